This design comes from an exercise in tuning for small area, a short achievable clock period and few clock cycles on the open sky130 flow, not from production work.
In this exercise RTL edits were held to simulation tests only and were not proved equivalent to the original.
Order is by start time. A run may have started before the one above it ended, and the first run may already hold edits.
Some runs may be left out. An edit can pass the tests and still lose a function that they never use.

<file path="flow/design.v">
module MulDiv(input clk, input reset,
    output io_req_ready,
    input  io_req_valid,
    input [3:0] io_req_bits_fn,
    input  io_req_bits_dw,
    input [63:0] io_req_bits_in1,
    input [63:0] io_req_bits_in2,
    input [4:0] io_req_bits_tag,
    input  io_kill,
    input  io_resp_ready,
    output io_resp_valid,
    output[63:0] io_resp_bits_data,
    output[4:0] io_resp_bits_tag
);
  reg [4:0] req_tag;
  wire[4:0] T0;
  wire T1;
  wire[63:0] T2;
  wire[63:0] T3;
  reg [129:0] remainder;
  wire[129:0] T4;
  wire[129:0] T5;
  wire[129:0] T6;
  wire[129:0] T7;
  wire[129:0] T8;
  wire[129:0] T9;
  wire[129:0] T10;
  wire[129:0] T188;
  wire[63:0] negated_remainder;
  wire[63:0] T126;
  wire T11;
  wire T12;
  reg  isMul;
  wire T13;
  wire cmdMul;
  wire T14;
  wire T15;
  wire[3:0] T16;
  wire T17;
  wire[3:0] T18;
  wire T19;
  wire T20;
  reg [2:0] state;
  wire[2:0] T189;
  wire[2:0] T21;
  wire[2:0] T22;
  wire[2:0] T23;
  wire[2:0] T24;
  wire[2:0] T25;
  wire[2:0] T26;
  wire[2:0] T27;
  wire[2:0] T28;
  reg  neg_out;
  wire T29;
  wire T30;
  wire T31;
  wire T32;
  wire T33;
  reg  isHi;
  wire T34;
  wire cmdHi;
  wire T35;
  wire T36;
  wire T37;
  wire[3:0] T38;
  wire T39;
  wire[3:0] T40;
  wire T41;
  wire T42;
  wire less;
  wire[64:0] subtractor;
  reg [64:0] divisor;
  wire[64:0] T43;
  wire[64:0] T44;
  wire T45;
  wire T46;
  wire T47;
  wire[64:0] T48;
  wire[63:0] rhs_in;
  wire[31:0] T49;
  wire[31:0] T50;
  wire[31:0] T51;
  wire[31:0] T190;
  wire[31:0] T52;
  wire T53;
  wire T54;
  wire rhs_sign;
  wire T55;
  wire T56;
  wire T57;
  wire T58;
  wire T59;
  wire rhsSigned;
  wire T60;
  wire T61;
  wire[3:0] T62;
  wire[64:0] T63;
  wire T64;
  reg [6:0] count;
  wire[6:0] T65;
  wire[6:0] T66;
  wire[6:0] T67;
  wire[6:0] T68;
  wire[6:0] T69;
  wire[6:0] T70;
  wire[6:0] T191;
  wire[5:0] T71;
  wire[5:0] T72;
  wire[5:0] T73;
  wire[5:0] T192;
  wire[5:0] T193;
  wire[5:0] T194;
  wire[5:0] T195;
  wire[5:0] T196;
  wire[5:0] T197;
  wire[5:0] T198;
  wire[5:0] T199;
  wire[5:0] T200;
  wire[5:0] T201;
  wire[5:0] T202;
  wire[5:0] T203;
  wire[5:0] T204;
  wire[5:0] T205;
  wire[5:0] T206;
  wire[5:0] T207;
  wire[5:0] T208;
  wire[5:0] T209;
  wire[5:0] T210;
  wire[5:0] T211;
  wire[5:0] T212;
  wire[5:0] T213;
  wire[5:0] T214;
  wire[5:0] T215;
  wire[5:0] T216;
  wire[5:0] T217;
  wire[5:0] T218;
  wire[5:0] T219;
  wire[5:0] T220;
  wire[5:0] T221;
  wire[5:0] T222;
  wire[5:0] T223;
  wire[4:0] T224;
  wire[4:0] T225;
  wire[4:0] T226;
  wire[4:0] T227;
  wire[4:0] T228;
  wire[4:0] T229;
  wire[4:0] T230;
  wire[4:0] T231;
  wire[4:0] T232;
  wire[4:0] T233;
  wire[4:0] T234;
  wire[4:0] T235;
  wire[4:0] T236;
  wire[4:0] T237;
  wire[4:0] T238;
  wire[4:0] T239;
  wire[3:0] T240;
  wire[3:0] T241;
  wire[3:0] T242;
  wire[3:0] T243;
  wire[3:0] T244;
  wire[3:0] T245;
  wire[3:0] T246;
  wire[3:0] T247;
  wire[2:0] T248;
  wire[2:0] T249;
  wire[2:0] T250;
  wire[2:0] T251;
  wire[1:0] T252;
  wire[1:0] T253;
  wire T254;
  wire[63:0] T75;
  wire[63:0] T76;
  wire T255;
  wire T256;
  wire T257;
  wire T258;
  wire T259;
  wire T260;
  wire T261;
  wire T262;
  wire T263;
  wire T264;
  wire T265;
  wire T266;
  wire T267;
  wire T268;
  wire T269;
  wire T270;
  wire T271;
  wire T272;
  wire T273;
  wire T274;
  wire T275;
  wire T276;
  wire T277;
  wire T278;
  wire T279;
  wire T280;
  wire T281;
  wire T282;
  wire T283;
  wire T284;
  wire T285;
  wire T286;
  wire T287;
  wire T288;
  wire T289;
  wire T290;
  wire T291;
  wire T292;
  wire T293;
  wire T294;
  wire T295;
  wire T296;
  wire T297;
  wire T298;
  wire T299;
  wire T300;
  wire T301;
  wire T302;
  wire T303;
  wire T304;
  wire T305;
  wire T306;
  wire T307;
  wire T308;
  wire T309;
  wire T310;
  wire T311;
  wire T312;
  wire T313;
  wire T314;
  wire T315;
  wire T316;
  wire[5:0] T77;
  wire[5:0] T317;
  wire[5:0] T318;
  wire[5:0] T319;
  wire[5:0] T320;
  wire[5:0] T321;
  wire[5:0] T322;
  wire[5:0] T323;
  wire[5:0] T324;
  wire[5:0] T325;
  wire[5:0] T326;
  wire[5:0] T327;
  wire[5:0] T328;
  wire[5:0] T329;
  wire[5:0] T330;
  wire[5:0] T331;
  wire[5:0] T332;
  wire[5:0] T333;
  wire[5:0] T334;
  wire[5:0] T335;
  wire[5:0] T336;
  wire[5:0] T337;
  wire[5:0] T338;
  wire[5:0] T339;
  wire[5:0] T340;
  wire[5:0] T341;
  wire[5:0] T342;
  wire[5:0] T343;
  wire[5:0] T344;
  wire[5:0] T345;
  wire[5:0] T346;
  wire[5:0] T347;
  wire[5:0] T348;
  wire[4:0] T349;
  wire[4:0] T350;
  wire[4:0] T351;
  wire[4:0] T352;
  wire[4:0] T353;
  wire[4:0] T354;
  wire[4:0] T355;
  wire[4:0] T356;
  wire[4:0] T357;
  wire[4:0] T358;
  wire[4:0] T359;
  wire[4:0] T360;
  wire[4:0] T361;
  wire[4:0] T362;
  wire[4:0] T363;
  wire[4:0] T364;
  wire[3:0] T365;
  wire[3:0] T366;
  wire[3:0] T367;
  wire[3:0] T368;
  wire[3:0] T369;
  wire[3:0] T370;
  wire[3:0] T371;
  wire[3:0] T372;
  wire[2:0] T373;
  wire[2:0] T374;
  wire[2:0] T375;
  wire[2:0] T376;
  wire[1:0] T377;
  wire[1:0] T378;
  wire T379;
  wire[63:0] T79;
  wire[63:0] T80;
  wire T380;
  wire T381;
  wire T382;
  wire T383;
  wire T384;
  wire T385;
  wire T386;
  wire T387;
  wire T388;
  wire T389;
  wire T390;
  wire T391;
  wire T392;
  wire T393;
  wire T394;
  wire T395;
  wire T396;
  wire T397;
  wire T398;
  wire T399;
  wire T400;
  wire T401;
  wire T402;
  wire T403;
  wire T404;
  wire T405;
  wire T406;
  wire T407;
  wire T408;
  wire T409;
  wire T410;
  wire T411;
  wire T412;
  wire T413;
  wire T414;
  wire T415;
  wire T416;
  wire T417;
  wire T418;
  wire T419;
  wire T420;
  wire T421;
  wire T422;
  wire T423;
  wire T424;
  wire T425;
  wire T426;
  wire T427;
  wire T428;
  wire T429;
  wire T430;
  wire T431;
  wire T432;
  wire T433;
  wire T434;
  wire T435;
  wire T436;
  wire T437;
  wire T438;
  wire T439;
  wire T440;
  wire T441;
  wire T81;
  wire T82;
  wire T83;
  wire T84;
  wire lhs_sign;
  wire T85;
  wire T86;
  wire T87;
  wire T88;
  wire T89;
  wire lhsSigned;
  wire T90;
  wire T91;
  wire[3:0] T92;
  wire T93;
  wire T94;
  wire[2:0] T95;
  wire T96;
  wire T97;
  wire T98;
  wire T99;
  wire T100;
  wire[63:0] T101;
  wire[63:0] T102;
  wire[63:0] T103;
  wire[64:0] T104;
  wire[5:0] T105;
  wire[10:0] T106;
  wire[63:0] T107;
  wire[128:0] T108;
  wire[63:0] T109;
  wire[64:0] T110;
  wire T111;
  wire T112;
  wire T113;
  wire T114;
  wire T115;
  wire[2:0] T116;
  wire[2:0] T117;
  wire T118;
  wire T119;
  wire T120;
  wire T121;
  wire[2:0] T122;
  wire T123;
  wire T124;
  wire T125;
  wire[129:0] T442;
  wire T127;
  wire[129:0] T443;
  wire[63:0] T128;
  wire T129;
  wire[129:0] T130;
  wire[64:0] T131;
  wire[63:0] T132;
  wire[128:0] T133;
  wire[63:0] T134;
  wire[128:0] T135;
  wire[128:0] T136;
  wire[128:0] T137;
  wire[55:0] T138;
  wire[72:0] T139;
  wire[72:0] T444;
  wire[64:0] T140;
  wire[64:0] T141;
  wire[7:0] T445;
  wire T446;
  wire[72:0] T142;
  wire[8:0] T143;
  wire[8:0] T144;
  wire[7:0] T145;
  wire[64:0] T146;
  wire[128:0] T147;
  wire[5:0] T148;
  wire[10:0] T149;
  wire[10:0] T150;
  wire[64:0] T151;
  wire[64:0] T152;
  wire T153;
  wire T154;
  wire[129:0] T447;
  wire[128:0] T155;
  wire[64:0] T156;
  wire T157;
  wire[63:0] T158;
  wire[63:0] T159;
  wire[63:0] T160;
  wire[63:0] T161;
  wire T162;
  wire T163;
  wire T164;
  wire[129:0] T448;
  wire[127:0] T165;
  wire[6:0] eout_shift;
  wire[63:0] T166;
  wire T167;
  wire T168;
  wire T169;
  wire T170;
  wire T171;
  wire T172;
  wire[129:0] T449;
  wire[63:0] lhs_in;
  wire[31:0] T173;
  wire[31:0] T174;
  wire[31:0] T175;
  wire[31:0] T450;
  wire[31:0] T176;
  wire T177;
  wire T178;
  wire[63:0] T179;
  wire[31:0] T180;
  wire[31:0] T181;
  wire[31:0] T451;
  wire T182;
  wire T183;
  wire T184;
  reg  req_dw;
  wire T185;
  wire T186;
  wire T187;
  assign eout_shift = T81 ? 7'h40 : ({1'h0, T72} + 7'h1);
  assign io_resp_bits_tag = req_tag;
  assign T0 = T1 ? io_req_bits_tag : req_tag;
  assign T1 = io_req_ready & io_req_valid;
  assign io_resp_bits_data = T2;
  assign T2 = T183 ? T179 : T3;
  assign T3 = remainder[6'h3f:1'h0];
  assign T4 = T1 ? T449 : T5;
  assign T5 = T167 ? T448 : T6;
  assign T6 = T162 ? T447 : T7;
  assign T7 = T153 ? T130 : T8;
  assign T8 = T129 ? T443 : T9;
  assign T9 = T127 ? T442 : T10;
  assign T10 = T11 ? T188 : remainder;
  assign T188 = {66'h0, negated_remainder};
  assign negated_remainder = 64'h0 - T126;
  assign T126 = remainder[6'h3f:1'h0];
  assign T11 = T20 & T12;
  assign T12 = T19 | isMul;
  assign T13 = T1 ? cmdMul : isMul;
  assign cmdMul = T14;
  assign T14 = T17 | T15;
  assign T15 = T16 == 4'h8;
  assign T16 = io_req_bits_fn & 4'h8;
  assign T17 = T18 == 4'h0;
  assign T18 = io_req_bits_fn & 4'h4;
  assign T19 = remainder[6'h3f:6'h3f];
  assign T20 = state == 3'h1;
  assign T189 = reset ? 3'h0 : T21;
  assign T21 = T1 ? T122 : T22;
  assign T22 = T120 ? 3'h0 : T23;
  assign T23 = T118 ? T116 : T24;
  assign T24 = T96 ? T95 : T25;
  assign T25 = T129 ? T28 : T26;
  assign T26 = T127 ? 3'h5 : T27;
  assign T27 = T20 ? 3'h2 : state;
  assign T28 = neg_out ? 3'h4 : 3'h5;
  assign T29 = T1 ? T82 : T30;
  assign T30 = T31 ? 1'h0 : neg_out;
  assign T31 = T162 & T32;
  assign T32 = T41 & T33;
  assign T33 = isHi ^ 1'h1;
  assign T34 = T1 ? cmdHi : isHi;
  assign cmdHi = T35;
  assign T35 = T36 | T15;
  assign T36 = T39 | T37;
  assign T37 = T38 == 4'h2;
  assign T38 = io_req_bits_fn & 4'h2;
  assign T39 = T40 == 4'h1;
  assign T40 = io_req_bits_fn & 4'h5;
  assign T41 = T64 & T42;
  assign T42 = less ^ 1'h1;
  assign less = subtractor[7'h40:7'h40];
  assign subtractor = T63 - divisor;
  assign T43 = T1 ? T48 : T44;
  assign T44 = T45 ? subtractor : divisor;
  assign T45 = T20 & T46;
  assign T46 = T47 | isMul;
  assign T47 = divisor[6'h3f:6'h3f];
  assign T48 = {rhs_sign, rhs_in};
  assign rhs_in = {T50, T49};
  assign T49 = io_req_bits_in2[5'h1f:1'h0];
  assign T50 = T53 ? T52 : T51;
  assign T51 = 32'h0 - T190;
  assign T190 = {31'h0, rhs_sign};
  assign T52 = io_req_bits_in2[6'h3f:6'h20];
  assign T53 = 1'h1 == T54;
  assign T54 = io_req_bits_dw & 1'h1;
  assign rhs_sign = rhsSigned & T55;
  assign T55 = T58 ? T57 : T56;
  assign T56 = io_req_bits_in2[5'h1f:5'h1f];
  assign T57 = io_req_bits_in2[6'h3f:6'h3f];
  assign T58 = 1'h1 == T59;
  assign T59 = io_req_bits_dw & 1'h1;
  assign rhsSigned = T60;
  assign T60 = T61 | T17;
  assign T61 = T62 == 4'h0;
  assign T62 = io_req_bits_fn & 4'h9;
  assign T63 = remainder[8'h80:7'h40];
  assign T64 = count == 7'h0;
  assign T65 = T1 ? 7'h0 : T66;
  assign T66 = T167 ? T191 : T67;
  assign T67 = T162 ? T70 : T68;
  assign T68 = T153 ? T69 : count;
  assign T69 = count + 7'h1;
  assign T70 = count + 7'h1;
  assign T191 = eout_shift;
  assign T71 = T81 ? 6'h3f : T72;
  assign T72 = T73[3'h5:1'h0];
  assign T73 = T77 - T192;
  assign T192 = T316 ? 6'h3f : T193;
  assign T193 = T315 ? 6'h3e : T194;
  assign T194 = T314 ? 6'h3d : T195;
  assign T195 = T313 ? 6'h3c : T196;
  assign T196 = T312 ? 6'h3b : T197;
  assign T197 = T311 ? 6'h3a : T198;
  assign T198 = T310 ? 6'h39 : T199;
  assign T199 = T309 ? 6'h38 : T200;
  assign T200 = T308 ? 6'h37 : T201;
  assign T201 = T307 ? 6'h36 : T202;
  assign T202 = T306 ? 6'h35 : T203;
  assign T203 = T305 ? 6'h34 : T204;
  assign T204 = T304 ? 6'h33 : T205;
  assign T205 = T303 ? 6'h32 : T206;
  assign T206 = T302 ? 6'h31 : T207;
  assign T207 = T301 ? 6'h30 : T208;
  assign T208 = T300 ? 6'h2f : T209;
  assign T209 = T299 ? 6'h2e : T210;
  assign T210 = T298 ? 6'h2d : T211;
  assign T211 = T297 ? 6'h2c : T212;
  assign T212 = T296 ? 6'h2b : T213;
  assign T213 = T295 ? 6'h2a : T214;
  assign T214 = T294 ? 6'h29 : T215;
  assign T215 = T293 ? 6'h28 : T216;
  assign T216 = T292 ? 6'h27 : T217;
  assign T217 = T291 ? 6'h26 : T218;
  assign T218 = T290 ? 6'h25 : T219;
  assign T219 = T289 ? 6'h24 : T220;
  assign T220 = T288 ? 6'h23 : T221;
  assign T221 = T287 ? 6'h22 : T222;
  assign T222 = T286 ? 6'h21 : T223;
  assign T223 = T285 ? 6'h20 : T224;
  assign T224 = T284 ? 5'h1f : T225;
  assign T225 = T283 ? 5'h1e : T226;
  assign T226 = T282 ? 5'h1d : T227;
  assign T227 = T281 ? 5'h1c : T228;
  assign T228 = T280 ? 5'h1b : T229;
  assign T229 = T279 ? 5'h1a : T230;
  assign T230 = T278 ? 5'h19 : T231;
  assign T231 = T277 ? 5'h18 : T232;
  assign T232 = T276 ? 5'h17 : T233;
  assign T233 = T275 ? 5'h16 : T234;
  assign T234 = T274 ? 5'h15 : T235;
  assign T235 = T273 ? 5'h14 : T236;
  assign T236 = T272 ? 5'h13 : T237;
  assign T237 = T271 ? 5'h12 : T238;
  assign T238 = T270 ? 5'h11 : T239;
  assign T239 = T269 ? 5'h10 : T240;
  assign T240 = T268 ? 4'hf : T241;
  assign T241 = T267 ? 4'he : T242;
  assign T242 = T266 ? 4'hd : T243;
  assign T243 = T265 ? 4'hc : T244;
  assign T244 = T264 ? 4'hb : T245;
  assign T245 = T263 ? 4'ha : T246;
  assign T246 = T262 ? 4'h9 : T247;
  assign T247 = T261 ? 4'h8 : T248;
  assign T248 = T260 ? 3'h7 : T249;
  assign T249 = T259 ? 3'h6 : T250;
  assign T250 = T258 ? 3'h5 : T251;
  assign T251 = T257 ? 3'h4 : T252;
  assign T252 = T256 ? 2'h3 : T253;
  assign T253 = T255 ? 2'h2 : T254;
  assign T254 = T75[1'h1:1'h1];
  assign T75 = T76[6'h3f:1'h0];
  assign T76 = remainder[6'h3f:1'h0];
  assign T255 = T75[2'h2:2'h2];
  assign T256 = T75[2'h3:2'h3];
  assign T257 = T75[3'h4:3'h4];
  assign T258 = T75[3'h5:3'h5];
  assign T259 = T75[3'h6:3'h6];
  assign T260 = T75[3'h7:3'h7];
  assign T261 = T75[4'h8:4'h8];
  assign T262 = T75[4'h9:4'h9];
  assign T263 = T75[4'ha:4'ha];
  assign T264 = T75[4'hb:4'hb];
  assign T265 = T75[4'hc:4'hc];
  assign T266 = T75[4'hd:4'hd];
  assign T267 = T75[4'he:4'he];
  assign T268 = T75[4'hf:4'hf];
  assign T269 = T75[5'h10:5'h10];
  assign T270 = T75[5'h11:5'h11];
  assign T271 = T75[5'h12:5'h12];
  assign T272 = T75[5'h13:5'h13];
  assign T273 = T75[5'h14:5'h14];
  assign T274 = T75[5'h15:5'h15];
  assign T275 = T75[5'h16:5'h16];
  assign T276 = T75[5'h17:5'h17];
  assign T277 = T75[5'h18:5'h18];
  assign T278 = T75[5'h19:5'h19];
  assign T279 = T75[5'h1a:5'h1a];
  assign T280 = T75[5'h1b:5'h1b];
  assign T281 = T75[5'h1c:5'h1c];
  assign T282 = T75[5'h1d:5'h1d];
  assign T283 = T75[5'h1e:5'h1e];
  assign T284 = T75[5'h1f:5'h1f];
  assign T285 = T75[6'h20:6'h20];
  assign T286 = T75[6'h21:6'h21];
  assign T287 = T75[6'h22:6'h22];
  assign T288 = T75[6'h23:6'h23];
  assign T289 = T75[6'h24:6'h24];
  assign T290 = T75[6'h25:6'h25];
  assign T291 = T75[6'h26:6'h26];
  assign T292 = T75[6'h27:6'h27];
  assign T293 = T75[6'h28:6'h28];
  assign T294 = T75[6'h29:6'h29];
  assign T295 = T75[6'h2a:6'h2a];
  assign T296 = T75[6'h2b:6'h2b];
  assign T297 = T75[6'h2c:6'h2c];
  assign T298 = T75[6'h2d:6'h2d];
  assign T299 = T75[6'h2e:6'h2e];
  assign T300 = T75[6'h2f:6'h2f];
  assign T301 = T75[6'h30:6'h30];
  assign T302 = T75[6'h31:6'h31];
  assign T303 = T75[6'h32:6'h32];
  assign T304 = T75[6'h33:6'h33];
  assign T305 = T75[6'h34:6'h34];
  assign T306 = T75[6'h35:6'h35];
  assign T307 = T75[6'h36:6'h36];
  assign T308 = T75[6'h37:6'h37];
  assign T309 = T75[6'h38:6'h38];
  assign T310 = T75[6'h39:6'h39];
  assign T311 = T75[6'h3a:6'h3a];
  assign T312 = T75[6'h3b:6'h3b];
  assign T313 = T75[6'h3c:6'h3c];
  assign T314 = T75[6'h3d:6'h3d];
  assign T315 = T75[6'h3e:6'h3e];
  assign T316 = T75[6'h3f:6'h3f];
  assign T77 = 6'h3f + T317;
  assign T317 = T441 ? 6'h3f : T318;
  assign T318 = T440 ? 6'h3e : T319;
  assign T319 = T439 ? 6'h3d : T320;
  assign T320 = T438 ? 6'h3c : T321;
  assign T321 = T437 ? 6'h3b : T322;
  assign T322 = T436 ? 6'h3a : T323;
  assign T323 = T435 ? 6'h39 : T324;
  assign T324 = T434 ? 6'h38 : T325;
  assign T325 = T433 ? 6'h37 : T326;
  assign T326 = T432 ? 6'h36 : T327;
  assign T327 = T431 ? 6'h35 : T328;
  assign T328 = T430 ? 6'h34 : T329;
  assign T329 = T429 ? 6'h33 : T330;
  assign T330 = T428 ? 6'h32 : T331;
  assign T331 = T427 ? 6'h31 : T332;
  assign T332 = T426 ? 6'h30 : T333;
  assign T333 = T425 ? 6'h2f : T334;
  assign T334 = T424 ? 6'h2e : T335;
  assign T335 = T423 ? 6'h2d : T336;
  assign T336 = T422 ? 6'h2c : T337;
  assign T337 = T421 ? 6'h2b : T338;
  assign T338 = T420 ? 6'h2a : T339;
  assign T339 = T419 ? 6'h29 : T340;
  assign T340 = T418 ? 6'h28 : T341;
  assign T341 = T417 ? 6'h27 : T342;
  assign T342 = T416 ? 6'h26 : T343;
  assign T343 = T415 ? 6'h25 : T344;
  assign T344 = T414 ? 6'h24 : T345;
  assign T345 = T413 ? 6'h23 : T346;
  assign T346 = T412 ? 6'h22 : T347;
  assign T347 = T411 ? 6'h21 : T348;
  assign T348 = T410 ? 6'h20 : T349;
  assign T349 = T409 ? 5'h1f : T350;
  assign T350 = T408 ? 5'h1e : T351;
  assign T351 = T407 ? 5'h1d : T352;
  assign T352 = T406 ? 5'h1c : T353;
  assign T353 = T405 ? 5'h1b : T354;
  assign T354 = T404 ? 5'h1a : T355;
  assign T355 = T403 ? 5'h19 : T356;
  assign T356 = T402 ? 5'h18 : T357;
  assign T357 = T401 ? 5'h17 : T358;
  assign T358 = T400 ? 5'h16 : T359;
  assign T359 = T399 ? 5'h15 : T360;
  assign T360 = T398 ? 5'h14 : T361;
  assign T361 = T397 ? 5'h13 : T362;
  assign T362 = T396 ? 5'h12 : T363;
  assign T363 = T395 ? 5'h11 : T364;
  assign T364 = T394 ? 5'h10 : T365;
  assign T365 = T393 ? 4'hf : T366;
  assign T366 = T392 ? 4'he : T367;
  assign T367 = T391 ? 4'hd : T368;
  assign T368 = T390 ? 4'hc : T369;
  assign T369 = T389 ? 4'hb : T370;
  assign T370 = T388 ? 4'ha : T371;
  assign T371 = T387 ? 4'h9 : T372;
  assign T372 = T386 ? 4'h8 : T373;
  assign T373 = T385 ? 3'h7 : T374;
  assign T374 = T384 ? 3'h6 : T375;
  assign T375 = T383 ? 3'h5 : T376;
  assign T376 = T382 ? 3'h4 : T377;
  assign T377 = T381 ? 2'h3 : T378;
  assign T378 = T380 ? 2'h2 : T379;
  assign T379 = T79[1'h1:1'h1];
  assign T79 = T80[6'h3f:1'h0];
  assign T80 = divisor[6'h3f:1'h0];
  assign T380 = T79[2'h2:2'h2];
  assign T381 = T79[2'h3:2'h3];
  assign T382 = T79[3'h4:3'h4];
  assign T383 = T79[3'h5:3'h5];
  assign T384 = T79[3'h6:3'h6];
  assign T385 = T79[3'h7:3'h7];
  assign T386 = T79[4'h8:4'h8];
  assign T387 = T79[4'h9:4'h9];
  assign T388 = T79[4'ha:4'ha];
  assign T389 = T79[4'hb:4'hb];
  assign T390 = T79[4'hc:4'hc];
  assign T391 = T79[4'hd:4'hd];
  assign T392 = T79[4'he:4'he];
  assign T393 = T79[4'hf:4'hf];
  assign T394 = T79[5'h10:5'h10];
  assign T395 = T79[5'h11:5'h11];
  assign T396 = T79[5'h12:5'h12];
  assign T397 = T79[5'h13:5'h13];
  assign T398 = T79[5'h14:5'h14];
  assign T399 = T79[5'h15:5'h15];
  assign T400 = T79[5'h16:5'h16];
  assign T401 = T79[5'h17:5'h17];
  assign T402 = T79[5'h18:5'h18];
  assign T403 = T79[5'h19:5'h19];
  assign T404 = T79[5'h1a:5'h1a];
  assign T405 = T79[5'h1b:5'h1b];
  assign T406 = T79[5'h1c:5'h1c];
  assign T407 = T79[5'h1d:5'h1d];
  assign T408 = T79[5'h1e:5'h1e];
  assign T409 = T79[5'h1f:5'h1f];
  assign T410 = T79[6'h20:6'h20];
  assign T411 = T79[6'h21:6'h21];
  assign T412 = T79[6'h22:6'h22];
  assign T413 = T79[6'h23:6'h23];
  assign T414 = T79[6'h24:6'h24];
  assign T415 = T79[6'h25:6'h25];
  assign T416 = T79[6'h26:6'h26];
  assign T417 = T79[6'h27:6'h27];
  assign T418 = T79[6'h28:6'h28];
  assign T419 = T79[6'h29:6'h29];
  assign T420 = T79[6'h2a:6'h2a];
  assign T421 = T79[6'h2b:6'h2b];
  assign T422 = T79[6'h2c:6'h2c];
  assign T423 = T79[6'h2d:6'h2d];
  assign T424 = T79[6'h2e:6'h2e];
  assign T425 = T79[6'h2f:6'h2f];
  assign T426 = T79[6'h30:6'h30];
  assign T427 = T79[6'h31:6'h31];
  assign T428 = T79[6'h32:6'h32];
  assign T429 = T79[6'h33:6'h33];
  assign T430 = T79[6'h34:6'h34];
  assign T431 = T79[6'h35:6'h35];
  assign T432 = T79[6'h36:6'h36];
  assign T433 = T79[6'h37:6'h37];
  assign T434 = T79[6'h38:6'h38];
  assign T435 = T79[6'h39:6'h39];
  assign T436 = T79[6'h3a:6'h3a];
  assign T437 = T79[6'h3b:6'h3b];
  assign T438 = T79[6'h3c:6'h3c];
  assign T439 = T79[6'h3d:6'h3d];
  assign T440 = T79[6'h3e:6'h3e];
  assign T441 = T79[6'h3f:6'h3f];
  assign T81 = T192 < T317;
  assign T82 = T94 & T83;
  assign T83 = cmdHi ? lhs_sign : T84;
  assign T84 = lhs_sign != rhs_sign;
  assign lhs_sign = lhsSigned & T85;
  assign T85 = T88 ? T87 : T86;
  assign T86 = io_req_bits_in1[5'h1f:5'h1f];
  assign T87 = io_req_bits_in1[6'h3f:6'h3f];
  assign T88 = 1'h1 == T89;
  assign T89 = io_req_bits_dw & 1'h1;
  assign lhsSigned = T90;
  assign T90 = T93 | T91;
  assign T91 = T92 == 4'h0;
  assign T92 = io_req_bits_fn & 4'h3;
  assign T93 = T61 | T17;
  assign T94 = cmdMul ^ 1'h1;
  assign T95 = isHi ? 3'h3 : 3'h5;
  assign T96 = T153 & T97;
  assign T97 = T99 | T98;
  assign T98 = count == 7'h7;
  assign T99 = T111 & T100;
  assign T100 = T101 == 64'h0;
  assign T101 = T107 & T102;
  assign T102 = ~ T103;
  assign T103 = T104[6'h3f:1'h0];
  assign T104 = $signed(65'h10000000000000000) >>> T105;
  assign T105 = T106[3'h5:1'h0];
  assign T106 = count * 4'h8;
  assign T107 = T108[6'h3f:1'h0];
  assign T108 = {T110, T109};
  assign T109 = remainder[6'h3f:1'h0];
  assign T110 = remainder[8'h81:7'h41];
  assign T111 = T113 & T112;
  assign T112 = isHi ^ 1'h1;
  assign T113 = T115 & T114;
  assign T114 = 1'h1;
  assign T115 = count != 7'h7;
  assign T116 = isHi ? 3'h3 : T117;
  assign T117 = neg_out ? 3'h4 : 3'h5;
  assign T118 = T162 & T119;
  assign T119 = count == 7'h40;
  assign T120 = T121 | io_kill;
  assign T121 = io_resp_ready & io_resp_valid;
  assign T122 = T123 ? 3'h1 : 3'h2;
  assign T123 = lhs_sign | T124;
  assign T124 = rhs_sign & T125;
  assign T125 = cmdMul ^ 1'h1;
  assign T442 = {66'h0, negated_remainder};
  assign T127 = state == 3'h4;
  assign T443 = {66'h0, T128};
  assign T128 = remainder[8'h80:7'h41];
  assign T129 = state == 3'h3;
  assign T130 = {T152, T131};
  assign T131 = {1'h0, T132};
  assign T132 = T133[6'h3f:1'h0];
  assign T133 = {T151, T134};
  assign T134 = T135[6'h3f:1'h0];
  assign T135 = T99 ? T147 : T136;
  assign T136 = T137;
  assign T137 = {T139, T138};
  assign T138 = T107[6'h3f:4'h8];
  assign T139 = T142 + T444;
  assign T444 = {T445, T140};
  assign T140 = T141;
  assign T141 = T108[8'h80:7'h40];
  assign T445 = T446 ? 8'hff : 8'h0;
  assign T446 = T140[7'h40:7'h40];
  assign T142 = $signed(T146) * $signed(T143);
  assign T143 = T144;
  assign T144 = {1'h0, T145};
  assign T145 = T107[3'h7:1'h0];
  assign T146 = divisor;
  assign T147 = T108 >> T148;
  assign T148 = T149[3'h5:1'h0];
  assign T149 = 11'h40 - T150;
  assign T150 = count * 4'h8;
  assign T151 = T136[8'h80:7'h40];
  assign T152 = T133 >> 7'h40;
  assign T153 = T154 & isMul;
  assign T154 = state == 3'h2;
  assign T447 = {1'h0, T155};
  assign T155 = {T159, T156};
  assign T156 = {T158, T157};
  assign T157 = less ^ 1'h1;
  assign T158 = remainder[6'h3f:1'h0];
  assign T159 = less ? T161 : T160;
  assign T160 = subtractor[6'h3f:1'h0];
  assign T161 = remainder[7'h7f:7'h40];
  assign T162 = T164 & T163;
  assign T163 = isMul ^ 1'h1;
  assign T164 = state == 3'h2;
  assign T448 = {2'h0, T165};
  assign T165 = {64'h0, T166} << eout_shift;
  assign T166 = remainder[6'h3f:1'h0];
  assign T167 = T162 & T168;
  assign T168 = T171 & T169;
  assign T169 = 1'h1;
  assign T170 = 6'h0 < T73;
  assign T171 = T172 & less;
  assign T172 = count == 7'h0;
  assign T449 = {66'h0, lhs_in};
  assign lhs_in = {T174, T173};
  assign T173 = io_req_bits_in1[5'h1f:1'h0];
  assign T174 = T177 ? T176 : T175;
  assign T175 = 32'h0 - T450;
  assign T450 = {31'h0, lhs_sign};
  assign T176 = io_req_bits_in1[6'h3f:6'h20];
  assign T177 = 1'h1 == T178;
  assign T178 = io_req_bits_dw & 1'h1;
  assign T179 = {T181, T180};
  assign T180 = remainder[5'h1f:1'h0];
  assign T181 = 32'h0 - T451;
  assign T451 = {31'h0, T182};
  assign T182 = remainder[5'h1f:5'h1f];
  assign T183 = 1'h0 == T184;
  assign T184 = req_dw & 1'h1;
  assign T185 = T1 ? io_req_bits_dw : req_dw;
  assign io_resp_valid = T186;
  assign T186 = state == 3'h5;
  assign io_req_ready = T187;
  assign T187 = state == 3'h0;
  always @(posedge clk) begin
    if(T1) begin
      req_tag <= io_req_bits_tag;
    end
    if(T1) begin
      remainder <= T449;
    end else if(T167) begin
      remainder <= T448;
    end else if(T162) begin
      remainder <= T447;
    end else if(T153) begin
      remainder <= T130;
    end else if(T129) begin
      remainder <= T443;
    end else if(T127) begin
      remainder <= T442;
    end else if(T11) begin
      remainder <= T188;
    end
    if(T1) begin
      isMul <= cmdMul;
    end
    if(reset) begin
      state <= 3'h0;
    end else if(T1) begin
      state <= T122;
    end else if(T120) begin
      state <= 3'h0;
    end else if(T118) begin
      state <= T116;
    end else if(T96) begin
      state <= T95;
    end else if(T129) begin
      state <= T28;
    end else if(T127) begin
      state <= 3'h5;
    end else if(T20) begin
      state <= 3'h2;
    end
    if(T1) begin
      neg_out <= T82;
    end else if(T31) begin
      neg_out <= 1'h0;
    end
    if(T1) begin
      isHi <= cmdHi;
    end
    if(T1) begin
      divisor <= T48;
    end else if(T45) begin
      divisor <= subtractor;
    end
    if(T1) begin
      count <= 7'h0;
    end else if(T167) begin
      count <= T191;
    end else if(T162) begin
      count <= T70;
    end else if(T153) begin
      count <= T69;
    end
    if(T1) begin
      req_dw <= io_req_bits_dw;
    end
  end
endmodule
</file>
<file path="flow/run.sh">
#!/bin/bash
# synth_recipe.tcl (not shown) runs the flow's synth.tcl, then flattens the netlist and writes it again
# the make line also repeats each setting of config.mk as NAME=value (left out here)
make -C /OpenROAD-flow-scripts/flow DESIGN_CONFIG=/design/flow/config.mk WORK_HOME=/design/flow/orfs CLKGATE_MAP_FILE= SYNTH_SCRIPT=/design/flow/synth_recipe.tcl finish
</file>
<file path="flow/config.mk">
export PLATFORM = sky130hd
export DESIGN_NAME = MulDiv
export DESIGN_NICKNAME = MulDiv
export VERILOG_FILES = /design/flow/design.v
export SDC_FILE = /design/flow/constraint.sdc
export NUM_CORES = 4
export LEC_CHECK = 0
export CAP_MARGIN = 20
export CORE_MARGIN = 2
export CORE_UTILIZATION = 40
export PLACE_DENSITY = 0.6
export SLEW_MARGIN = 20
</file>
<file path="flow/constraint.sdc">
create_clock -name core_clock -period 12.0 [get_ports {clk}]
set_input_delay 2.4000 -clock core_clock [delete_from_list [all_inputs] [get_ports {clk}]]
set_output_delay 2.4000 -clock core_clock [all_outputs]
set_load 0.01 [all_outputs]
</file>
==> results.txt, run 1 <==
- Most numerous cell in the Yosys netlist: nand2_1
- Slew HR: 14.0%
- Top post-synthesis cells by count: nand2_1, nor2_1, inv_1
- Startpoint Class: flip-flop
- Final Cycle Share: 83.5%
- M1 GR Usage: 55.1%
- Sequential area share after synthesis: 11.6%
- GR Overflow Total: 0
- DRC Markers: 0
- Routing usage on met3: 14.7%
- Clock Latency Late Sink: 650 ps
- Flop2flop setup slack: 1980 ps
- Starting Density: 40.2%
- Class of the worst hold path: reg2reg
- Post-synth EDFFs: 138
- Synth top area share: 19.0%
- I/O Buffers: 213
- Root Buffer: clkbuf_16
- GR peak layer: met2
- Post-synthesis cell area: 48900 um2
- Area Overhead vs Synth: 10.1%
- Clk sinks: 214
- Status: complete, no violations
- Die height: 354 um
- Hold Violations, Final: 0
- HPWL after detailed placement: 213 mm
- Antenna Violating Nets Remaining: 0
- Post-CTS sizing: 0
- Layout Skew: 73.7 ps
- Largest cells by area after synthesis: fa_1, edfxtp_1, nand2_1, ha_1, a21oi_1
- Critical path arrival: 10520 ps
- Async set-or-reset flop fraction in the synthesized netlist: 0%
- Reg clk slew, reported paths: 70 ps
- Largest net degree at the start of global routing: 84
- Mean Syn Cell Area: 7.63 um2
- Worst EP required: 12510 ps
- Cts hold-fix bufs: 0
- Slew @ Worst Pin: 1280 ps
- Share of cells above drive strength 1: 7.28%
- Drt initial violations: 8139
- H-Tree Level Count: 2
- Synthesis warning total: 1
- Drt via density: 6.73
- Register bit total from synthesis: 214
- Top_reg_cell synth: edfxtp_1
- First-pass GRT wire length: 392 mm
- Detailed-route wire length per cell: 35.0 um
- Worst-path maximum fanout: 15
- TritonCTS clock tree: yes
- RSZ-0062 raised after global routing: false
- Min Tclk post-route: 10020 ps
- Die X: 354 um
- Total Die Area: 125000 um2
- Global placer's final weighted congestion: 1.11
- Deepest clock path buffer count: 3
- Leading area contributor after synthesis: fa_1
- Overall routing resource usage: 43.6%
- Initial antenna violation count: 30
- Synth Instances: 6412
- Synth cell types: 105
- Row cnt: 128
- Core footprint: 122000 um2
- Final Max Tran Viols: 0
- Vias in the first global route: 51000
- Pre-antenna DRT Iters: 10
- Postcts setup bufs: 0
- Fmax: 99.8 MHz
- Critical Path End Type: flip-flop
- Num CTS Buffers: 35
- Final net count: 7187
- Final Routed Wirelength: 281 mm
- GRT met2 Usage: 61.1%
- I/O pins: 214
- Fin Setup TNS: 0 ps
- Setup violators final: 0
- Setup CP Type: reg2reg
- Max Cap Viol: 0
- Syn nets: 7254
- Via count: 53900
## metal layers
metal	routed length, um	vias to the layer above
met2	111000	4103
li1	-	22300
met1	105000	26300
met3	36900	1093
met4	27000	20
met5	146	-
## final timing paths
check / cells past startpoint / from / endpoint
min: 2 / count[4] / count[4]
min reg2reg: 2 / count[4] / count[4]
max reg2reg: 23 / divisor[2] / remainder[124]
max: 23 / divisor[2] / remainder[124]
## state kept, by name (all words and copies together), names as in the netlist
name and cells:
isMul 1, count 7, isHi 1, req_dw 1, neg_out 1, req_tag 5
remainder 130, state 3, divisor 65
## logic make-up (layout without fill, tap and decap cells)
| group | Yosys count | in the layout | synth area share [%] |
|---|---|---|---|
| adders and majority gates | 699 | 699 | 25.0 |
| AOI/OAI and AO/OA | 1827 | 1827 | 24.6 |
| other | 0 | 13 | 0 |
| xor gates and xnor gates | 181 | 181 | 3.30 |
| buffers and inverters | 1130 | 1089 | 9.20 |
| DFF | 214 | 214 | 11.6 |
| and+or+nand+nor | 2055 | 2055 | 18.8 |
| muxes | 306 | 306 | 7.48 |
## through the flow
step	instances	util [%]	area [um2]	hold slack [ps]	worst slack [ps]
6_report	8009	44.3	53800	508	1980
5_1_grt	7996	44.3	53800	560	1890
4_1_cts	7995	44.2	53800	515	2000
3_5_place_dp	7932	43.3	52600	506	2090
3_3_place_gp	7932	43.3	52600	496	2070
2_1_floorplan	6412	-	48900	474	1760
## cells in the final DEF (no fill, tap or decap), types with 36 or more instances in the layout
cell type,synthesis,final
a22oi_1,40,40
a31oi_1,76,75
inv_1,597,595
xnor2_1,109,109
a211oi_1,104,100
a21oi_1,494,494
nor2_1,603,589
a21o_1,95,95
dfxtp_1,76,74
and2_1,170,170
nand3_1,102,102
o211ai_1,102,102
o22ai_1,48,48
mux2_2,37,37
and3_1,37,37
o21a_1,45,44
xor2_1,70,70
a221oi_1,52,52
clkdlybuf4s50_1,0,212
fa_1,464,464
o21ai_0,376,374
edfxtp_1,138,138
nand4_1,44,44
ha_1,235,233
nor3_1,86,85
mux4_2,44,44
clkbuf_16,0,36
buf_4,41,206
mux2i_1,225,225
nand2_1,824,822
## critical path, stage by stage (launching register included)
cell	delay [ps]
edfxtp_1	490
nor2_1	110
o311ai_0	430
a311oi_1	240
o311ai_0	480
a311oi_1	200
o311ai_0	490
a311oi_1	200
o311ai_0	690
a21oi_1	260
nor4_2	1040
or4_1	300
fa_1	490
ha_1	730
clkinv_1	520
a221oi_2	620
o22ai_1	290
o21ai_0	730
mux2i_1	190
a211oi_2	690
nor2_1	160
a211oi_1	270
o21ai_0	130
o311ai_1	110
## area by class of cell
class	count	area [um2]
multi-input combinational	5068	39000
tap	1625	2030
clock buffer	45	955
clock inverter	18	170
timing repair buffer	422	3720
fill	12400	67700
antenna	13	32.5
inverter	604	2270
sequential	214	5670
Testbench counts, summed over its fixed seeds: cycles 28,774.
Power of run 1 is not shown: default switching activity piles up to over one toggle a cycle in this logic, so the estimate is an artifact.
==> inputs of run 2 (changes only) <==
==> flow/design.v (replaced) <==
module MulDiv(input clk, input reset,
    output io_req_ready,
    input  io_req_valid,
    input [3:0] io_req_bits_fn,
    input  io_req_bits_dw,
    input [63:0] io_req_bits_in1,
    input [63:0] io_req_bits_in2,
    input [4:0] io_req_bits_tag,
    input  io_kill,
    input  io_resp_ready,
    output io_resp_valid,
    output[63:0] io_resp_bits_data,
    output[4:0] io_resp_bits_tag
);
  wire [3:0] fn = io_req_bits_fn;
  wire       dw = io_req_bits_dw;
  wire cmdMul    = ((fn & 4'h4) == 4'h0) | ((fn & 4'h8) == 4'h8);
  wire cmdHi     = ((fn & 4'h5) == 4'h1) | ((fn & 4'h2) == 4'h2) | ((fn & 4'h8) == 4'h8);
  wire lhsSigned = ((fn & 4'h9) == 4'h0) | ((fn & 4'h4) == 4'h0) | ((fn & 4'h3) == 4'h0);
  wire rhsSigned = ((fn & 4'h9) == 4'h0) | ((fn & 4'h4) == 4'h0);
  wire lhs_sign  = lhsSigned & (dw ? io_req_bits_in1[63] : io_req_bits_in1[31]);
  wire rhs_sign  = rhsSigned & (dw ? io_req_bits_in2[63] : io_req_bits_in2[31]);
  wire [63:0] lhs_ext = dw ? io_req_bits_in1 : {{32{lhs_sign}}, io_req_bits_in1[31:0]};
  wire [63:0] rhs_ext = dw ? io_req_bits_in2 : {{32{rhs_sign}}, io_req_bits_in2[31:0]};
  wire [63:0] a_mag = lhs_sign ? (64'h0 - lhs_ext) : lhs_ext;
  wire [63:0] b_mag = rhs_sign ? (64'h0 - rhs_ext) : rhs_ext;
  wire [63:0] a_est = lhs_ext ^ {64{lhs_sign}};
  wire [63:0] b_est = rhs_ext ^ {64{rhs_sign}};
  wire  [7:0] a_nz, b_nz, a_th, b_th;
  genvar gi;
  generate for (gi = 0; gi < 8; gi = gi + 1) begin : g_est
    assign a_nz[gi] = |a_est[8*gi+7:8*gi];
    assign b_nz[gi] = |b_est[8*gi+7:8*gi];
    assign a_th[gi] = |a_nz[7:gi];
    assign b_th[gi] = |b_nz[7:gi];
  end endgenerate
  wire swap = cmdMul & (|(a_th & ~b_th));
  reg        busy;       
  reg        isMul, isHi, isW, sA, sB;
  reg        prep;       
  reg        tail;       
  reg  [5:0] cnt;        
  reg  [7:0] mm;         
  reg  [4:0] tag;
  reg [63:0] P;          
  reg [63:0] L;          
  reg [63:0] B;          
  reg        ov;         
  reg [63:0] od;
  reg        oneg, oinc, ow;
  reg  [4:0] otag;
  wire  [7:0] d = tail ? 8'h00 : L[7:0];
  wire [71:0] p0 = d[0] ? {8'b0, B} : 72'h0;
  wire [71:0] p1 = d[1] ? {7'b0, B, 1'b0} : 72'h0;
  wire [71:0] p2 = d[2] ? {6'b0, B, 2'b0} : 72'h0;
  wire [71:0] p3 = d[3] ? {5'b0, B, 3'b0} : 72'h0;
  wire [71:0] p4 = d[4] ? {4'b0, B, 4'b0} : 72'h0;
  wire [71:0] p5 = d[5] ? {3'b0, B, 5'b0} : 72'h0;
  wire [71:0] p6 = d[6] ? {2'b0, B, 6'b0} : 72'h0;
  wire [71:0] p7 = d[7] ? {1'b0, B, 7'b0} : 72'h0;
  wire [71:0] px = {8'b0, P};
  wire [71:0] s1 = px ^ p0 ^ p1, c1 = ((px & p0) | (px & p1) | (p0 & p1)) << 1;
  wire [71:0] s2 = p2 ^ p3 ^ p4, c2 = ((p2 & p3) | (p2 & p4) | (p3 & p4)) << 1;
  wire [71:0] s3 = p5 ^ p6 ^ p7, c3 = ((p5 & p6) | (p5 & p7) | (p6 & p7)) << 1;
  wire [71:0] s4 = s1 ^ c1 ^ s2, c4 = ((s1 & c1) | (s1 & s2) | (c1 & s2)) << 1;
  wire [71:0] s5 = c2 ^ s3 ^ c3, c5 = ((c2 & s3) | (c2 & c3) | (s3 & c3)) << 1;
  wire [71:0] s6 = s4 ^ c4 ^ s5, c6 = ((s4 & c4) | (s4 & s5) | (c4 & s5)) << 1;
  wire [71:0] s7 = s6 ^ c6 ^ c5, c7 = ((s6 & c6) | (s6 & c5) | (c6 & c5)) << 1;
  wire [71:0] s;
  wire        s_co;
  MulDiv_add #(72) u_madd(.a(s7), .b(c7), .cin(1'b0), .sum(s), .cout(s_co));
  wire  [7:0] nzb;
  generate for (gi = 0; gi < 8; gi = gi + 1) begin : g_nzb
    assign nzb[gi] = |L[8*gi+7:8*gi];
  end endgenerate
  wire more = |(nzb[7:1] & mm[7:1]);
  wire t32  = tail & (cnt[3:2] != 2'b00);            
  wire t16  = tail & ~t32 & cnt[1];                  
  reg  [63:0] mP;
  reg  [63:0] mL;
  reg   [5:0] mcnt;
  always @(*) begin
    if (t32) begin
      mP = {32'h0, P[63:32]};
      mL = {P[31:0], L[63:32]};
      mcnt = cnt - 6'd4;
    end else if (t16) begin
      mP = {16'h0, P[63:16]};
      mL = {P[15:0], L[63:16]};
      mcnt = cnt - 6'd2;
    end else begin
      mP = s[71:8];
      mL = {s[7:0], L[63:8]};
      mcnt = cnt - 6'd1;
    end
  end
  wire mul_last = (mcnt == 6'd0);
  wire mul_tail_next = tail | ~more;
  function [6:0] lzc64(input [63:0] x);
    reg [31:0] z1, c1;
    reg [15:0] z2; reg [31:0] c2;
    reg [7:0]  z3; reg [23:0] c3;
    reg [3:0]  z4; reg [15:0] c4;
    reg [1:0]  z5; reg [9:0]  c5;
    reg        z6; reg [5:0]  c6;
    integer i;
    begin
      for (i = 0; i < 32; i = i + 1) begin
        z1[i] = ~(x[2*i+1] | x[2*i]);
        c1[i] = ~x[2*i+1];
      end
      for (i = 0; i < 16; i = i + 1) begin
        z2[i] = z1[2*i+1] & z1[2*i];
        c2[2*i +: 2] = z1[2*i+1] ? {1'b1, c1[2*i]} : {1'b0, c1[2*i+1]};
      end
      for (i = 0; i < 8; i = i + 1) begin
        z3[i] = z2[2*i+1] & z2[2*i];
        c3[3*i +: 3] = z2[2*i+1] ? {1'b1, c2[2*(2*i) +: 2]} : {1'b0, c2[2*(2*i+1) +: 2]};
      end
      for (i = 0; i < 4; i = i + 1) begin
        z4[i] = z3[2*i+1] & z3[2*i];
        c4[4*i +: 4] = z3[2*i+1] ? {1'b1, c3[3*(2*i) +: 3]} : {1'b0, c3[3*(2*i+1) +: 3]};
      end
      for (i = 0; i < 2; i = i + 1) begin
        z5[i] = z4[2*i+1] & z4[2*i];
        c5[5*i +: 5] = z4[2*i+1] ? {1'b1, c4[4*(2*i) +: 4]} : {1'b0, c4[4*(2*i+1) +: 4]};
      end
      z6 = z5[1] & z5[0];
      c6 = z5[1] ? {1'b1, c5[4:0]} : {1'b0, c5[9:5]};
      lzc64 = z6 ? 7'd64 : {1'b0, c6};
    end
  endfunction
  wire [6:0] lzA = lzc64(L);
  wire [6:0] lzB = lzc64(B);
  wire       bzero = lzB[6];
  wire [6:0] dlt   = lzB - lzA;                     
  wire       dimm  = bzero | dlt[6];                
  wire [5:1] shh   = ~dlt[5:1];                     
  reg  [63:0] rot;
  always @(*) begin
    rot = L;
    if (shh[1]) rot = {rot[61:0], rot[63:62]};
    if (shh[2]) rot = {rot[59:0], rot[63:60]};
    if (shh[3]) rot = {rot[55:0], rot[63:56]};
    if (shh[4]) rot = {rot[47:0], rot[63:48]};
    if (shh[5]) rot = {rot[31:0], rot[63:32]};
  end
  wire [31:0] lm2 = ~({32{1'b1}} << shh);
  wire [63:0] lowmask;
  generate for (gi = 0; gi < 32; gi = gi + 1) begin : g_mask
    assign lowmask[2*gi+1:2*gi] = {2{lm2[gi]}};
  end endgenerate
  wire [63:0] pP = rot & lowmask;
  wire [63:0] pL = rot & ~lowmask;
  wire  [5:0] pcnt = {1'b0, dlt[5:1]} + 6'd1;
  wire [64:0] r2a  = {P, L[63]};
  wire [65:0] ta;
  wire        ta_co;
  MulDiv_add #(66) u_sa(.a({1'b0, r2a}), .b(~{2'b0, B}), .cin(1'b1), .sum(ta), .cout(ta_co));
  wire        qa   = ~ta[65];
  wire [64:0] ra   = qa ? ta[64:0] : r2a;
  wire [64:0] r2b  = {ra[63:0], L[62]};
  wire [65:0] tb;
  wire        tb_co;
  MulDiv_add #(66) u_sb(.a({1'b0, r2b}), .b(~{2'b0, B}), .cin(1'b1), .sum(tb), .cout(tb_co));
  wire        qb   = ~tb[65];
  wire [63:0] rb   = qb ? tb[63:0] : r2b[63:0];
  wire [63:0] dL   = {L[61:0], qa, qb};
  wire        div_last = prep ? dimm : (cnt == 6'd1);
  wire last     = isMul ? mul_last : div_last;
  wire oblock   = ov & ~io_resp_ready;
  wire ready    = ~busy | (last & ~oblock);
  wire fire     = io_req_valid & ready;
  wire complete = busy & last & ~oblock & ~io_kill;
  wire step     = busy & ~(last & oblock);
  assign io_req_ready = ready;
  assign io_resp_valid = ov;
  assign io_resp_bits_tag = otag;
  wire [63:0] ox = (od ^ {64{oneg}}) + {63'h0, oinc};
  assign io_resp_bits_data = ow ? {{32{ox[31]}}, ox[31:0]} : ox;
  reg [63:0] res;
  reg        rneg, rinc;
  always @(*) begin
    if (isMul) begin
      res  = isHi ? mP : (isW ? {32'h0, mL[63:32]} : mL);
      rneg = sA ^ sB;
      rinc = (sA ^ sB) & (~isHi | (mL == 64'h0));
    end else if (prep) begin
      res  = isHi ? L : (bzero ? {64{1'b1}} : 64'h0);
      rneg = isHi & sA;
      rinc = isHi & sA;
    end else begin
      res  = isHi ? rb : dL;
      rneg = isHi ? sA : (sA ^ sB);
      rinc = isHi ? sA : (sA ^ sB);
    end
  end
  always @(posedge clk) begin
    if (reset) begin
      busy <= 1'b0;
      ov   <= 1'b0;
    end else begin
      if (fire) busy <= 1'b1;
      else if (io_kill | complete) busy <= 1'b0;
      if (complete) ov <= 1'b1;
      else if (io_resp_ready) ov <= 1'b0;
    end
  end
  always @(posedge clk) begin
    if (complete) begin
      od   <= res;
      oneg <= rneg;
      oinc <= rinc;
      ow   <= isW;
      otag <= tag;
    end
  end
  always @(posedge clk) begin
    if (fire) begin
      isMul <= cmdMul;
      isHi  <= cmdHi;
      isW   <= ~dw;
      sA    <= lhs_sign;
      sB    <= rhs_sign;
      prep  <= ~cmdMul;
      tail  <= 1'b0;
      cnt   <= dw ? 6'd8 : 6'd4;
      mm    <= 8'hff;
      tag   <= io_req_bits_tag;
      P     <= 64'h0;
      L     <= swap ? b_mag : a_mag;
      B     <= swap ? a_mag : b_mag;
    end else if (step) begin
      if (isMul) begin
        P    <= mP;
        L    <= mL;
        cnt  <= mcnt;
        tail <= mul_tail_next;
        mm   <= {1'b0, mm[7:1]};
      end else if (prep) begin
        prep <= 1'b0;
        P    <= pP;
        L    <= pL;
        cnt  <= pcnt;
      end else begin
        P    <= rb;
        L    <= dL;
        cnt  <= cnt - 6'd1;
      end
    end
  end
endmodule
module MulDiv_add #(parameter W = 64) (input [W-1:0] a, input [W-1:0] b, input cin,
                                        output [W-1:0] sum, output cout);
  reg [W-1:0] G, P, c;
  integer l, i;
  always @(*) begin
    G = a & b;
    P = a ^ b;
    G[0] = G[0] | (P[0] & cin);
    for (l = 1; l < W; l = l * 2)
      for (i = 2*l - 1; i < W; i = i + 2*l) begin
        G[i] = G[i] | (P[i] & G[i-l]);
        P[i] = P[i] & P[i-l];
      end
    for (l = 64; l >= 1; l = l / 2)
      for (i = 3*l - 1; i < W; i = i + 2*l)
        if (l < W) begin
          G[i] = G[i] | (P[i] & G[i-l]);
          P[i] = P[i] & P[i-l];
        end
    c = {G[W-2:0], cin};
  end
  assign sum = a ^ b ^ c;
  assign cout = G[W-1];
endmodule
--- a/flow/config.mk
+++ b/flow/config.mk
@@ -11,2 +11,3 @@
 export PLACE_DENSITY = 0.6
+export SETUP_SLACK_MARGIN = 5
 export SLEW_MARGIN = 20
==> run 2 against run 1 <==
Compared with the run above:
- cell count increased by 13%
- maximum frequency is 29% higher
- die area rose by 11%
- global-route usage grew 5.0 points
- area after synthesis rose by 12%
- the layout now fails its checks (max-capacitance violations, max-slew violations)
- design area up 26%
- count of clock-buffer cells in the layout increased by 5
- synthesized cell count up 6.7%
- utilization up 5.8 points
- clock skew down 43 ps
- routed wire length grew 26%
==> results.txt, run 2 <==
- Non-filler cells, final: 9024 (was 8009)
- Top post-synthesis cells by count: inv_1, nand2_1, fa_1 (was nand2_1, nor2_1, inv_1)
- Critical Path End Type: output pin (was flip-flop)
- Syn nets: 7746 (was 7254)
- Via count: 60100 (was 53900)
- Flop2flop setup slack: 4260 ps (was 1980 ps)
- Die height: 373 um (was 354 um)
- Starting Density: 40.3% (was 40.2%)
- H-Tree Level Count: 2 (unchanged)
- Fmax: 129 MHz (was 99.8 MHz)
- Deepest clock path buffer count: 3 (unchanged)
- HPWL after detailed placement: 261 mm (was 213 mm)
- Startpoint Class: flip-flop (unchanged)
- First-pass GRT wire length: 473 mm (was 392 mm)
- Synthesis warning total: 3 (was 1)
- Share of cells above drive strength 1: 18.4% (was 7.28%)
- Leading area contributor after synthesis: fa_1 (unchanged)
- Critical path arrival: 5380 ps (was 10520 ps)
- Dpl cells: 8522 (was 7932)
- RSZ-0062 raised after global routing: true (was false)
- Worst r2r path cells: 35 (was 23)
- GR Overflow Total: 0 (unchanged)
- Fin Setup TNS: 0 ps (unchanged)
- Synth Instances: 6840 (was 6412)
- Final Cycle Share: 64.8% (was 83.5%)
- Top_reg_cell synth: edfxtp_1 (unchanged)
- Slew @ Worst Pin: 1790 ps (was 1280 ps)
- Final Routed Wirelength: 352 mm (was 281 mm)
- Num CTS Buffers: 43 (was 35)
- Drt initial violations: 8704 (was 8139)
- Async set-or-reset flop fraction in the synthesized netlist: 0% (unchanged)
- Reg2Reg Launch Point: B[6] (was divisor[2])
- TritonCTS clock tree: yes (unchanged)
- Post-synthesis cell area: 54500 um2 (was 48900 um2)
- Setup violators final: 0 (unchanged)
- Mean Syn Cell Area: 7.97 um2 (was 7.63 um2)
- Layout Skew: 30.6 ps (was 73.7 ps)
- Vias in the first global route: 56600 (was 51000)
- Reg-to-Reg End: od[62] (was remainder[124])
- DRC Markers: 0 (unchanged)
- Largest net degree at the start of global routing: 155 (was 84)
- Drt via density: 6.67 (was 6.73)
- Largest cells by area after synthesis: fa_1, edfxtp_1, mux2i_1, inv_1, ha_1 (was fa_1, edfxtp_1, nand2_1, ha_1, a21oi_1)
- Synth cell types: 105 (unchanged)
- Reg clk slew, reported paths: 60 ps (was 70 ps)
- Failing Checks: max-capacitance violations, max-slew violations
- Commonest non-fill, non-tap cells in the layout: inv_1, nand2_1, fa_1, a21oi_1, buf_4 (was nand2_1, inv_1, nor2_1, a21oi_1, fa_1)
- Status: failed layout checks (was complete, no violations)
- Hold Path End: otag[2] (was count[4])
- Max Cap Viol: 1 (was 0)
- Most numerous cell in the Yosys netlist: inv_1 (was nand2_1)
- I/O Buffers: 213 (unchanged)
- Row cnt: 135 (was 128)
- Clk sinks: 291 (was 214)
- Post-synth EDFFs: 217 (was 138)
- Setup CP Type: reg2out (was reg2reg)
- Root Buffer: clkbuf_16 (unchanged)
- Initial antenna violation count: 47 (was 30)
- Hold Violations, Final: 0 (unchanged)
- Pre-antenna DRT Iters: 9 (was 10)
- Global placer's final weighted congestion: 1.11 (about the same)
- Final net count: 8086 (was 7187)
- Worst-path maximum fanout: 4 (was 15)
- Commonest non-fill, non-tap cell in the layout: inv_1 (was nand2_1)
- Class of the worst hold path: reg2reg (unchanged)
- Clock Latency Late Sink: 690 ps (was 650 ps)
- Synth top area share: 19.7% (was 19.0%)
- Min Tclk post-route: 7780 ps (was 10020 ps)
- Hold path depth: 0 (was 2)
- Core footprint: 135000 um2 (was 122000 um2)
- Antenna Violating Nets Remaining: 0 (unchanged)
- Worst EP required: 9600 ps (was 12510 ps)
- Slew HR: -19.7% (was 14.0%)
- Overall routing resource usage: 48.7% (was 43.6%)
- Total Die Area: 139000 um2 (was 125000 um2)
- I/O pins: 214 (unchanged)
- Hold_sp: tag[2] (was count[4])
- Sequential area share after synthesis: 14.7% (was 11.6%)
- Die X: 373 um (was 354 um)
- Final Max Tran Viols: 2 (was 0)
- Detailed-route wire length per cell: 39.0 um (was 35.0 um)
- Area Overhead vs Synth: 24.6% (was 10.1%)
- Register bit total from synthesis: 291 (was 214)
==> run 2: cell type report <==
| type | count | area (um2) |
|---|---|---|
| Inverter | 813 | 3100 |
| Clock buffer | 50 | 1110 |
| Antenna cell | 29 | 72.6 |
| Tap cell | 1781 | 2230 |
| Fill cell | 13000 | 67500 |
| Timing Repair Buffer | 796 | 7950 |
| Sequential cell | 291 | 8020 |
| Multi-Input combinational cell | 5235 | 45100 |
| Clock inverter | 29 | 363 |
==> run 2: repair_timing <==
item                                    CTS  global route
pin swaps                               211           147
gates resized for setup                 649           218
cloned                                   18             9
hold buffers                              0             0
endpoints found under the setup margin  472           263
buffers inserted                        273            89
==> run 2: cell families after synthesis <==
group           after synthesis  synth area share, %
fa+ha+maj                   763                 24.9
simple gates               2005                 18.0
flops                       291                 14.7
mux                         398                 7.49
xor+xnor                    303                 4.87
compound gates             1764                 20.7
buf+inv                    1316                 9.33
==> run 2: through the flow <==
step / hold WS, ps / worst slack (ps) / utilization [%] / cell area (um2)
after global routing: 432 / 4050 / 50.1 / 67900
after floorplan: 400 / 4960 / - / 54800
after detailed placement: 406 / 2280 / 43.4 / 58800
after CTS: 420 / 4300 / 48.7 / 65900
final: 417 / 4220 / 50.1 / 67900
after global placement: 401 / 2360 / 43.4 / 58700
==> run 2: worst max-delay path: stages, from the launching register on <==
cell and delay [ps]:
edfxtp_1 480, buf_4 200, nor4_4 330, o21ai_2 160, nand2_1 110, nand2_1 90
nand2_2 120, nand3_4 110, a311oi_4 760, ha_4 320, nor2b_1 140, o31a_1 300
o21a_1 200, a311o_1 360, a31oi_4 350, a311oi_2 90, buf_4 230, o21ai_4 190
buf_6 130
==> run 2: worst max-delay path by stage <==
stage | from | endpoint | slack [ps] | depth (start not counted)
after CTS | L[63] | od[62] | 4300 | 36
after floorplan | tail | od[38] | 4960 | 35
after global placement | B[16] | od[37] | 2360 | 24
after global routing | B[6] | od[62] | 4050 | 35
after detailed placement | B[16] | od[37] | 2280 | 24
final | B[13] | io_req_ready | 4220 | 18
==> run 2: layer usage <==
| layer | track usage [%] | share of wire (%) |
|---|---|---|
| met2 | 68.5 | 40 |
| met1 | 59.8 | 36 |
| met5 | 0.0343 | 0.033 |
| met3 | 17.1 | 13 |
| met4 | 39.6 | 10 |
Testbench counts for the RTL of run 2, summed over its fixed seeds: cycles 13,644.
Power of run 2 is left out for the same reason.
==> inputs of run 3 (changes only) <==
--- a/flow/design.v
+++ b/flow/design.v
@@ -40,3 +40,2 @@
   reg        prep;       
-  reg        tail;       
   reg  [5:0] cnt;        
@@ -51,3 +50,3 @@
   reg  [4:0] otag;
-  wire  [7:0] d = tail ? 8'h00 : L[7:0];
+  wire  [7:0] d = L[7:0];
   wire [71:0] p0 = d[0] ? {8'b0, B} : 72'h0;
@@ -76,24 +75,15 @@
   wire more = |(nzb[7:1] & mm[7:1]);
-  wire t32  = tail & (cnt[3:2] != 2'b00);            
-  wire t16  = tail & ~t32 & cnt[1];                  
-  reg  [63:0] mP;
-  reg  [63:0] mL;
-  reg   [5:0] mcnt;
-  always @(*) begin
-    if (t32) begin
-      mP = {32'h0, P[63:32]};
-      mL = {P[31:0], L[63:32]};
-      mcnt = cnt - 6'd4;
-    end else if (t16) begin
-      mP = {16'h0, P[63:16]};
-      mL = {P[15:0], L[63:16]};
-      mcnt = cnt - 6'd2;
-    end else begin
-      mP = s[71:8];
-      mL = {s[7:0], L[63:8]};
-      mcnt = cnt - 6'd1;
-    end
-  end
-  wire mul_last = (mcnt == 6'd0);
-  wire mul_tail_next = tail | ~more;
+  wire [63:0] mP = s[71:8];
+  wire [63:0] mL = {s[7:0], L[63:8]};
+  wire        mul_last = ~more;
+  wire  [2:0] t = cnt[2:0] - 3'd1;
+  wire [127:0] win0 = isHi ? {64'h0, mP} : {mP, mL};
+  wire [95:0]  win1 = t[2] ? win0[127:32] : win0[95:0];
+  wire [79:0]  win2 = t[1] ? win1[95:16] : win1[79:0];
+  wire [63:0]  win3 = t[0] ? win2[71:8] : win2[63:0];
+  wire  [7:0] pzb;
+  generate for (gi = 0; gi < 8; gi = gi + 1) begin : g_pzb
+    assign pzb[gi] = ~|mP[8*gi+7:8*gi] | (gi >= t);
+  end endgenerate
+  wire lo_zero = (mL == 64'h0) & (&pzb);
   function [6:0] lzc64(input [63:0] x);
@@ -184,5 +174,5 @@
     if (isMul) begin
-      res  = isHi ? mP : (isW ? {32'h0, mL[63:32]} : mL);
+      res  = win3;
       rneg = sA ^ sB;
-      rinc = (sA ^ sB) & (~isHi | (mL == 64'h0));
+      rinc = (sA ^ sB) & (~isHi | lo_zero);
     end else if (prep) begin
@@ -225,4 +215,3 @@
       prep  <= ~cmdMul;
-      tail  <= 1'b0;
-      cnt   <= dw ? 6'd8 : 6'd4;
+      cnt   <= cmdMul ? 6'd8 : 6'd0;
       mm    <= 8'hff;
@@ -236,4 +225,3 @@
         L    <= mL;
-        cnt  <= mcnt;
-        tail <= mul_tail_next;
+        cnt  <= cnt - 6'd1;
         mm   <= {1'b0, mm[7:1]};
==> run 3 against run 2 <==
Compared with the run above:
- now clean on timing, DRC and antenna
- utilization grew 0.79 points
- sequential share of layout area shrank 0.27 points
- first-iteration DRC count grew 0.46%
- critical path type is now reg2reg
==> results.txt, run 3 <==
- Status: complete, no violations (was failed layout checks)
- Largest cells by area after synthesis: fa_1, edfxtp_1, mux2i_1, ha_1, a21oi_1 (was fa_1, edfxtp_1, mux2i_1, inv_1, ha_1)
- Worst r2r path cells: 29 (was 35)
- Sequential area share after synthesis: 14.6% (was 14.7%)
- Num CTS Buffers: 42 (was 43)
- Final Hold Slack: 419 ps (was 417 ps)
- Vias in the first global route: 56200 (was 56600)
- Critical Path End Type: flip-flop (was output pin)
- Async set-or-reset flop fraction in the synthesized netlist: 0% (unchanged)
- Final net count: 8050 (was 8086)
- Worst EP required: 12370 ps (was 9600 ps)
- Area Overhead vs Synth: 26.2% (was 24.6%)
- Drt initial violations: 8744 (was 8704)
- Fin Setup TNS: 0 ps (unchanged)
- Worst path bufs/invs: 7 (was 3)
- GR Overflow Total: 0 (unchanged)
- RSZ-0062 raised after global routing: true (unchanged)
- Most used cell, CP: fa_1
- TritonCTS clock tree: yes (unchanged)
- Pre-antenna DRT Iters: 9 (unchanged)
- Critical path arrival: 8300 ps (was 5380 ps)
- CP max stage delay: 650 ps (was 760 ps)
- Slew HR: 5.81% (was -19.7%)
- H-Tree Level Count: 2 (unchanged)
- Reg clk slew, reported paths: 70 ps (was 60 ps)
- Row cnt: 135 (unchanged)
- Clk sinks: 290 (was 291)
- Hold path depth: 0 (unchanged)
- Commonest non-fill, non-tap cells in the layout: inv_1, nand2_1, fa_1, a21oi_1, buf_4 (unchanged)
- Die X: 374 um (was 373 um)
- Detailed-route wire length per cell: 35.9 um (was 39.0 um)
- DRC Markers: 0 (unchanged)
- Most numerous cell in the Yosys netlist: inv_1 (unchanged)
- I/O pins: 214 (unchanged)
- Min Tclk post-route: 7930 ps (was 7780 ps)
- Global placer's final weighted congestion: 1.11 (about the same)
- Deepest clock path buffer count: 3 (unchanged)
- First-pass GRT wire length: 440 mm (was 473 mm)
- Post-synthesis cell area: 54800 um2 (was 54500 um2)
- Synthesis warning total: 3 (unchanged)
- Slew @ Worst Pin: 1400 ps (was 1790 ps)
- Total Die Area: 140000 um2 (was 139000 um2)
- Starting Density: 40.4% (was 40.3%)
- Final Max Tran Viols: 0 (was 2)
- Fin area: 69200 um2 (was 67900 um2)
- Max Cap Viol: 0 (was 1)
- Critical path depth: 29 (was 18)
- Leading area contributor after synthesis: fa_1 (unchanged)
- Clock Latency Late Sink: 690 ps (about the same)
- HPWL after detailed placement: 236 mm (was 261 mm)
- Synth top area share: 19.6% (was 19.7%)
- Crit-path leading delay family: adder cells (was compound AO/OA/AOI/OAI gates)
- Mean Syn Cell Area: 8.10 um2 (was 7.97 um2)
- Synth cell types: 97 (was 105)
- Startpoint Class: flip-flop (unchanged)
- Slowest-stage cell, CP: o211ai_1 (was a311oi_4)
- Setup violators final: 0 (unchanged)
- Setup CP Type: reg2reg (was reg2out)
- Placement Cell Area: 59100 um2 (was 58800 um2)
- Via count: 59500 (was 60100)
- Top post-synthesis cells by count: inv_1, a21oi_1, nand2_1 (was inv_1, nand2_1, fa_1)
- Die height: 374 um (was 373 um)
- Root Buffer: clkbuf_16 (unchanged)
- Final Routed Wirelength: 323 mm (was 352 mm)
- Post-synth EDFFs: 217 (unchanged)
- Drt via density: 6.63 (was 6.67)
- Register bit total from synthesis: 290 (was 291)
- Synth Instances: 6768 (was 6840)
- Fmax: 126 MHz (was 129 MHz)
- Initial antenna violation count: 39 (was 47)
- Final Cycle Share: 66.1% (was 64.8%)
- Hold Violations, Final: 0 (unchanged)
- Overall routing resource usage: 44.4% (was 48.7%)
- Antenna Violating Nets Remaining: 0 (unchanged)
- Class of the worst hold path: reg2reg (unchanged)
- Share of cells above drive strength 1: 20.2% (was 18.4%)
- Layout Skew: 59.2 ps (was 30.6 ps)
- Commonest non-fill, non-tap cell in the layout: inv_1 (unchanged)
- Fillcell total: 13000 (about the same)
- Largest net degree at the start of global routing: 143 (was 155)
- Top_reg_cell synth: edfxtp_1 (unchanged)
- Core footprint: 136000 um2 (was 135000 um2)
- Syn nets: 7673 (was 7746)
- Worst-path maximum fanout: 6 (was 4)
- I/O Buffers: 213 (unchanged)
==> run 3: cell types whose count changed in the layout (fill, tap and decap cells not counted), moves of 35 or more <==
cell / delta
nor3_1: -58
nor2_1: +47
o22ai_1: -42
a22o_1: -35
nand2_1: -82
inv_1: -106
and2_1: +86
mux2i_1: +47
==> run 3: per-stage QoR <==
step	setup WS [ps]	util, %	std cells
2_1_floorplan	5000	-	6768
3_3_place_gp	1590	43.5	8466
4_1_cts	4320	48.7	8845
6_report	4070	50.9	8983
3_5_place_dp	1640	43.5	8472
5_1_grt	4040	50.9	8966
==> run 3: timing repair <==
item | in CTS | in global routing
gates resized for setup | 636 | 376
setup endpoints to repair | 443 | 243
cloned | 23 | 8
setup buffers | 275 | 103
hold buffers | 0 | 0
pin swaps | 161 | 176
==> run 3: cell families after synthesis <==
kind of cell	share of synthesized area, %
simple gates	18.5
compound gates	19.1
buf+inv	8.31
fa+ha+maj	24.7
mux	9.84
xor+xnor	4.90
flops	14.6
==> run 3: worst register-to-register path, delay by kind of cell (launching register included) <==
| kind | cells | cell delay [ps] |
|---|---|---|
| fa+ha+maj | 6 | 2950 |
| compound gates | 7 | 1570 |
| buf+inv | 7 | 970 |
| simple gates | 8 | 970 |
| mux | 1 | 600 |
| flops | 1 | 570 |
==> run 3: per-layer routing <==
metal	track usage (%)	share of wire, %	up-vias
met5	0.617	0.11	-
met4	29.9	9.3	21
met3	16.1	13	1259
met2	64.2	40	4427
met1	55.2	37	29500
li1	-	-	24300
==> run 3: path summary, 6_finish.rpt <==
check | startpoint | end | slack, ps
max reg2reg | L[5] | od[20] | 4070
max | L[5] | od[20] | 4070
min reg2reg | tag[0] | otag[0] | 420
min | tag[0] | otag[0] | 420
==> run 3: area by class of cell <==
type                            count  area (um2)  share of cell area (%)
Antenna cell                       26        65.1                  0.0941
Clock buffer                       54        1150                    1.66
Clock inverter                     21         181                   0.262
Inverter                          712        2760                    3.99
Multi-Input combinational cell   5282       46500                    67.2
Sequential cell                   290        7980                    11.5
Tap cell                         1781        2230                    3.22
Timing Repair Buffer              816        8290                    12.0
Timing Repair inverter              1        8.76                  0.0127
Testbench counts for the RTL of run 3, summed over its fixed seeds: cycles 11,700.
Power of run 3 is left out for the same reason.
==> inputs of run 4 (changes only) <==
--- a/flow/config.mk
+++ b/flow/config.mk
@@ -11,3 +11,3 @@
 export PLACE_DENSITY = 0.6
-export SETUP_SLACK_MARGIN = 5
+export SETUP_SLACK_MARGIN = 4
 export SLEW_MARGIN = 20
==> run 4 against run 3 <==
Compared with the run above:
- global-route usage down 0.98 points
- synthesized cell count unchanged
- maximum frequency down 2.1%
- hold slack worse by 8.5 ps
- via count down 4.0%
- die area unchanged
- design area down 8.0%
- non-clock buffer count down 257
- clock skew down 16 ps
- critical endpoint is now od[22]
==> results.txt, run 4 <==
- Status: complete, no violations (unchanged)
- Syn nets: 7673 (unchanged)
- Drt initial violations: 8570 (was 8744)
- I/O Buffers: 213 (unchanged)
- GRT met2 Usage: 62.4% (was 64.2%)
- Hold Path End: otag[3] (was otag[0])
- Critical path arrival: 8470 ps (was 8300 ps)
- Worst-path maximum fanout: 9 (was 6)
- Detailed-route wire length per cell: 36.4 um (was 35.9 um)
- Area Overhead vs Synth: 16.1% (was 26.2%)
- Leading area contributor after synthesis: fa_1 (unchanged)
- Final Max Tran Viols: 0 (unchanged)
- HPWL after detailed placement: 242 mm (was 236 mm)
- Reg clk slew, reported paths: 90 ps (was 70 ps)
- Setup violators final: 0 (unchanged)
- Via count: 57100 (was 59500)
- Synth top area share: 19.6% (unchanged)
- Async set-or-reset flop fraction in the synthesized netlist: 0% (unchanged)
- Most numerous cell in the Yosys netlist: inv_1 (unchanged)
- Synth Instances: 6768 (unchanged)
- Die height: 374 um (unchanged)
- Starting Density: 40.4% (unchanged)
- Fin area: 63700 um2 (was 69200 um2)
- Top_reg_cell synth: edfxtp_1 (unchanged)
- Fmax: 124 MHz (was 126 MHz)
- DRC Markers: 0 (unchanged)
- Hold path depth: 0 (unchanged)
- CP max stage delay: 720 ps (was 650 ps)
- Reg-to-Reg End: od[22] (was od[20])
- Cts hold-fix bufs: 0 (unchanged)
- H-Tree Level Count: 2 (unchanged)
- Commonest non-fill, non-tap cells in the layout: inv_1, a21oi_1, nand2_1, fa_1, nor2_1 (was inv_1, nand2_1, fa_1, a21oi_1, buf_4)
- Commonest non-fill, non-tap cell in the layout: inv_1 (unchanged)
- Worst EP required: 12380 ps (was 12370 ps)
- Share of cells above drive strength 1: 11.7% (was 20.2%)
- Top post-synthesis cells by count: inv_1, a21oi_1, nand2_1 (unchanged)
- Reg2Reg Launch Point: L[6] (was L[5])
- GR Overflow Total: 0 (unchanged)
- Global placer's final weighted congestion: 1.09 (was 1.11)
- Slowest-stage cell, CP: fa_2 (was o211ai_1)
- Placement Cell Area: 59100 um2 (about the same)
- Final net count: 7796 (was 8050)
- Post-synth EDFFs: 217 (unchanged)
- Setup CP Type: reg2reg (unchanged)
- Setup WS pre-CTS: 2230 ps (was 1640 ps)
- M1 GR Usage: 56.3% (was 55.2%)
- Drt via density: 6.55 (was 6.63)
- Synthesis warning total: 3 (unchanged)
- Flop2flop setup slack: 3900 ps (was 4070 ps)
- Clk sinks: 290 (unchanged)
- Vias in the first global route: 53800 (was 56200)
- Critical Path End Type: flip-flop (unchanged)
- Largest cells by area after synthesis: fa_1, edfxtp_1, mux2i_1, ha_1, a21oi_1 (unchanged)
- Core footprint: 136000 um2 (unchanged)
- GR peak layer: met2 (unchanged)
- Pre-antenna DRT Iters: 8 (was 9)
- RSZ-0062 raised after global routing: true (unchanged)
- Slew @ Worst Pin: 1310 ps (was 1400 ps)
- Mean Syn Cell Area: 8.10 um2 (unchanged)
- Overall routing resource usage: 43.4% (was 44.4%)
- Fin Setup TNS: 0 ps (unchanged)
- Final Routed Wirelength: 318 mm (was 323 mm)
- Worst r2r path cells: 29 (unchanged)
- Fillcell total: 13400 (was 13000)
- Min Tclk post-route: 8100 ps (was 7930 ps)
- Register bit total from synthesis: 290 (unchanged)
- TritonCTS clock tree: yes (unchanged)
- Antenna Violating Nets Remaining: 0 (unchanged)
- Class of the worst hold path: reg2reg (unchanged)
- Root Buffer: clkbuf_16 (unchanged)
- Row cnt: 135 (unchanged)
- Initial antenna violation count: 44 (was 39)
- Max Cap Viol: 0 (unchanged)
- Hold Violations, Final: 0 (unchanged)
- Clock Latency Late Sink: 670 ps (was 690 ps)
- Routing usage on met3: 14.3% (was 16.1%)
- First-pass GRT wire length: 429 mm (was 440 mm)
- Die X: 374 um (unchanged)
- Largest net degree at the start of global routing: 168 (was 143)
- Fin worst setup slack: 3900 ps (was 4070 ps)
- Hold_sp: tag[3] (was tag[0])
- I/O pins: 214 (unchanged)
- Total Die Area: 140000 um2 (unchanged)
- Num CTS Buffers: 43 (was 42)
- Fin util: 46.9% (was 50.9%)
- Sequential area share after synthesis: 14.6% (unchanged)
- Post-synthesis cell area: 54800 um2 (unchanged)
- Layout Skew: 43.1 ps (was 59.2 ps)
- Most used cell, CP: fa_1 (unchanged)
- Final Cycle Share: 67.5% (was 66.1%)
- Synth cell types: 97 (unchanged)
- Deepest clock path buffer count: 3 (unchanged)
- Startpoint Class: flip-flop (unchanged)
- Slew HR: 11.9% (was 5.81%)
[run 4: cell types whose count changed in the layout (fill, tap and decap cells not counted), sizes merged]
cell,previous run,this run
bufbuf,10,1
dlygate4sd2,6,0
clkinvlp,16,6
clkbuf,62,50
inv,701,714
buf,588,340
bufinv,1,7
diode,26,21
clkdlybuf4s50,203,212
clkinv,16,20
dlymetal6s2s,1,0
nand3,102,104
[run 4: worst max path at each step]
stage	to	depth (start not counted)	slack, ps	startpoint
floorplan	io_resp_bits_data[58]	19	4280	oneg
global placement	od[59]	29	2300	L[63]
detailed placement	od[31]	29	2230	L[63]
CTS	io_req_ready	18	3970	L[2]
global route	io_req_ready	19	3820	L[6]
finish	od[22]	29	3900	L[6]
[run 4: cell families (layout without fill, tap and decap cells)]
| group | after synthesis | in the layout | share of synthesized area [%] |
|---|---|---|---|
| AO/OA/AOI/OAI | 1661 | 1661 | 19.1 |
| XOR/XNOR | 307 | 307 | 4.90 |
| adder cells (fa/ha/maj) | 762 | 762 | 24.7 |
| buffers and inverters | 1196 | 1350 | 8.31 |
| flip-flops | 290 | 290 | 14.6 |
| multiplexers | 513 | 513 | 9.84 |
| other | 0 | 21 | 0 |
| AND/OR/NAND/NOR | 2039 | 2041 | 18.5 |
[run 4: area by class of cell]
cell class / count / area (um2) / area share, %
multi-input combinational: 5284 / 43900 / 69.0
sequential: 290 / 7980 / 12.5
timing repair buffer: 559 / 5300 / 8.32
inverter: 712 / 2710 / 4.25
tap: 1781 / 2230 / 3.50
clock buffer: 44 / 1080 / 1.70
clock inverter: 34 / 377 / 0.591
antenna: 21 / 52.6 / 0.0825
timing repair inverter: 1 / 11.3 / 0.0177
[run 4: timing repair]
action,in CTS,in global routing
gates cloned,4,12
gates resized for setup,159,176
setup buffers,77,67
setup endpoints to repair,157,94
pin swaps,17,56
[run 4: worst max-delay path: cells and delay by family (launching register included)]
kind / cells / cell delay [ps]
mux: 1 / 520
simple gates: 9 / 1460
fa+ha+maj: 6 / 3050
compound gates: 7 / 1420
flops: 1 / 620
buf+inv: 6 / 720
[run 4: stage by stage]
step,std cells,hold slack (ps)
5_1_grt,8715,436
3_5_place_dp,8465,405
6_report,8726,410
2_1_floorplan,6768,400
3_3_place_gp,8464,401
4_1_cts,8624,414
[run 4: metal layers]
metal | vias up | wire length, um
met3 | 999 | 41700
met1 | 28300 | 122000
met4 | 24 | 26400
li1 | 23800 | -
met5 | - | 155
met2 | 3977 | 128000
Power of run 4 is left out for the same reason.
==> inputs of run 5 (changes only) <==
--- a/flow/config.mk
+++ b/flow/config.mk
@@ -11,3 +11,3 @@
 export PLACE_DENSITY = 0.6
-export SETUP_SLACK_MARGIN = 4
+export SETUP_SLACK_MARGIN = 4.5
 export SLEW_MARGIN = 20
==> run 5 against run 4 <==
Compared with the run above:
- sequential cell count unchanged
- first-iteration DRC count down 1.7%
- critical path depth down 3
- sequential share of layout area down 0.52 points
- via count up 3.4%
==> results.txt, run 5 <==
- Root Buffer: clkbuf_16 (unchanged)
- Critical path arrival: 8200 ps (was 8470 ps)
- Reg-to-Reg End: od[14] (was od[22])
- Setup violators final: 0 (unchanged)
- Total Die Area: 140000 um2 (unchanged)
- Starting Density: 40.4% (unchanged)
- Layout Skew: 46.5 ps (was 43.1 ps)
- CP max stage delay: 690 ps (was 720 ps)
- Sequential area share after synthesis: 14.6% (unchanged)
- Antenna Violating Nets Remaining: 0 (unchanged)
- Die height: 374 um (unchanged)
- Clock Latency Late Sink: 690 ps (was 670 ps)
- Slew @ Worst Pin: 1420 ps (was 1310 ps)
- Critical Path End Type: flip-flop (unchanged)
- Final Routed Wirelength: 319 mm (was 318 mm)
- H-Tree Level Count: 2 (unchanged)
- Hold_sp: tag[2] (was tag[3])
- End point of the critical path: od[14] (was od[22])
- Core footprint: 136000 um2 (unchanged)
- Row cnt: 135 (unchanged)
- I/O Buffers: 213 (unchanged)
- Most numerous cell in the Yosys netlist: inv_1 (unchanged)
- Fin Setup TNS: 0 ps (unchanged)
- Top post-synthesis cells by count: inv_1, a21oi_1, nand2_1 (unchanged)
- Fmax: 128 MHz (was 124 MHz)
- I/O pins: 214 (unchanged)
- Via count: 59100 (was 57100)
- Share of cells above drive strength 1: 15.9% (was 11.7%)
- Post-synthesis cell area: 54800 um2 (unchanged)
- Cts hold-fix bufs: 0 (unchanged)
- Global placer's final weighted congestion: 1.12 (was 1.09)
- Startpoint Class: flip-flop (unchanged)
- GR Overflow Total: 0 (unchanged)
- Detailed-route wire length per cell: 35.9 um (was 36.4 um)
- Slew HR: 5.15% (was 11.9%)
- Top_reg_cell synth: edfxtp_1 (unchanged)
- RSZ-0062 raised after global routing: true (unchanged)
- Worst EP required: 12390 ps (was 12380 ps)
- Post-synth EDFFs: 217 (unchanged)
- Num CTS Buffers: 43 (unchanged)
- Mean Syn Cell Area: 8.10 um2 (unchanged)
- HPWL after detailed placement: 229 mm (was 242 mm)
- Slowest-stage cell, CP: fa_2 (unchanged)
- Worst r2r path cells: 26 (was 29)
- Leading area contributor after synthesis: fa_1 (unchanged)
- Largest cells by area after synthesis: fa_1, edfxtp_1, mux2i_1, ha_1, a21oi_1 (unchanged)
- Initial antenna violation count: 39 (was 44)
- Async set-or-reset flop fraction in the synthesized netlist: 0% (unchanged)
- Min Tclk post-route: 7810 ps (was 8100 ps)
- Die X: 374 um (unchanged)
- Status: complete, no violations (unchanged)
- Final net count: 7951 (was 7796)
- Vias in the first global route: 55100 (was 53800)
- Most used cell, CP: fa_1 (unchanged)
- TritonCTS clock tree: yes (unchanged)
- Area Overhead vs Synth: 21.1% (was 16.1%)
- Final Cycle Share: 65.1% (was 67.5%)
- Flop2flop setup slack: 4190 ps (was 3900 ps)
- Drt via density: 6.64 (was 6.55)
- Syn nets: 7673 (unchanged)
- Hold Violations, Final: 0 (unchanged)
- Register bit total from synthesis: 290 (unchanged)
- Reg clk slew, reported paths: 70 ps (was 90 ps)
- Overall routing resource usage: 42.9% (was 43.4%)
- Deepest clock path buffer count: 3 (unchanged)
- Commonest non-fill, non-tap cell in the layout: inv_1 (unchanged)
- Clk sinks: 290 (unchanged)
- Setup CP Type: reg2reg (unchanged)
- Synthesis warning total: 3 (unchanged)
- Worst-path maximum fanout: 14 (was 9)
- Crit path launch: L[0] (was L[6])
- Pre-antenna DRT Iters: 6 (was 8)
- Largest net degree at the start of global routing: 148 (was 168)
- Final Max Tran Viols: 0 (unchanged)
- Hold path depth: 0 (unchanged)
- Synth cell types: 97 (unchanged)
- Drt initial violations: 8425 (was 8570)
- Fillcell total: 13200 (was 13400)
- Reg2Reg Launch Point: L[0] (was L[6])
- DRC Markers: 0 (unchanged)
- Max Cap Viol: 0 (unchanged)
- First-pass GRT wire length: 427 mm (was 429 mm)
- Commonest non-fill, non-tap cells in the layout: inv_1, nand2_1, a21oi_1, fa_1, nor2_1 (was inv_1, a21oi_1, nand2_1, fa_1, nor2_1)
- Synth Instances: 6768 (unchanged)
- Class of the worst hold path: reg2reg (unchanged)
- Synth top area share: 19.6% (unchanged)
## run 5: worst min path at each step
stage / to / slack [ps]
floorplan: otag[0] / 400
global placement: otag[0] / 400
detailed placement: otag[1] / 410
CTS: otag[1] / 420
global route: otag[0] / 440
finish: otag[2] / 420
## run 5: cell families (layout without fill, tap and decap cells)
group / Yosys count / after routing / synth area share (%)
xor+xnor: 307 / 307 / 4.90
flops: 290 / 290 / 14.6
mux: 513 / 513 / 9.84
compound gates: 1661 / 1661 / 19.1
other cells: 0 / 37 / 0
buf+inv: 1196 / 1504 / 8.31
fa+ha+maj: 762 / 762 / 24.7
simple gates: 2039 / 2042 / 18.5
## run 5: final cells by class
type / count / area (um2) / area share, %
diodes: 37 / 92.6 / 0.139
clock buffers: 57 / 1230 / 1.86
clock inverters: 21 / 166 / 0.251
inverters: 712 / 2710 / 4.07
multi-input cells: 5285 / 44900 / 67.5
flip-flops and latches: 290 / 7980 / 12.0
well taps: 1781 / 2230 / 3.36
repair buffers: 713 / 7150 / 10.8
repair inverters: 1 / 8.76 / 0.0132
## run 5: what timing repair did
item,CTS,global route
endpoints found under the hold margin,0,0
setup endpoints to repair,406,131
gates resized for setup,346,270
pin swaps,71,135
gates cloned,18,18
setup buffers,179,103
## run 5: per-layer routing
metal  up-vias  track usage [%]  wire length, um
li1      24100                -                -
met1     29000             53.2           116000
met2      4538             61.3           127000
met3      1355             15.8            45300
met4        14             30.0            31500
met5         -            0.206              126
## run 5: metrics by stage
step	hold WS, ps	instances	util (%)	setup WS (ps)	area, um2
6_report	422	8897	48.9	4190	66400
5_1_grt	439	8869	48.9	4090	66300
3_5_place_dp	411	8463	43.5	2210	59000
4_1_cts	424	8738	47.0	4390	63900
3_3_place_gp	402	8458	43.4	2330	58900
2_1_floorplan	400	6768	-	4560	54800
## run 5: critical path: cells and delay by family, from the launching register on
family	cells	cell delay (ps)
multiplexers	3	920
adder cells (fa/ha/maj)	6	2970
flip-flops	1	440
buffers and inverters	6	970
AO/OA/AOI/OAI	5	1120
AND/OR/NAND/NOR	6	1080
Power of run 5 is left out for the same reason.
==> inputs of run 6 (changes only) <==
--- a/flow/design.v
+++ b/flow/design.v
@@ -37,25 +37,24 @@
   wire swap = cmdMul & (|(a_th & ~b_th));
-  reg        busy;       
-  reg        isMul, isHi, isW, sA, sB;
-  reg        prep;       
-  reg  [5:0] cnt;        
-  reg  [7:0] mm;         
-  reg  [4:0] tag;
-  reg [63:0] P;          
-  reg [63:0] L;          
-  reg [63:0] B;          
-  reg        ov;         
-  reg [63:0] od;
-  reg        oneg, oinc, ow;
-  reg  [4:0] otag;
-  wire  [7:0] d = L[7:0];
-  wire [71:0] p0 = d[0] ? {8'b0, B} : 72'h0;
-  wire [71:0] p1 = d[1] ? {7'b0, B, 1'b0} : 72'h0;
-  wire [71:0] p2 = d[2] ? {6'b0, B, 2'b0} : 72'h0;
-  wire [71:0] p3 = d[3] ? {5'b0, B, 3'b0} : 72'h0;
-  wire [71:0] p4 = d[4] ? {4'b0, B, 4'b0} : 72'h0;
-  wire [71:0] p5 = d[5] ? {3'b0, B, 5'b0} : 72'h0;
-  wire [71:0] p6 = d[6] ? {2'b0, B, 6'b0} : 72'h0;
-  wire [71:0] p7 = d[7] ? {1'b0, B, 7'b0} : 72'h0;
-  wire [71:0] px = {8'b0, P};
+  reg  [2:0] head, tail;   
+  reg        lastM;        
+  reg        mbusy, mHi, mW, mneg;
+  reg  [3:0] mcnt;         
+  reg  [7:0] mm;           
+  reg  [4:0] mtag;
+  reg  [2:0] mseq;
+  reg [63:0] MP, ML, MB;
+  reg        mov, moneg, moinc, mow;
+  reg [63:0] mod;
+  reg  [4:0] motag;
+  reg  [2:0] moseq;
+  wire  [7:0] d = ML[7:0];
+  wire [71:0] p0 = d[0] ? {8'b0, MB} : 72'h0;
+  wire [71:0] p1 = d[1] ? {7'b0, MB, 1'b0} : 72'h0;
+  wire [71:0] p2 = d[2] ? {6'b0, MB, 2'b0} : 72'h0;
+  wire [71:0] p3 = d[3] ? {5'b0, MB, 3'b0} : 72'h0;
+  wire [71:0] p4 = d[4] ? {4'b0, MB, 4'b0} : 72'h0;
+  wire [71:0] p5 = d[5] ? {3'b0, MB, 5'b0} : 72'h0;
+  wire [71:0] p6 = d[6] ? {2'b0, MB, 6'b0} : 72'h0;
+  wire [71:0] p7 = d[7] ? {1'b0, MB, 7'b0} : 72'h0;
+  wire [71:0] px = {8'b0, MP};
   wire [71:0] s1 = px ^ p0 ^ p1, c1 = ((px & p0) | (px & p1) | (p0 & p1)) << 1;
@@ -72,10 +71,10 @@
   generate for (gi = 0; gi < 8; gi = gi + 1) begin : g_nzb
-    assign nzb[gi] = |L[8*gi+7:8*gi];
+    assign nzb[gi] = |ML[8*gi+7:8*gi];
   end endgenerate
-  wire more = |(nzb[7:1] & mm[7:1]);
+  wire        more = |(nzb[7:1] & mm[7:1]);
   wire [63:0] mP = s[71:8];
-  wire [63:0] mL = {s[7:0], L[63:8]};
-  wire        mul_last = ~more;
-  wire  [2:0] t = cnt[2:0] - 3'd1;
-  wire [127:0] win0 = isHi ? {64'h0, mP} : {mP, mL};
+  wire [63:0] mL = {s[7:0], ML[63:8]};
+  wire        mlast = ~more;
+  wire  [2:0] t = mcnt[2:0] - 3'd1;
+  wire [127:0] win0 = mHi ? {64'h0, mP} : {mP, mL};
   wire [95:0]  win1 = t[2] ? win0[127:32] : win0[95:0];
@@ -88,2 +87,11 @@
   wire lo_zero = (mL == 64'h0) & (&pzb);
+  reg        dbusy, dHi, dW, dsA, dsB, prep;
+  reg  [5:0] dcnt;         
+  reg  [4:0] dtag;
+  reg  [2:0] dseq;
+  reg [63:0] DP, DL, DB;
+  reg        dov, doneg, dow;
+  reg [63:0] dod;
+  reg  [4:0] dotag;
+  reg  [2:0] doseq;
   function [6:0] lzc64(input [63:0] x);
@@ -122,4 +130,4 @@
   endfunction
-  wire [6:0] lzA = lzc64(L);
-  wire [6:0] lzB = lzc64(B);
+  wire [6:0] lzA = lzc64(DL);
+  wire [6:0] lzB = lzc64(DB);
   wire       bzero = lzB[6];
@@ -130,3 +138,3 @@
   always @(*) begin
-    rot = L;
+    rot = DL;
     if (shh[1]) rot = {rot[61:0], rot[63:62]};
@@ -145,42 +153,51 @@
   wire  [5:0] pcnt = {1'b0, dlt[5:1]} + 6'd1;
-  wire [64:0] r2a  = {P, L[63]};
+  wire [64:0] r2a  = {DP, DL[63]};
   wire [65:0] ta;
   wire        ta_co;
-  MulDiv_add #(66) u_sa(.a({1'b0, r2a}), .b(~{2'b0, B}), .cin(1'b1), .sum(ta), .cout(ta_co));
+  MulDiv_add #(66) u_sa(.a({1'b0, r2a}), .b(~{2'b0, DB}), .cin(1'b1), .sum(ta), .cout(ta_co));
   wire        qa   = ~ta[65];
   wire [64:0] ra   = qa ? ta[64:0] : r2a;
-  wire [64:0] r2b  = {ra[63:0], L[62]};
+  wire [64:0] r2b  = {ra[63:0], DL[62]};
   wire [65:0] tb;
   wire        tb_co;
-  MulDiv_add #(66) u_sb(.a({1'b0, r2b}), .b(~{2'b0, B}), .cin(1'b1), .sum(tb), .cout(tb_co));
+  MulDiv_add #(66) u_sb(.a({1'b0, r2b}), .b(~{2'b0, DB}), .cin(1'b1), .sum(tb), .cout(tb_co));
   wire        qb   = ~tb[65];
   wire [63:0] rb   = qb ? tb[63:0] : r2b[63:0];
-  wire [63:0] dL   = {L[61:0], qa, qb};
-  wire        div_last = prep ? dimm : (cnt == 6'd1);
-  wire last     = isMul ? mul_last : div_last;
-  wire oblock   = ov & ~io_resp_ready;
-  wire ready    = ~busy | (last & ~oblock);
-  wire fire     = io_req_valid & ready;
-  wire complete = busy & last & ~oblock & ~io_kill;
-  wire step     = busy & ~(last & oblock);
+  wire [63:0] dL   = {DL[61:0], qa, qb};
+  wire        dlast = prep ? dimm : (dcnt == 6'd1);
+  wire selM    = mov & (moseq == head);
+  wire selD    = dov & (doseq == head);
+  wire mtake   = selM & io_resp_ready;
+  wire dtake   = selD & io_resp_ready;
+  wire mblock  = mov & ~mtake;
+  wire dblock  = dov & ~dtake;
+  wire mfree   = ~mbusy | (mlast & ~mblock);
+  wire dfree   = ~dbusy | (dlast & ~dblock);
+  wire ready   = cmdMul ? mfree : dfree;
+  wire fireM   = io_req_valid & cmdMul & mfree;
+  wire fireD   = io_req_valid & ~cmdMul & dfree;
+  wire killM   = io_kill & lastM;
+  wire killD   = io_kill & ~lastM;
+  wire mcomp   = mbusy & mlast & ~mblock & ~killM;
+  wire dcomp   = dbusy & dlast & ~dblock & ~killD;
+  wire mstep   = mbusy & ~(mlast & mblock);
+  wire dstep   = dbusy & ~(dlast & dblock);
   assign io_req_ready = ready;
-  assign io_resp_valid = ov;
-  assign io_resp_bits_tag = otag;
+  assign io_resp_valid = selM | selD;
+  assign io_resp_bits_tag = selM ? motag : dotag;
+  wire [63:0] od   = selM ? mod : dod;
+  wire        oneg = selM ? moneg : doneg;
+  wire        oinc = selM ? moinc : doneg;
+  wire        ow   = selM ? mow : dow;
   wire [63:0] ox = (od ^ {64{oneg}}) + {63'h0, oinc};
   assign io_resp_bits_data = ow ? {{32{ox[31]}}, ox[31:0]} : ox;
-  reg [63:0] res;
-  reg        rneg, rinc;
+  reg [63:0] dres;
+  reg        drneg;
   always @(*) begin
-    if (isMul) begin
-      res  = win3;
-      rneg = sA ^ sB;
-      rinc = (sA ^ sB) & (~isHi | lo_zero);
-    end else if (prep) begin
-      res  = isHi ? L : (bzero ? {64{1'b1}} : 64'h0);
-      rneg = isHi & sA;
-      rinc = isHi & sA;
+    if (prep) begin
+      dres  = dHi ? DL : (bzero ? {64{1'b1}} : 64'h0);
+      drneg = dHi & dsA;
     end else begin
-      res  = isHi ? rb : dL;
-      rneg = isHi ? sA : (sA ^ sB);
-      rinc = isHi ? sA : (sA ^ sB);
+      dres  = dHi ? rb : dL;
+      drneg = dHi ? dsA : (dsA ^ dsB);
     end
@@ -189,9 +206,20 @@
     if (reset) begin
-      busy <= 1'b0;
-      ov   <= 1'b0;
+      mbusy <= 1'b0;
+      dbusy <= 1'b0;
+      mov   <= 1'b0;
+      dov   <= 1'b0;
+      head  <= 3'd0;
+      tail  <= 3'd0;
     end else begin
-      if (fire) busy <= 1'b1;
-      else if (io_kill | complete) busy <= 1'b0;
-      if (complete) ov <= 1'b1;
-      else if (io_resp_ready) ov <= 1'b0;
+      if (fireM) mbusy <= 1'b1;
+      else if (killM | mcomp) mbusy <= 1'b0;
+      if (fireD) dbusy <= 1'b1;
+      else if (killD | dcomp) dbusy <= 1'b0;
+      if (mcomp) mov <= 1'b1;
+      else if (mtake) mov <= 1'b0;
+      if (dcomp) dov <= 1'b1;
+      else if (dtake) dov <= 1'b0;
+      if (mtake | dtake) head <= head + 3'd1;
+      if (fireM | fireD) tail <= tail + 3'd1;
+      else if (io_kill) tail <= tail - 3'd1;
     end
@@ -199,8 +227,17 @@
   always @(posedge clk) begin
-    if (complete) begin
-      od   <= res;
-      oneg <= rneg;
-      oinc <= rinc;
-      ow   <= isW;
-      otag <= tag;
+    if (fireM | fireD) lastM <= fireM;
+    if (mcomp) begin
+      mod   <= win3;
+      moneg <= mneg;
+      moinc <= mneg & (~mHi | lo_zero);
+      mow   <= mW;
+      motag <= mtag;
+      moseq <= mseq;
+    end
+    if (dcomp) begin
+      dod   <= dres;
+      doneg <= drneg;
+      dow   <= dW;
+      dotag <= dtag;
+      doseq <= dseq;
     end
@@ -208,30 +245,41 @@
   always @(posedge clk) begin
-    if (fire) begin
-      isMul <= cmdMul;
-      isHi  <= cmdHi;
-      isW   <= ~dw;
-      sA    <= lhs_sign;
-      sB    <= rhs_sign;
-      prep  <= ~cmdMul;
-      cnt   <= cmdMul ? 6'd8 : 6'd0;
-      mm    <= 8'hff;
-      tag   <= io_req_bits_tag;
-      P     <= 64'h0;
-      L     <= swap ? b_mag : a_mag;
-      B     <= swap ? a_mag : b_mag;
-    end else if (step) begin
-      if (isMul) begin
-        P    <= mP;
-        L    <= mL;
-        cnt  <= cnt - 6'd1;
-        mm   <= {1'b0, mm[7:1]};
-      end else if (prep) begin
+    if (fireM) begin
+      mHi  <= cmdHi;
+      mW   <= ~dw;
+      mneg <= lhs_sign ^ rhs_sign;
+      mcnt <= 4'd8;
+      mm   <= 8'hff;
+      mtag <= io_req_bits_tag;
+      mseq <= tail;
+      MP   <= 64'h0;
+      ML   <= swap ? b_mag : a_mag;
+      MB   <= swap ? a_mag : b_mag;
+    end else if (mstep) begin
+      MP   <= mP;
+      ML   <= mL;
+      mcnt <= mcnt - 4'd1;
+      mm   <= {1'b0, mm[7:1]};
+    end
+  end
+  always @(posedge clk) begin
+    if (fireD) begin
+      dHi  <= cmdHi;
+      dW   <= ~dw;
+      dsA  <= lhs_sign;
+      dsB  <= rhs_sign;
+      prep <= 1'b1;
+      dtag <= io_req_bits_tag;
+      dseq <= tail;
+      DL   <= a_mag;
+      DB   <= b_mag;
+    end else if (dstep) begin
+      if (prep) begin
         prep <= 1'b0;
-        P    <= pP;
-        L    <= pL;
-        cnt  <= pcnt;
+        DP   <= pP;
+        DL   <= pL;
+        dcnt <= pcnt;
       end else begin
-        P    <= rb;
-        L    <= dL;
-        cnt  <= cnt - 6'd1;
+        DP   <= rb;
+        DL   <= dL;
+        dcnt <= dcnt - 6'd1;
       end
--- a/flow/config.mk
+++ b/flow/config.mk
@@ -11,3 +11,3 @@
 export PLACE_DENSITY = 0.6
-export SETUP_SLACK_MARGIN = 4.5
+export SETUP_SLACK_MARGIN = 4
 export SLEW_MARGIN = 20
==> run 6 against run 5 <==
Compared with the run above:
- sequential cell count is 294 higher
- non-clock buffer count is 259 lower
- hold slack worse by 4.6 ps
- design area is 11% higher
- clock skew is 4.3 ps lower
- critical endpoint is now io_req_ready
- largest cell class unchanged
==> results.txt, run 6 <==
- RSZ-0062 raised after global routing: true (unchanged)
- Synth top area share: 23.3% (was 19.6%)
- Commonest non-fill, non-tap cell in the layout: inv_1 (unchanged)
- Final Cycle Share: 66.0% (was 65.1%)
- Critical Path End Type: output pin (was flip-flop)
- Core footprint: 160000 um2 (was 136000 um2)
- Slew @ Worst Pin: 1220 ps (was 1420 ps)
- Share of cells above drive strength 1: 8.98% (was 15.9%)
- Worst EP required: 9600 ps (was 12390 ps)
- Cells along the critical path: or4_4 > nand4b_1 > inv_2 > a21oi_1 > o211ai_1 > o211ai_2 > fa_2 > a21o_1 > a21oi_4 > o21bai_1 > a21oi_2 > xnor2_2 > a311o_1 > nand3_1 > o21a_2 > clkdlybuf4s50_1
- Detailed-route wire length per cell: 30.4 um (was 35.9 um)
- Non-filler cells, final: 9543 (was 8897)
- Area Overhead vs Synth: 14.2% (was 21.1%)
- Async set-or-reset flop fraction in the synthesized netlist: 0% (unchanged)
- Antenna Violating Nets Remaining: 0 (unchanged)
- Fin util: 45.9% (was 48.9%)
- Pre-antenna DRT Iters: 8 (was 6)
- Post-synthesis cell area: 64400 um2 (was 54800 um2)
- Reg clk slew, reported paths: 60 ps (was 70 ps)
- Mean Syn Cell Area: 8.97 um2 (was 8.10 um2)
- Clock Latency Late Sink: 720 ps (was 690 ps)
- Num CTS Buffers: 77 (was 43)
- Critical path arrival: 5520 ps (was 8200 ps)
- Storage cell area: 16700 um2 (was 7980 um2)
- Fin Setup TNS: 0 ps (unchanged)
- Initial antenna violation count: 26 (was 39)
- GR Overflow Total: 0 (unchanged)
- Overall routing resource usage: 34.2% (was 42.9%)
- Setup violators final: 0 (unchanged)
- Register bit total from synthesis: 584 (was 290)
- Synth Instances: 7180 (was 6768)
- Fillcell total: 15500 (was 13200)
- First-pass GRT wire length: 404 mm (was 427 mm)
- Vias in the first global route: 55200 (was 55100)
- Die X: 405 um (was 374 um)
- H-Tree Level Count: 3 (was 2)
- Cts hold-fix bufs: 0 (unchanged)
- Layout Skew: 42.2 ps (was 46.5 ps)
- Clk sinks: 584 (was 290)
- CP max stage delay: 560 ps (was 690 ps)
- Dpl cells: 9268 (was 8463)
- TritonCTS clock tree: yes (unchanged)
- Largest cells by area after synthesis: edfxtp_1, fa_1, mux2i_1, ha_1, and2_1 (was fa_1, edfxtp_1, mux2i_1, ha_1, a21oi_1)
- Startpoint Class: flip-flop (unchanged)
- Setup WS pre-CTS: 2460 ps (was 2210 ps)
- Most numerous cell in the Yosys netlist: inv_1 (unchanged)
- Flop2flop setup slack: 4090 ps (was 4190 ps)
- I/O Buffers: 213 (unchanged)
- Slowest-stage cell, CP: or4_4 (was fa_2)
- Syn nets: 8088 (was 7673)
- Die height: 405 um (was 374 um)
- Final Routed Wirelength: 290 mm (was 319 mm)
- Global placer's final weighted congestion: 1.08 (was 1.12)
- Sequential area share after synthesis: 25.9% (was 14.6%)
- Drt initial violations: 8612 (was 8425)
- Synth cell types: 106 (was 97)
- HPWL after detailed placement: 220 mm (was 229 mm)
- Top_reg_cell synth: edfxtp_1 (unchanged)
- Root Buffer: clkbuf_16 (unchanged)
- Final Max Tran Viols: 0 (unchanged)
- Leading area contributor after synthesis: edfxtp_1 (was fa_1)
- Largest net degree at the start of global routing: 85 (was 148)
- DRC Markers: 0 (unchanged)
- Final net count: 8219 (was 7951)
- Deepest clock path buffer count: 3 (unchanged)
- Starting Density: 40.2% (was 40.4%)
- Drt via density: 6.17 (was 6.64)
- Commonest non-fill, non-tap cells in the layout: inv_1, nand2_1, fa_1, edfxtp_1, a21oi_1 (was inv_1, nand2_1, a21oi_1, fa_1, nor2_1)
- Hold Violations, Final: 0 (unchanged)
- Synthesis warning total: 3 (unchanged)
- Fin worst setup slack: 4080 ps (was 4190 ps)
- Top post-synthesis cells by count: inv_1, nand2_1, fa_1 (was inv_1, a21oi_1, nand2_1)
- Fmax: 126 MHz (was 128 MHz)
- Via count: 58900 (was 59100)
- Max Cap Viol: 0 (unchanged)
- Total Die Area: 164000 um2 (was 140000 um2)
- I/O pins: 214 (unchanged)
- Slew HR: 16.2% (was 5.15%)
- Class of the worst hold path: reg2reg (unchanged)
- Multi-input logic area: 44400 um2 (was 44900 um2)
- Row cnt: 147 (was 135)
- Post-synth EDFFs: 499 (was 217)
- Status: complete, no violations (unchanged)
- Setup CP Type: reg2out (was reg2reg)
- Min Tclk post-route: 7920 ps (was 7810 ps)
- Worst-path maximum fanout: 4 (was 14)
-- run 6: cell types whose count changed after synthesis, sizes merged, moves of 52 or more --
cell    previous run  this run
and2             380       439
mux2i            395       493
a221oi            64        12
o21ai            344       398
nand3            102       189
clkbuf           381       284
edfxtp           217       499
-- run 6: area by class of cell --
cell class                 count  area share [%]
multi-input combinational   5480            60.4
sequential                   584            22.7
timing repair buffer         454            5.94
tap                         2160            3.67
inverter                     714            3.66
clock buffer                  92            2.78
clock inverter                48           0.796
antenna                       11          0.0374
-- run 6: what timing repair did --
item,CTS,global route
endpoints found under the setup margin,240,204
gates resized for setup,125,96
pin swaps,10,35
cloned,6,6
setup buffers,25,86
-- run 6: layer usage --
layer | vias up | track usage (%) | part of all wire [%]
li1 | 25300 | - | -
met1 | 29200 | 45.8 | 39
met2 | 3708 | 48.9 | 41
met3 | 703 | 9.37 | 12
met4 | 14 | 20.7 | 7.3
met5 | - | 0 | 0.034
-- run 6: path summary, 6_finish.rpt --
check / cells after the start / startpoint / endpoint
worst max-delay path: 16 / DB[13] / io_req_ready
worst min-delay path: 0 / dtag[2] / dotag[2]
worst max register to register: 27 / DL[63] / dod[37]
worst min register to register: 0 / dtag[2] / dotag[2]
-- run 6: worst max-delay path: cells and delay by family (launching register included) --
kind / cells / cell delay [ps]
DFF: 1 / 430
adders and majority gates: 1 / 440
buffers and inverters: 2 / 720
and+or+nand+nor: 3 / 1010
AOI/OAI and AO/OA: 9 / 2030
xor gates and xnor gates: 1 / 170
-- run 6: through the flow --
step,hold slack (ps),area [um2]
3_3_place_gp,400,68600
3_5_place_dp,406,68800
5_1_grt,421,73500
4_1_cts,419,72300
6_report,418,73600
2_1_floorplan,400,64400
-- run 6: logic make-up after synthesis --
logic type                 Yosys count  share of synthesized area (%)
AOI/OAI and AO/OA                 1559                           14.9
xor gates and xnor gates           353                           4.80
adders and majority gates          765                           21.1
buffers and inverters             1119                           6.77
DFF                                584                           25.9
muxes                              562                           9.00
and+or+nand+nor                   2238                           17.5
Testbench counts for the RTL of run 6, summed over its fixed seeds: cycles 9,895.
Power of run 6 is left out for the same reason.
==> inputs of run 7 (changes only) <==
--- a/flow/config.mk
+++ b/flow/config.mk
@@ -11,3 +11,3 @@
 export PLACE_DENSITY = 0.6
-export SETUP_SLACK_MARGIN = 4
+export SETUP_SLACK_MARGIN = 3.5
 export SLEW_MARGIN = 20
==> run 7 against run 6 <==
Compared with the run above:
- area after synthesis unchanged
- cell count fell by 1.3%
- critical path depth increased by 1
- routed wire length shrank 5.0%
- design area fell by 2.4%
- synthesized cell count did not move
- die area stayed put
- register-to-register slack got worse by 330 ps
- first-iteration DRC count decreased by 5.3%
- still clean on timing, DRC and antenna
- clock skew up 8.9 ps
==> results.txt, run 7 <==
- H-Tree Level Count: 3 (unchanged)
- DRC Markers: 0 (unchanged)
- Critical path arrival: 5970 ps (was 5520 ps)
- Worst EP required: 9600 ps (about the same)
- Commonest non-fill, non-tap cells in the layout: inv_1, nand2_1, fa_1, a21oi_1, edfxtp_1 (was inv_1, nand2_1, fa_1, edfxtp_1, a21oi_1)
- Die X: 405 um (unchanged)
- GR Overflow Total: 0 (unchanged)
- Cells along the critical path: or4_1 > nand4b_1 > buf_4 > inv_1 > a21oi_1 > o211ai_1 > o211ai_2 > fa_2 > a21o_1 > a21oi_4 > o21bai_1 > a21oi_2 > xnor2_2 > a311o_1 > nand3_1 > o21a_1 > clkdlybuf4s50_1 (was or4_4 > nand4b_1 > inv_2 > a21oi_1 > o211ai_1 > o211ai_2 > fa_2 > a21o_1 > a21oi_4 > o21bai_1 > a21oi_2 > xnor2_2 > a311o_1 > nand3_1 > o21a_2 > clkdlybuf4s50_1)
- Most numerous cell in the Yosys netlist: inv_1 (unchanged)
- Num CTS Buffers: 74 (was 77)
- Cts hold-fix bufs: 0 (unchanged)
- Mean Syn Cell Area: 8.97 um2 (unchanged)
- Reg2Reg Launch Point: ML[2] (was DL[63])
- Largest cells by area after synthesis: edfxtp_1, fa_1, mux2i_1, ha_1, and2_1 (unchanged)
- Reg-to-Reg End: moinc (was dod[37])
- Max Cap Viol: 0 (unchanged)
- Share of cells above drive strength 1: 6.47% (was 8.98%)
- Critical path depth: 17 (was 16)
- Final Max Tran Viols: 0 (unchanged)
- Drt via density: 6.12 (was 6.17)
- Deepest clock path buffer count: 3 (unchanged)
- Final Routed Wirelength: 276 mm (was 290 mm)
- Top_reg_cell synth: edfxtp_1 (unchanged)
- Antenna Violating Nets Remaining: 0 (unchanged)
- Clk sinks: 584 (unchanged)
- Total Die Area: 164000 um2 (unchanged)
- Top post-synthesis cells by count: inv_1, nand2_1, fa_1 (unchanged)
- HPWL after detailed placement: 215 mm (was 220 mm)
- Hold Violations, Final: 0 (unchanged)
- RSZ-0062 raised after global routing: true (unchanged)
- Slowest-stage cell, CP: o211ai_1 (was or4_4)
- Largest net degree at the start of global routing: 91 (was 85)
- Post-synthesis cell area: 64400 um2 (unchanged)
- Crit path launch: DB[13] (unchanged)
- Root Buffer: clkbuf_16 (unchanged)
- First-pass GRT wire length: 393 mm (was 404 mm)
- Starting Density: 40.2% (unchanged)
- Setup violators final: 0 (unchanged)
- Overall routing resource usage: 33.0% (was 34.2%)
- Flop2flop setup slack: 3760 ps (was 4090 ps)
- Crit-path leading delay family: compound AO/OA/AOI/OAI gates (unchanged)
- Via count: 57600 (was 58900)
- Worst r2r path cells: 31 (was 27)
- Clock Latency Late Sink: 710 ps (was 720 ps)
- Synth top area share: 23.3% (unchanged)
- Class of the worst hold path: reg2reg (unchanged)
- Register bit total from synthesis: 584 (unchanged)
- Vias in the first global route: 55300 (was 55200)
- Startpoint Class: flip-flop (unchanged)
- Placement Cell Area: 68500 um2 (was 68800 um2)
- Pre-antenna DRT Iters: 6 (was 8)
- Fmax: 119 MHz (was 126 MHz)
- Reg clk slew, reported paths: 60 ps (about the same)
- Critical Path End Type: output pin (unchanged)
- Row cnt: 147 (unchanged)
- Setup CP Type: reg2out (unchanged)
- Worst-path maximum fanout: 4 (unchanged)
- CP max stage delay: 670 ps (was 560 ps)
- I/O pins: 214 (unchanged)
- Slew HR: 4.28% (was 16.2%)
- Sequential area share after synthesis: 25.9% (unchanged)
- Detailed-route wire length per cell: 29.3 um (was 30.4 um)
- Leading area contributor after synthesis: edfxtp_1 (unchanged)
- Layout Skew: 51.1 ps (was 42.2 ps)
- Global placer's final weighted congestion: 1.05 (was 1.08)
- End point of the critical path: io_req_ready (unchanged)
- TritonCTS clock tree: yes (unchanged)
- Drt initial violations: 8153 (was 8612)
- Fin Setup TNS: 0 ps (unchanged)
- Fin area: 71800 um2 (was 73600 um2)
- Area Overhead vs Synth: 11.5% (was 14.2%)
- Slew @ Worst Pin: 1430 ps (was 1220 ps)
- Synthesis warning total: 3 (unchanged)
- Min Tclk post-route: 8370 ps (was 7920 ps)
- Syn nets: 8088 (unchanged)
- Async set-or-reset flop fraction in the synthesized netlist: 0% (unchanged)
- Initial antenna violation count: 14 (was 26)
- Synth cell types: 106 (unchanged)
- Synth Instances: 7180 (unchanged)
- Post-synth EDFFs: 499 (unchanged)
- Worst path bufs/invs: 3 (was 2)
- Die height: 405 um (unchanged)
- I/O Buffers: 213 (unchanged)
- Status: complete, no violations (unchanged)
- Final Cycle Share: 69.8% (was 66.0%)
- Commonest non-fill, non-tap cell in the layout: inv_1 (unchanged)
- Final net count: 8097 (was 8219)
- Core footprint: 160000 um2 (unchanged)
[run 7: cell counts after synthesis]
Identical to the previous run, type by type.
[run 7: worst min-delay path by stage]
stage	slack, ps	to	cells past startpoint	start
2_1_floorplan	400	doseq[0]	0	dseq[0]
3_3_place_gp	400	dotag[2]	0	dtag[2]
3_5_place_dp	410	doseq[1]	0	dseq[1]
4_1_cts	420	doseq[1]	0	dseq[1]
5_1_grt	420	doseq[1]	0	dseq[1]
6_report	420	moseq[1]	0	mseq[1]
[run 7: kinds of logic after synthesis]
logic type	after synthesis	share of synthesized area [%]
AO/OA/AOI/OAI	1559	14.9
XOR/XNOR	353	4.80
adder cells (fa/ha/maj)	765	21.1
buffers and inverters	1119	6.77
flip-flops	584	25.9
multiplexers	562	9.00
AND/OR/NAND/NOR	2238	17.5
[run 7: metal layers]
metal | global-route usage (%) | vias to the layer above | part of all wire, %
met5 | 0 | - | 0.015
met4 | 19.3 | 6 | 6.9
met2 | 48.2 | 3524 | 42
met3 | 8.92 | 689 | 12
li1 | - | 25000 | -
met1 | 43.6 | 28400 | 39
[run 7: worst reg2reg max path, delay by kind of cell (launching register included)]
| family | cells | cell delay [ps] |
|---|---|---|
| buffers and inverters | 5 | 480 |
| adder cells (fa/ha/maj) | 6 | 2870 |
| AO/OA/AOI/OAI | 13 | 3180 |
| AND/OR/NAND/NOR | 7 | 1180 |
| flip-flops | 1 | 400 |
[run 7: final cells by class]
type	instances	area, um2
multi-input cells	5478	43900
clock buffers	84	1890
well taps	2160	2700
repair buffers	337	3180
clock inverters	52	716
flip-flops and latches	584	16700
fillers	15400	88400
inverters	714	2690
diodes	9	22.5
[run 7: per-stage QoR]
stage | setup slack, ps | hold slack (ps) | instances | util [%]
floorplan | 3840 | 400 | 7180 | -
global placement | 2610 | 400 | 9247 | 42.7
detailed placement | 2390 | 406 | 9248 | 42.8
CTS | 3500 | 417 | 9396 | 44.6
global route | 3450 | 421 | 9412 | 44.8
finish | 3630 | 419 | 9418 | 44.8
[run 7: what timing repair did]
item,in CTS,in global routing
cloned,1,0
endpoints found under the setup margin,167,160
resized for setup,40,63
setup buffers,11,13
pin swaps,4,5
Power of run 7 is left out for the same reason.
==> inputs of run 8 (changes only) <==
--- a/flow/config.mk
+++ b/flow/config.mk
@@ -9,5 +9,5 @@
 export CORE_MARGIN = 2
-export CORE_UTILIZATION = 40
-export PLACE_DENSITY = 0.6
-export SETUP_SLACK_MARGIN = 3.5
+export CORE_UTILIZATION = 55
+export PLACE_DENSITY = 0.72
+export SETUP_SLACK_MARGIN = 4
 export SLEW_MARGIN = 20
==> run 8 against run 7 <==
Compared with the run above:
- design area is 0.26% higher
- routed wire length increased by 1.3%
- maximum frequency up 2.1%
- critical endpoint unchanged
- critical path type unchanged
- hold slack got worse by 1.6 ps
- still clean on timing, DRC and antenna
- first-iteration DRC count increased by 15%
- largest cell class unchanged
==> results.txt, run 8 <==
- Status: complete, no violations (unchanged)
- Max Cap Viol: 0 (unchanged)
- Core footprint: 116000 um2 (was 160000 um2)
- Hold Path End: motag[2] (was moseq[1])
- Top post-synthesis cells by count: inv_1, nand2_1, fa_1 (unchanged)
- Storage cell area: 16700 um2 (unchanged)
- Startpoint Class: flip-flop (unchanged)
- Worst EP required: 9600 ps (about the same)
- Row cnt: 125 (was 147)
- Critical Path End Type: output pin (unchanged)
- Slew @ Worst Pin: 1300 ps (was 1430 ps)
- Largest net degree at the start of global routing: 151 (was 91)
- Sequential area share after synthesis: 25.9% (unchanged)
- Detailed-route wire length per cell: 31.5 um (was 29.3 um)
- Fmax: 122 MHz (was 119 MHz)
- Class of the worst hold path: reg2reg (unchanged)
- Via count: 59500 (was 57600)
- Overall routing resource usage: 45.1% (was 33.0%)
- Reg-to-Reg End: mod[33] (was moinc)
- Flop2flop setup slack: 4050 ps (was 3760 ps)
- Leading area contributor after synthesis: edfxtp_1 (unchanged)
- Vias in the first global route: 55800 (was 55300)
- Register bit total from synthesis: 584 (unchanged)
- Reg clk slew, reported paths: 60 ps (about the same)
- Top_reg_cell synth: edfxtp_1 (unchanged)
- GRT met2 Usage: 63.4% (was 48.2%)
- M1 GR Usage: 60.2% (was 43.6%)
- Synthesis warning total: 3 (unchanged)
- Mux contribution to synthesized area: 9.00% (unchanged)
- Clk sinks: 584 (unchanged)
- Async set-or-reset flop fraction in the synthesized netlist: 0% (unchanged)
- Fin worst setup slack: 3800 ps (was 3630 ps)
- Slew HR: 12.5% (was 4.28%)
- GR peak layer: met2 (unchanged)
- Commonest non-fill, non-tap cell in the layout: inv_1 (unchanged)
- Post-synthesis cell area: 64400 um2 (unchanged)
- Post-synthesis xor/xnor area fraction: 4.80% (unchanged)
- Layout Skew: 44.7 ps (was 51.1 ps)
- Hold path depth: 0 (unchanged)
- Synth cell types: 106 (unchanged)
- Synth Area in Compound Gates: 14.9% (unchanged)
- Post-synth EDFFs: 499 (unchanged)
- Multi-input logic area: 44300 um2 (was 43900 um2)
- Area Overhead vs Synth: 11.8% (was 11.5%)
- Adder-Cell Fraction of Synth Area: 21.1% (unchanged)
- Syn nets: 8088 (unchanged)
- DRC Markers: 0 (unchanged)
- Hold Violations, Final: 0 (unchanged)
- Fin Setup TNS: 0 ps (unchanged)
- Share of cells above drive strength 1: 7.86% (was 6.47%)
- Setup CP Type: reg2out (unchanged)
- Deepest clock path buffer count: 3 (unchanged)
- Crit path launch: DB[36] (was DB[13])
- Root Buffer: clkbuf_16 (unchanged)
- Final Hold Slack: 418 ps (was 419 ps)
- Most numerous cell in the Yosys netlist: inv_1 (unchanged)
- Die height: 346 um (was 405 um)
- Fillcell total: 9910 (was 15400)
- Pre-antenna DRT Iters: 13 (was 6)
- Routing usage on met3: 16.8% (was 8.92%)
- GR Overflow Total: 0 (unchanged)
- Hold_sp: mtag[2] (was mseq[1])
- H-Tree Level Count: 3 (unchanged)
- Setup WS pre-CTS: 2460 ps (was 2390 ps)
- Antenna Violating Nets Remaining: 0 (unchanged)
- Worst r2r path cells: 25 (was 31)
- Synth top area share: 23.3% (unchanged)
- Die X: 346 um (was 405 um)
- I/O Buffers: 213 (unchanged)
- HPWL after detailed placement: 214 mm (was 215 mm)
- TritonCTS clock tree: yes (unchanged)
- Mean Syn Cell Area: 8.97 um2 (unchanged)
- Largest family of logic cells by synthesized area: adder cells (unchanged)
- Global placer's final weighted congestion: 1.12 (was 1.05)
- I/O pins: 214 (unchanged)
- Starting Density: 55.4% (was 40.2%)
- Synth Area in Simple Gates: 17.5% (unchanged)
- Largest cells by area after synthesis: edfxtp_1, fa_1, mux2i_1, ha_1, and2_1 (unchanged)
- Final net count: 8166 (was 8097)
- Commonest non-fill, non-tap cells in the layout: inv_1, nand2_1, fa_1, a21oi_1, edfxtp_1 (unchanged)
- Initial antenna violation count: 24 (was 14)
- Final Cycle Share: 68.3% (was 69.8%)
- Setup violators final: 0 (unchanged)
- Clock Latency Late Sink: 700 ps (was 710 ps)
- Drt via density: 6.72 (was 6.12)
- Synth Instances: 7180 (unchanged)
- RSZ-0062 raised after global routing: true (unchanged)
- Drt initial violations: 9412 (was 8153)
- Final Routed Wirelength: 279 mm (was 276 mm)
- First-pass GRT wire length: 394 mm (was 393 mm)
- Critical path arrival: 5800 ps (was 5970 ps)
- Min Tclk post-route: 8200 ps (was 8370 ps)
- Num CTS Buffers: 72 (was 74)
- Fin util: 61.9% (was 44.8%)
- Reg2Reg Launch Point: ML[0] (was ML[2])
- Total Die Area: 120000 um2 (was 164000 um2)
- Worst-path maximum fanout: 4 (unchanged)
- Final Max Tran Viols: 0 (unchanged)
run 8: cell count changes in the layout (fill, tap and decap cells not counted), sizes merged, moves of 2 or more:
cell      change
buf          +67
clkbuf        +7
bufinv        -3
clkinvlp      -2
inv           -2
run 8: logic make-up (layout without fill, tap and decap cells):
| family | count (synthesis) | in the layout |
|---|---|---|
| fa+ha+maj | 765 | 765 |
| compound gates | 1559 | 1560 |
| xor+xnor | 353 | 353 |
| other cells | 0 | 9 |
| simple gates | 2238 | 2238 |
| buf+inv | 1119 | 1255 |
| flops | 584 | 584 |
| mux | 562 | 562 |
run 8: worst max-delay path by stage:
stage,slack [ps],endpoint
final,3800,io_req_ready
after global routing,3740,io_req_ready
after CTS,3880,io_req_ready
after detailed placement,2460,moinc
after global placement,2530,moinc
after floorplan,4390,io_resp_bits_data[60]
run 8: metal layers:
layer	wire length, um	vias up	part of all wire [%]
met5	478	-	0.17
met4	18600	22	6.7
met1	104000	29000	37
met2	113000	4491	40
met3	43100	877	15
li1	-	25100	-
run 8: cell type report:
class	instances	area share [%]
multi-input cells	5478	61.5
flip-flops and latches	584	23.2
repair buffers	408	5.46
inverters	714	3.74
well taps	1524	2.65
clock buffers	88	2.59
clock inverters	45	0.819
diodes	9	0.0313
run 8: through the flow:
| step | cells | area [um2] |
|---|---|---|
| final | 8850 | 72000 |
| after global routing | 8848 | 72000 |
| after CTS | 8795 | 71100 |
| after detailed placement | 8612 | 67700 |
| after global placement | 8611 | 67700 |
| after floorplan | 7180 | 64400 |
run 8: critical path: stages, from the launching register on:
cell	delay, ps
edfxtp_1	570
nor4_1	420
nand4_1	180
buf_4	210
or2_2	400
a211oi_1	350
o211ai_1	390
o211ai_4	280
fa_2	270
a21o_1	150
a21oi_4	60
o21bai_1	170
a21oi_2	140
xnor2_4	210
a311o_1	400
nand3_1	130
o21a_1	220
clkdlybuf4s50_1	560
run 8: repair_timing:
action,4_1_cts,5_1_grt
gates resized for setup,93,108
cloned,2,7
pin swaps,13,38
hold buffers,0,0
endpoints found under the setup margin,294,213
buffers inserted,48,39
Power of run 8 is left out for the same reason.

## re-timing with driven ports
The results above use ideal ports. As a check the final layouts listed here were re-extracted and re-timed, cells and wires unchanged.
Step 1: set_driving_cell puts a clkbuf_16 on clk and a buf_2 on each other input, an assumption about the parent block.
Step 2 also shifts input and output timing later by t, the mid clock arrival at the registers, as if the neighbouring blocks saw the same clock.
a / b / c = ideal / step 1 / step 2; a / b = the first two.
run | t, ns | setup WS [ns] | clock arrival spread, ns
run 1 | 0.698 | 1.984 / 1.984 / 1.984 | 0.074 / 0.074
run 2 | 0.742 | 4.219 / 4.147 / 4.258 | 0.030 / 0.031
run 3 | 0.742 | 4.071 / 4.071 / 4.071 | 0.059 / 0.059
run 4 | 0.722 | 3.903 / 3.903 / 3.903 | 0.044 / 0.044
run 5 | 0.754 | 4.189 / 4.189 / 4.189 | 0.047 / 0.047
run 6 | 0.766 | 4.078 / 4.008 / 3.871 | 0.042 / 0.043
run 7 | 0.770 | 3.630 / 3.544 / 3.756 | 0.057 / 0.057
run 8 | 0.760 | 3.798 / 3.720 / 3.239 | 0.045 / 0.045
For run 8, which loses most, drivers alone change the setup slack by -0.078 ns; drivers and shift together by -0.559 ns.
